Background: an optimization exercise with open tools, aiming at small area. Do not read the settings as production practice. RTL that was checked went through simulation tests only; none was proved equivalent to the original. Order is by start time. A run may have started before the one above it ended, and the first run may already hold edits. Some runs may be left out. An edit can pass the tests and still lose a function that they never use. The RTL of run 1 was laid out without a check of its function. Power figures rest on the tool's default switching activity, not on a simulated workload.

`design/flow/config.mk`:
```
export PLATFORM = sky130hd
export DESIGN_NAME = obj_track
export DESIGN_NICKNAME = obj_track
export VERILOG_FILES = /design/flow/design.v
export SDC_FILE = /design/flow/constraint.sdc
export NUM_CORES = 4
export LEC_CHECK = 0
export CAP_MARGIN = 20
export CORE_MARGIN = 2
export CORE_UTILIZATION = 40
export PLACE_DENSITY = 0.6
export SLEW_MARGIN = 20
```
`design/flow/constraint.sdc`:
```
create_clock -name core_clock -period 8.0 [get_ports {sys_clk}]
set_input_delay 1.6000 -clock core_clock [delete_from_list [all_inputs] [get_ports {sys_clk}]]
set_output_delay 1.6000 -clock core_clock [all_outputs]
set_load 0.01 [all_outputs]
```
`design/flow/design.v`:
```
module mul_obj_check #(
    parameter H_PIXEL  = 11'd800,
    parameter V_PIXEL  = 10'd600,
    parameter MIN_DISC = 10'd50
) 
(
    input  wire                         sys_clk                    ,
    input  wire                         sys_rst_n                  ,
    input  wire                         pre_hs                     ,
    input  wire                         pre_vs                     ,
    input  wire                         pre_wr_en                  ,
    input  wire                         pre_1bit                   ,
    output wire                         mul_hs                     ,
    output wire                         mul_vs                     ,
    output wire                         mul_wr_en                  ,
    output wire  [687:0]                pos_data_flat    
);
  reg [42:0] pos_data [15:0];
  reg [42:0] pos_data_out [15:0];
  reg vs_r;
  reg vs_fall,vs_rise;
  reg [10:0] cnt_x,cnt_x_r;
  reg [ 9:0] cnt_y,cnt_y_r;
  wire field_valid;
always_ff @(posedge sys_clk or negedge sys_rst_n) begin 
    if(sys_rst_n == 1'b0) begin
        vs_r <= 1'b0;
    end
    else begin
        vs_r <= pre_vs;
    end
end
always_ff @(posedge sys_clk or negedge sys_rst_n) begin : fall
    if(sys_rst_n == 1'b0) begin
    	vs_fall <= 1'b0;
        vs_rise <= 1'b0;
    end
    else if (!pre_vs && vs_r) begin
        vs_fall <= 1'b1;
    end
    else if (!vs_r && pre_vs) begin
        vs_rise <= 1'b1;
    end
    else begin
        vs_fall <= 1'b0;
        vs_rise <= 1'b0;
    end
end
reg wr_en_r,pre_1bit_r;
always @(posedge sys_clk or negedge sys_rst_n) begin
    if(!sys_rst_n) begin
    	wr_en_r <= 1'b0;
        pre_1bit_r <= 1'b0;
    end
    else begin
        wr_en_r <= pre_wr_en;
        pre_1bit_r <= pre_1bit;
    end
end
assign field_valid = ((cnt_x > 20 && cnt_x < (H_PIXEL - 20))&& (cnt_y > 15 && cnt_y < (V_PIXEL - 15))) ? 1'b1 : 1'b0;
always @(posedge sys_clk or negedge sys_rst_n) begin
    if(sys_rst_n == 1'b0) begin
    	cnt_x <= 11'd0;
    end
    else if(pre_wr_en)begin
        if(cnt_x < (H_PIXEL - 1)) begin
            cnt_x <= cnt_x + 1'b1;
        end
        else begin
            cnt_x <= 11'd0;
        end
    end
end
always @(posedge sys_clk or negedge sys_rst_n) begin
    if(sys_rst_n == 1'b0) begin
    	cnt_y <= 10'd0;
    end
    else if ((cnt_x == H_PIXEL - 1) && pre_wr_en) begin
        if (cnt_y < V_PIXEL - 1) begin
            cnt_y <= cnt_y + 1'b1;
        end
        else begin
            cnt_y <= 10'd0;
        end
    end
end
always @(posedge sys_clk or negedge sys_rst_n) begin
    if(!sys_rst_n) begin
    	cnt_x_r <= 11'd0;
        cnt_y_r <= 10'd0;
    end
    else begin
        cnt_x_r <= cnt_x;
        cnt_y_r <= cnt_y;
    end
end
  wire        target_flag [15:0];
  wire [10:0] target_right[15:0];
  wire [10:0] target_left [15:0];
  wire [ 9:0] target_up   [15:0];
  wire [ 9:0] target_down [15:0];
  wire [10:0] pixel_right[15:0];
  wire [10:0] pixel_left [15:0];
  wire [ 9:0] pixel_up   [15:0];
  wire [ 9:0] pixel_down [15:0];
  genvar i;
generate for ( i=0; i<16; i = i + 1) begin :sd
    assign pos_data_flat[43*i +: 43] = pos_data_out[i];
    assign target_flag[i]  = pos_data[i][42];
    assign target_down[i]  = pixel_down[i]  < (V_PIXEL - MIN_DISC)  ? (pixel_down[i] + MIN_DISC)    : (V_PIXEL);
    assign target_right[i] = pixel_right[i] < (H_PIXEL - MIN_DISC)  ? (pixel_right[i] + MIN_DISC)   : H_PIXEL;
    assign target_up[i]    = pixel_up[i]    > (MIN_DISC)            ? (pixel_up[i] - MIN_DISC)      : 10'd0;
    assign target_left[i]  = pixel_left[i]  > (MIN_DISC)            ? (pixel_left[i] - MIN_DISC)    : 11'd0;
    assign pixel_down[i] = pos_data[i][41:32];
    assign pixel_right[i]= pos_data[i][31:21];
    assign pixel_up[i]   = pos_data[i][20:11];
    assign pixel_left[i] = pos_data[i][10:0];
end 
endgenerate
reg [ 3:0]  tar_cnt;
reg [15:0] tar_flag; 
integer j,k;
always @(posedge sys_clk or negedge sys_rst_n) begin
    if(!sys_rst_n) begin
    	for (j =0; j<16; ++j) begin
           pos_data[j] <= 43'd0;
        end
        tar_flag <= 16'd0;
        tar_cnt  <= 4'd0;
    end
    else if(vs_fall) begin
        for (j =0; j<16; ++j) begin  
            pos_data[j] <= 43'd0;
        end
        tar_flag <= 16'd0;
        tar_cnt  <= 4'd0;
    end
    else begin
        if(pre_wr_en && (!pre_1bit) && field_valid)begin
        for (j = 0;j < 16;++j) begin
            if((!target_flag[j]) && (tar_flag != 16'hffff)) begin
                tar_flag[j] <= 1'b1;
            end
            else begin
            if(((cnt_x < target_left[j]) || (cnt_x > target_right[j]) || (cnt_y < target_up[j]) || (cnt_y > target_down[j]))
            && (tar_flag != 16'hffff)) begin
                tar_flag[j] <= 1'b1; 
            end
            else begin
                tar_flag[j] <= 1'b0; 
            end 
            end
        end
    end
        else begin
            tar_flag <= 16'd0; 
        end
        if (wr_en_r && (!pre_1bit_r)&& field_valid) begin
            if (tar_flag == 16'hffff) begin  
            tar_cnt <= tar_cnt + 1'b1;
            pos_data[tar_cnt] <= {1'b1,cnt_y_r,cnt_x_r,cnt_y_r,cnt_x_r};
            tar_flag <= 16'd0;
        end
            else if(tar_flag > 16'd0) begin
            for (k = 0;k < 16;++k ) begin
                if(tar_flag[k] == 1'b0) begin  
                    pos_data[k][42] <= 1'b1;
                    if(cnt_x_r < pos_data[k][10:0]) begin
                        pos_data[k][10:0] <= cnt_x_r; 
                    end
                    else if(cnt_x_r > pos_data[k][31:21]) begin
                        pos_data[k][31:21] <= cnt_x_r; 
                    end
                    else if (cnt_y_r > pos_data[k][41:32]) begin
                        pos_data[k][41:32] <= cnt_y_r; 
                    end
                    else if (cnt_y_r < pos_data[k][20:11]) begin
                        pos_data[k][20:11] <= cnt_y_r; 
                    end
                end
            end
            tar_flag <= 16'd0;
        end
        end
    end
end
integer l;
always @(posedge sys_clk or negedge sys_rst_n) begin
    if(!sys_rst_n) begin
        for (l = 0;l<16 ;++l ) begin
            pos_data_out[l] <= 43'd0;
        end	
    end
    else if(vs_rise) begin
        for (l = 0;l<16 ;++l ) begin
            pos_data_out[l] <= pos_data[l];
        end
    end
    else begin
        for (l = 0;l<16 ;++l ) begin
            pos_data_out[l] <= pos_data_out[l];
        end
    end
end
reg [2:0] vs_reg;
reg [2:0] hs_reg;
reg [2:0] wr_en_reg;
always @(posedge sys_clk or negedge sys_rst_n) begin
    if(!sys_rst_n) begin
    	vs_reg <= 3'd0;
        hs_reg <= 3'd0;
        wr_en_reg <= 3'd0;
    end
    else begin
        vs_reg <= {vs_reg[1],vs_reg[0],pre_vs};
        hs_reg <= {hs_reg[1],hs_reg[0],pre_hs};
        wr_en_reg <= {wr_en_reg[1],wr_en_reg[0],pre_wr_en};
    end
end
assign mul_hs = hs_reg[2];
assign mul_vs = vs_reg[2];
assign mul_wr_en = wr_en_reg[2];
endmodule
module boundary_fusion #(
    parameter H_PIXEL = 'D1024,
    parameter V_PIXEL = 'D768
) 
(
    input wire sys_clk,
    input wire sys_rst_n,
    input wire pre_wr_en,
    input wire pre_hs,
    input wire pre_vs,
    input wire [687:0] pos_data_flat,
    input wire [15:0] cam_data,
    output wire [15:0] fusion_rgb565,
    output reg  fusion_hs,
    output reg  fusion_vs,
    output reg  fusion_wr_en,
    output reg [7:0] fusion_r,
    output reg [7:0] fusion_g,
    output reg [7:0] fusion_b,
    output wire [23:0] fusion_rgb888,
    output reg  [7:0] obj_num
);
  wire [7:0] cam_r = {cam_data[15:11], cam_data[15:13]};
  wire [7:0] cam_g = {cam_data[10:5] , cam_data[10:9] };
  wire [7:0] cam_b = {cam_data[4:0]  , cam_data[4:2]  };
(*keep = 1*)  reg [10:0] cnt_x;
(*keep = 1*)  reg [10:0] cnt_y;
(*keep = 1*)  wire [10:0] boundary_left [15:0];
(*keep = 1*)  wire [10:0] boundary_right [15:0];
(*keep = 1*)  wire [9:0] boundary_up [15:0];
(*keep = 1*)  wire [9:0] boundary_down [15:0];
(*keep = 1*)  wire boundary_flag[15:0];
genvar j;
generate 
    for (j = 0;j<16 ;++j ) begin : shift
        assign boundary_down[j]  = pos_data_flat[43*j+32 +: 10];
        assign boundary_right[j] = pos_data_flat[43*j+21 +: 11];
        assign boundary_up[j]    = pos_data_flat[43*j+11 +: 10];
        assign boundary_left[j]  = pos_data_flat[43*j +: 11];
        assign boundary_flag[j]  = pos_data_flat[43*j+42];
    end
endgenerate
always @(posedge sys_clk or negedge sys_rst_n) begin
    if(!sys_rst_n) begin
    	cnt_x <= 11'd0;
        cnt_y <= 11'd0;
    end
    else if(pre_wr_en) begin
        if (cnt_x < H_PIXEL - 1) begin
            cnt_x <= cnt_x + 1'b1;
            cnt_y <= cnt_y;
        end
        else if (cnt_x == H_PIXEL - 1)begin
            cnt_x <= 11'd0;
            if (cnt_y < V_PIXEL - 1) begin
                cnt_y <= cnt_y + 1'b1;
            end
            else begin
                cnt_y <= 11'd0;
            end
        end
    end
end
wire filed_valid;
assign filed_valid = (((H_PIXEL - 20)>cnt_x && cnt_x>20) && ((V_PIXEL-15)>cnt_y && cnt_y>20)) ? 1'b1 : 1'b0;
wire [15:0] add_flag1_r,add_flag2_r;
reg [15:0] add_flag1,add_flag2;
genvar i;
generate for ( i=0 ;i<16 ;++i ) begin 
    assign add_flag1_r[i] = (boundary_flag[i] && filed_valid && 
     (((cnt_x == boundary_right[i]) || (cnt_x == boundary_left[i]))
        && ((cnt_y <= boundary_down[i]) && (cnt_y >= boundary_up[i])))) ? 1'b1 : 1'b0;
    assign add_flag2_r[i] = (boundary_flag[i] && filed_valid && 
    (((cnt_x <= boundary_right[i]) && (cnt_x >= boundary_left[i]))
        && ((cnt_y == boundary_down[i]) || (cnt_y == boundary_up[i])))) ? 1'b1 : 1'b0;
end
endgenerate
always @(posedge sys_clk or negedge sys_rst_n) begin
    if(!sys_rst_n) begin
    	add_flag1 <= 16'd0;
        add_flag2 <= 16'd0;
    end
    else begin
        add_flag1 <= add_flag1_r;
        add_flag2 <= add_flag2_r;
    end
end
always @(posedge sys_clk or negedge sys_rst_n) begin
    if(!sys_rst_n) begin
    	fusion_r <= 8'd0;
        fusion_g <= 8'd0;
        fusion_b <= 8'd0;
    end
    else begin
            if ((add_flag1!=16'h0000) || (add_flag2!=16'h0000)) begin
                    fusion_r <= 8'd255;
                    fusion_g <= 8'd0;
                    fusion_b <= 8'd0;
            end
            else begin
                fusion_r <= cam_r;
                fusion_g <= cam_g;
                fusion_b <= cam_b;
            end
    end
end
always @(posedge sys_clk or negedge sys_rst_n) begin
    if(!sys_rst_n) begin
    	fusion_hs <= 1'b0;
        fusion_vs <= 1'b0;
        fusion_wr_en <= 1'b0;
    end
    else begin
        fusion_hs <= pre_hs;
        fusion_vs <= pre_vs;
        fusion_wr_en <= pre_wr_en;
    end
end
assign fusion_rgb565 = {fusion_r[7:3],fusion_g[7:2],fusion_b[7:3]};
assign fusion_rgb888 = {fusion_r,fusion_g,fusion_b};
reg [3:0] obj_num_reg1,obj_num_reg2,obj_num_reg3,obj_num_reg4;
reg [3:0] cnt_wait;
always @(posedge sys_clk or negedge sys_rst_n) begin
    if(!sys_rst_n) begin
    	obj_num_reg1 <= 4'd0;
        obj_num_reg2 <= 4'd0;
        obj_num_reg3 <= 4'd0;
        obj_num_reg4  <= 4'd0;
    end
    else begin
        obj_num_reg1 <= boundary_flag[0]+boundary_flag[1]+boundary_flag[2]+boundary_flag[3];
        obj_num_reg2 <= boundary_flag[4]+boundary_flag[5]+boundary_flag[6]+boundary_flag[7];
        obj_num_reg3 <= boundary_flag[8]+boundary_flag[9]+boundary_flag[10]+boundary_flag[11];
        obj_num_reg4 <= boundary_flag[12]+boundary_flag[13]+boundary_flag[14]+boundary_flag[15];
    end
end
always @(posedge sys_clk or negedge sys_rst_n) begin
    if(!sys_rst_n) begin
    	obj_num <= 8'd0;
    end
    else if (( obj_num_reg1 + obj_num_reg2 + obj_num_reg3 + obj_num_reg4) == 0 && cnt_wait!= 4'd2) begin
        obj_num <= obj_num;
    end
    else begin
        obj_num <= obj_num_reg1 + obj_num_reg2 + obj_num_reg3 + obj_num_reg4;
    end
end
always @(posedge sys_clk or negedge sys_rst_n) begin
    if(!sys_rst_n) begin
    	cnt_wait <= 4'd0;
    end
    else if (cnt_wait == 4'd2) begin
        cnt_wait <= 4'd0;
    end
    else begin
        cnt_wait <= cnt_wait + 1'b1;
    end
end
endmodule
module obj_track (
    input  wire        sys_clk,
    input  wire        sys_rst_n,
    input  wire        pre_hs,
    input  wire        pre_vs,
    input  wire        pre_wr_en,
    input  wire        pre_1bit,
    input  wire [15:0] cam_data,
    output wire [15:0] fusion_rgb565,
    output wire        fusion_hs,
    output wire        fusion_vs,
    output wire        fusion_wr_en,
    output wire [7:0]  obj_num
);
    localparam H_PIXEL  = 11'd800;
    localparam V_PIXEL  = 10'd600;
    localparam MIN_DISC = 'd100;
    wire         mul_hs, mul_vs, mul_wr_en;
    wire [687:0] pos_data;
    mul_obj_check #(
        .H_PIXEL  (H_PIXEL),
        .V_PIXEL  (V_PIXEL),
        .MIN_DISC (MIN_DISC)
    ) u_mul_obj_check (
        .sys_clk       (sys_clk),
        .sys_rst_n     (sys_rst_n),
        .pre_hs        (pre_hs),
        .pre_vs        (pre_vs),
        .pre_wr_en     (pre_wr_en),
        .pre_1bit      (pre_1bit),
        .mul_hs        (mul_hs),
        .mul_vs        (mul_vs),
        .mul_wr_en     (mul_wr_en),
        .pos_data_flat (pos_data)
    );
    boundary_fusion #(
        .H_PIXEL (H_PIXEL),
        .V_PIXEL (V_PIXEL)
    ) u_boundary_fusion (
        .sys_clk       (sys_clk),
        .sys_rst_n     (sys_rst_n),
        .pre_wr_en     (mul_wr_en),
        .pre_hs        (mul_hs),
        .pre_vs        (mul_vs),
        .pos_data_flat (pos_data),
        .cam_data      (cam_data),
        .fusion_rgb565 (fusion_rgb565),
        .fusion_hs     (fusion_hs),
        .fusion_vs     (fusion_vs),
        .fusion_wr_en  (fusion_wr_en),
        .fusion_r      (),
        .fusion_g      (),
        .fusion_b      (),
        .fusion_rgb888 (),
        .obj_num       (obj_num)
    );
endmodule
```
`design/flow/run.sh`:
```
#!/bin/bash
# synth_recipe.tcl (not shown) runs the flow's synth.tcl, then flattens the netlist and writes it again
# the make line also repeats each setting of config.mk as NAME=value (left out here)
make -C /OpenROAD-flow-scripts/flow DESIGN_CONFIG=/design/flow/config.mk WORK_HOME=/design/flow/orfs CLKGATE_MAP_FILE= SYNTH_SCRIPT=/design/flow/synth_recipe.tcl finish
```
==> flow_summary_export.csv, run 1 <==
group,metric,value,unit
clock_tree,clock-sinks,1544,
setup_path,crit_path_max_fanout,23,
final_layout,final_common_cell,"ha_1",
timing,rsz0062_at_grt,"false",
power,p_seq_share,33.0,%
power,power,28.2,mW
final_layout,drive_gt1_share,6.07,%
routing,final_antenna_net_count,0,
floorplan,die-area,293000,sq um
power,swShare,38.9,%
power,ir_worst_vdd,200,uV
timing,hold_viol,0,
synth,seq_area_frac_synth,33.5,%
grt,globalRouteTotalUtil,27.3,%
placement,place_ws,3.25,ns
synth,synth_cells,12700,
final_layout,layout.nets,14900,
setup_path,cp.arrival,5.45,ns
synth,async_flop_share,100,%
placement,hpwl,282000,um
grt,grt_pass1_wl,604000,um
floorplan,core,287000,sq um
synth,yosys_register_bits,1544,
timing,setup_slack,3.32,ns
clock_tree,cts_buffers,190,
synth,yosysTopAreaCell,"dfrtp_1",
routing,firstDrtPassIters,6,
synth,synth_top_area_share,33.5,%
routing,wl,407000,um
routing,wl_per_cell,24.4,um
timing,finalCritPeriodShare,58.6,%
synth,synth_edf_count,0,
power,pwr_density_cell,222,nW/um^2
clock_tree,cts_setup_buffers,0,
run_status,run_status,"timing/DRC/antenna clean",
placement,place_congestion,0.936,
timing,skew,0.0735,ns
floorplan,floorplan.rows,197,
routing,drtIter0Drc,9027,
final_layout,fillers,28000,
power,p_leak,59.7,nW
synth,synth_warnings,4,
clock_tree,clk_latency,0.90,ns
min_path,hp-class,"reg -> reg",
final_layout,multi_input_area,70500,sq um
final_layout,ff_latch_area,38800,sq um
grt,first_global_vias,92100,
clock_tree,cts_tree,"yes",
floorplan,initial_core_util,40.1,%
power,combinationalPowerShare,35.4,%
synth,synth_area_leaders,"dfrtp_1, ha_1, nand2_1",
routing,vias,97100,
timing,relSlewSlack,18.2,%
setup_path,cp-start-kind,"flop",
clock_tree,post_cts_resized,0,
synth,synth_cell_type_count,89,
routing,viasPerCell,5.81,
setup_path,r2r_setup_slack,3.32,ns
clock_tree,htreeDepth,4,
timing,max_freq,213,MHz
final_layout,synthToLayoutAreaGrowth,10.4,%
timing,fin_setup_tns,0,ns
routing,drc,0,
grt,antenna_found_initial,23,
timing,drv_slew,0,
grt,gr-total-overflow,0,
floorplan,io_pins,49,
floorplan,die_w,541,um
setup_path,worst-setup-path-type,"reg -> reg",
clock_tree,cts_root_buffer,"clkbuf_16",
grt,grt_max_degree,188,
setup_path,crit_path_end_kind,"flop",
timing,finalCriticalPeriod,4.68,ns
timing,worst_pin_slew,1.21,ns
synth,syn_area,115000,sq um
final_layout,reg_top3,"u_mul_obj_check.pos_data: 688 flops, u_mul_obj_check.pos_data_out: 688 flops",
synth,synth-main-ff-cell,"dfrtp_1",
clock_tree,cts_max_path_buffers,4,
power,p_int,17.3,mW
timing,hold_ws,0.345,ns
clock_tree,hold_buffers,0,
final_layout,layout_common_cells,"ha_1, dfrtp_1, nand2_1, inv_1, o21ai_0",
floorplan,fp.dieH,541,um
power,pwr-share-clk,31.6,%
synth,avgSynthCellArea,9.05,sq um
clock_tree,path_clk_slew,0.06,ns
timing,finalSetupViolations,0,
placement,io_buffers,45,
power,power.switching,11.0,mW
setup_path,required,8.77,ns
run,maxCapViolations,0,
-- cell usage after synthesis (85+ instances only) --
master,count
nor2b_1,184
nor2_1,459
a21oi_1,650
ha_1,2088
dfrtp_1,1544
nand4_1,281
xnor2_1,241
mux2i_1,406
o21ai_0,1118
clkbuf_1,329
nand3_1,270
mux2_2,105
a31oi_1,147
o21a_1,98
and2_1,85
nor3_1,216
o2bb2ai_1,121
a21o_1,262
nand2b_1,163
inv_1,1293
nand2_1,1497
a211oi_1,110
-- per-layer routing --
layer	GRT usage [%]	vias up	wire length [um]
met5	0	-	39
met4	10.8	6	17800
met3	4.44	782	30700
met2	43.2	3348	180000
met1	37.2	47400	178000
li1	-	45600	-
-- final timing paths --
path                                           startpoint                                   to  cells past startpoint
worst max-delay path             u_mul_obj_check.cnt_y[5]       u_mul_obj_check.pos_data[0][0]                      7
worst min-delay path            u_mul_obj_check.hs_reg[2]          u_boundary_fusion.fusion_hs                      0
worst max register to register   u_mul_obj_check.cnt_y[5]       u_mul_obj_check.pos_data[0][0]                      7
worst min register to register  u_mul_obj_check.hs_reg[2]          u_boundary_fusion.fusion_hs                      0
max in group asynchronous                       sys_rst_n  u_mul_obj_check.pos_data_out[0][35]                      3
min in group asynchronous                       sys_rst_n   u_mul_obj_check.pos_data_out[3][9]                      1
-- cells by family (layout without fill, tap and decap cells) --
kind of cell	count (synthesis)	in the layout	synth area share, %
other cells	2	28	0.00651
mux	513	513	4.57
xor+xnor	303	303	2.30
compound gates	3041	3041	16.4
flops	1544	1544	33.5
simple gates	3533	3533	14.7
buf+inv	1707	1869	5.64
fa+ha+maj	2097	2097	22.8
-- power by group through the flow --
stage	Clock [mW]	Combinational, mW	Sequential (mW)
CTS	9.06	9.75	9.30
finish	8.92	10.0	9.33
global route	9.35	11.0	9.37
floorplan	0	6.05	9.05
global placement	0	9.60	9.43
detailed placement	0	9.69	9.44
-- stage by stage --
step	instance area [sq um]	cells	util, %
5_1_grt	127000	16700	44.3
2_1_floorplan	115000	12800	-
3_5_place_dp	121000	16400	42.1
3_3_place_gp	121000	16400	42.1
4_1_cts	127000	16700	44.3
6_report	127000	16700	44.3
-- layout make-up --
type | instances | area share [%]
flip-flops and latches | 1544 | 30.5
multi-input cells | 9506 | 55.4
clock buffers | 257 | 4.27
clock inverters | 78 | 0.680
repair buffers | 239 | 1.64
well taps | 3781 | 3.72
diodes | 9 | 0.0177
inverters | 1295 | 3.82
-- critical path: stages (launching register included) --
cell and delay (ns):
dfrtp_2 0.73, or4_1 0.69, a21oi_1 0.28, o21ai_1 0.33, nor3_2 0.93, o21ai_0 0.57, a21o_1 0.61, mux2_2 0.41
==> inputs of run 2 (changes only) <==
==> design/flow/design.v (replaced) <==
module mul_obj_check (
    input  wire         sys_clk,
    input  wire         sys_rst_n,
    input  wire         pre_hs,
    input  wire         pre_vs,
    input  wire         pre_wr_en,
    input  wire         pre_1bit,
    output wire         mul_hs,
    output wire         mul_vs,
    output wire         mul_wr_en,
    output wire [639:0] box,        
    output reg  [3:0]   box_cnt,
    output reg          box_full
);
    reg [2:0] vs_reg, hs_reg, wr_en_reg;
    reg       vs_fall, vs_rise;
    reg       pre_1bit_r;
    reg [9:0] cnt_x, cnt_y;
    reg [15:0] tar_flag;
    reg [3:0]  tar_cnt;
    reg        full;
    wire vs_r    = vs_reg[0];
    wire wr_en_r = wr_en_reg[0];
    always @(posedge sys_clk or negedge sys_rst_n) begin
        if (!sys_rst_n) begin
            vs_reg <= 3'd0;
            hs_reg <= 3'd0;
            wr_en_reg <= 3'd0;
            pre_1bit_r <= 1'b0;
        end else begin
            vs_reg <= {vs_reg[1:0], pre_vs};
            hs_reg <= {hs_reg[1:0], pre_hs};
            wr_en_reg <= {wr_en_reg[1:0], pre_wr_en};
            pre_1bit_r <= pre_1bit;
        end
    end
    assign mul_hs = hs_reg[2];
    assign mul_vs = vs_reg[2];
    assign mul_wr_en = wr_en_reg[2];
    always @(posedge sys_clk or negedge sys_rst_n) begin
        if (!sys_rst_n) begin
            vs_fall <= 1'b0;
            vs_rise <= 1'b0;
        end else if (!pre_vs && vs_r) begin
            vs_fall <= 1'b1;
        end else if (!vs_r && pre_vs) begin
            vs_rise <= 1'b1;
        end else begin
            vs_fall <= 1'b0;
            vs_rise <= 1'b0;
        end
    end
    always @(posedge sys_clk or negedge sys_rst_n) begin
        if (!sys_rst_n) begin
            cnt_x <= 10'd0;
            cnt_y <= 10'd0;
        end else if (pre_wr_en) begin
            if (cnt_x != 10'd799) begin
                cnt_x <= cnt_x + 10'd1;
            end else begin
                cnt_x <= 10'd0;
                cnt_y <= (cnt_y != 10'd599) ? cnt_y + 10'd1 : 10'd0;
            end
        end
    end
    wire field_valid = (cnt_x > 10'd20) && (cnt_x < 10'd780) && (cnt_y > 10'd15) && (cnt_y < 10'd585);
    wire s1 = pre_wr_en && !pre_1bit && field_valid;
    wire s2 = wr_en_r && !pre_1bit_r && field_valid;
    wire tf_all = &tar_flag;
    wire tf_any = |tar_flag;
    wire proc = s2 && tf_any;               
    wire new_slot = !vs_fall && s2 && tf_all;
    wire widen = !vs_fall && s2 && tf_any && !tf_all;
    wire [9:0] x2 = cnt_x - 10'd1;
    wire [9:0] xp = cnt_x + 10'd100;
    wire [9:0] xm = (cnt_x >= 10'd100) ? cnt_x - 10'd100 : 10'd0;
    wire [9:0] yp = cnt_y + 10'd100;
    wire [9:0] ym = (cnt_y >= 10'd100) ? cnt_y - 10'd100 : 10'd0;
    wire [9:0] op_l = proc ? x2 : xp;
    wire [9:0] op_r = proc ? x2 : xm;
    wire [9:0] op_u = proc ? cnt_y : yp;
    wire [9:0] op_d = proc ? cnt_y : ym;
    reg [9:0] xmin [15:0];
    reg [9:0] xmax [15:0];
    reg [9:0] ymin [15:0];
    reg [9:0] ymax [15:0];
    wire [15:0] valid, outside, lt_l, gt_r, lt_u, gt_d;
    genvar i;
    generate for (i = 0; i < 16; i = i + 1) begin : sl
        assign valid[i] = full || (tar_cnt > i);
        assign lt_l[i] = op_l < xmin[i];
        assign gt_r[i] = op_r > xmax[i];
        assign lt_u[i] = op_u < ymin[i];
        assign gt_d[i] = op_d > ymax[i];
        assign outside[i] = lt_l[i] | gt_r[i] | lt_u[i] | gt_d[i];
        wire here = widen && !tar_flag[i];
        wire nw = new_slot && (tar_cnt == i);
        wire e_l = nw || (here && lt_l[i]);
        wire e_r = nw || (here && !lt_l[i] && gt_r[i]);
        wire e_d = nw || (here && !lt_l[i] && !gt_r[i] && gt_d[i]);
        wire e_u = nw || (here && !lt_l[i] && !gt_r[i] && !gt_d[i] && lt_u[i]);
        always @(posedge sys_clk) begin
            if (e_l) xmin[i] <= x2;
            if (e_r) xmax[i] <= x2;
            if (e_d) ymax[i] <= cnt_y;
            if (e_u) ymin[i] <= cnt_y;
        end
        reg [39:0] out;
        always @(posedge sys_clk) begin
            if (vs_rise) out <= {ymax[i], xmax[i], ymin[i], xmin[i]};
        end
        assign box[40*i +: 40] = out;
    end endgenerate
    always @(posedge sys_clk or negedge sys_rst_n) begin
        if (!sys_rst_n) begin
            tar_flag <= 16'd0;
            tar_cnt <= 4'd0;
            full <= 1'b0;
        end else if (vs_fall) begin
            tar_flag <= 16'd0;
            tar_cnt <= 4'd0;
            full <= 1'b0;
        end else begin
            if (s1 && !proc && !tf_all)
                tar_flag <= ~valid | outside;
            else
                tar_flag <= 16'd0;
            if (new_slot) begin
                tar_cnt <= tar_cnt + 4'd1;
                if (tar_cnt == 4'd15) full <= 1'b1;
            end
        end
    end
    always @(posedge sys_clk or negedge sys_rst_n) begin
        if (!sys_rst_n) begin
            box_cnt <= 4'd0;
            box_full <= 1'b0;
        end else if (vs_rise) begin
            box_cnt <= tar_cnt;
            box_full <= full;
        end
    end
endmodule
module boundary_fusion (
    input  wire         sys_clk,
    input  wire         sys_rst_n,
    input  wire         pre_wr_en,
    input  wire         pre_hs,
    input  wire         pre_vs,
    input  wire [639:0] box,
    input  wire [3:0]   box_cnt,
    input  wire         box_full,
    input  wire [15:0]  cam_data,
    output reg  [15:0]  fusion_rgb565,
    output reg          fusion_hs,
    output reg          fusion_vs,
    output reg          fusion_wr_en,
    output wire [7:0]   obj_num
);
    reg [9:0] cnt_x, cnt_y;
    always @(posedge sys_clk or negedge sys_rst_n) begin
        if (!sys_rst_n) begin
            cnt_x <= 10'd0;
            cnt_y <= 10'd0;
        end else if (pre_wr_en) begin
            if (cnt_x != 10'd799) begin
                cnt_x <= cnt_x + 10'd1;
            end else begin
                cnt_x <= 10'd0;
                cnt_y <= (cnt_y != 10'd599) ? cnt_y + 10'd1 : 10'd0;
            end
        end
    end
    wire field_valid = (cnt_x > 10'd20) && (cnt_x < 10'd780) && (cnt_y > 10'd20) && (cnt_y < 10'd585);
    wire [15:0] hit;
    genvar i;
    generate for (i = 0; i < 16; i = i + 1) begin : sl
        wire [9:0] xl = box[40*i +: 10];
        wire [9:0] yu = box[40*i+10 +: 10];
        wire [9:0] xr = box[40*i+20 +: 10];
        wire [9:0] yd = box[40*i+30 +: 10];
        wire valid = box_full || (box_cnt > i);
        assign hit[i] = valid && (cnt_x >= xl) && (cnt_x <= xr) && (cnt_y >= yu) && (cnt_y <= yd)
                        && ((cnt_x == xl) || (cnt_x == xr) || (cnt_y == yu) || (cnt_y == yd));
    end endgenerate
    reg red;
    always @(posedge sys_clk or negedge sys_rst_n) begin
        if (!sys_rst_n) begin
            red <= 1'b0;
            fusion_rgb565 <= 16'd0;
            fusion_hs <= 1'b0;
            fusion_vs <= 1'b0;
            fusion_wr_en <= 1'b0;
        end else begin
            red <= field_valid && (hit != 16'd0);
            fusion_rgb565 <= red ? 16'hF800 : cam_data;
            fusion_hs <= pre_hs;
            fusion_vs <= pre_vs;
            fusion_wr_en <= pre_wr_en;
        end
    end
    reg [4:0] num_r, num;
    reg [1:0] cnt_wait;
    always @(posedge sys_clk or negedge sys_rst_n) begin
        if (!sys_rst_n) begin
            num_r <= 5'd0;
            num <= 5'd0;
            cnt_wait <= 2'd0;
        end else begin
            num_r <= {box_full, box_full ? 4'd0 : box_cnt};
            if (num_r != 5'd0 || cnt_wait == 2'd2) num <= num_r;
            cnt_wait <= (cnt_wait == 2'd2) ? 2'd0 : cnt_wait + 2'd1;
        end
    end
    assign obj_num = {3'd0, num};
endmodule
module obj_track (
    input  wire        sys_clk,
    input  wire        sys_rst_n,
    input  wire        pre_hs,
    input  wire        pre_vs,
    input  wire        pre_wr_en,
    input  wire        pre_1bit,
    input  wire [15:0] cam_data,
    output wire [15:0] fusion_rgb565,
    output wire        fusion_hs,
    output wire        fusion_vs,
    output wire        fusion_wr_en,
    output wire [7:0]  obj_num
);
    wire         mul_hs, mul_vs, mul_wr_en;
    wire [639:0] box;
    wire [3:0]   box_cnt;
    wire         box_full;
    mul_obj_check u_mul_obj_check (
        .sys_clk   (sys_clk),
        .sys_rst_n (sys_rst_n),
        .pre_hs    (pre_hs),
        .pre_vs    (pre_vs),
        .pre_wr_en (pre_wr_en),
        .pre_1bit  (pre_1bit),
        .mul_hs    (mul_hs),
        .mul_vs    (mul_vs),
        .mul_wr_en (mul_wr_en),
        .box       (box),
        .box_cnt   (box_cnt),
        .box_full  (box_full)
    );
    boundary_fusion u_boundary_fusion (
        .sys_clk       (sys_clk),
        .sys_rst_n     (sys_rst_n),
        .pre_wr_en     (mul_wr_en),
        .pre_hs        (mul_hs),
        .pre_vs        (mul_vs),
        .box           (box),
        .box_cnt       (box_cnt),
        .box_full      (box_full),
        .cam_data      (cam_data),
        .fusion_rgb565 (fusion_rgb565),
        .fusion_hs     (fusion_hs),
        .fusion_vs     (fusion_vs),
        .fusion_wr_en  (fusion_wr_en),
        .obj_num       (obj_num)
    );
endmodule
==> run 2 against run 1 <==
Still clean. Non-clock buffer count increased by 5. Worst setup slack got worse by 2.3 ns. Synthesized area decreased by 34%. Worst hold slack improved by 0.010 ns. First-iteration DRC count decreased by 44%. Sequential share of layout area increased by 17 points. Flip-flop and latch count decreased by 154. Global-route usage decreased by 2.3 points. Via count decreased by 46%. Largest power group is now sequential cells.
==> flow_summary_export.csv, run 2 <==
group,metric,value,unit
synth,synth-main-ff-cell,"edfxtp_1",
power,power,20.0,mW
setup_path,cpMaxStageDelayCell,"o31ai_2",
timing,rsz0062_at_grt,"false",
floorplan,initial_core_util,40.2,%
setup_path,crit_path_max_fanout,16,
clock_tree,hold_buffers,0,
grt,grt_pass1_wl,349000,um
clock_tree,cts_tree,"yes",
synth,synth_area_leaders,"edfxtp_1, ha_1, inv_1",
timing,finalSetupViolations,0,
routing,viasPerCell,5.56,
grt,first_global_vias,51800,
clock_tree,clk_latency,0.84,ns
power,p_leak,42.0,nW
run,maxCapViolations,0,
clock_tree,cts_max_path_buffers,3,
synth,yosysTopAreaCell,"edfxtp_1",
floorplan,die_w,441,um
routing,vias,52100,
clock_tree,cts_setup_buffers,0,
setup_path,crit_path_end_kind,"flop",
floorplan,floorplan.rows,160,
final_layout,top_register,"u_mul_obj_check.sl.out",
timing,finalCriticalPeriod,6.99,ns
clock_tree,post_cts_resized,0,
floorplan,core,190000,sq um
final_layout,largest_reg_flops,640,
synth,synth_warnings,6,
routing,final_antenna_net_count,0,
grt,antenna_found_initial,21,
timing,drv_slew,0,
synth,synth_top_area_share,50.4,%
power,pwr_density_cell,230,nW/um^2
timing,finalCritPeriodShare,87.4,%
synth,yosys_register_bits,1390,
placement,hpwl,170000,um
synth,seq_area_frac_synth,54.0,%
final_layout,postLayoutCoreUtil,45.9,%
final_layout,final_common_cell,"edfxtp_1",
setup_path,slowest_delay,0.91,ns
floorplan,io_pins,49,
timing,worst_pin_slew,1.33,ns
setup_path,cp.arrival,7.43,ns
synth,synth_edf_count,1280,
timing,relSlewSlack,10.9,%
routing,drtIter0Drc,5019,
clock_tree,cts_root_buffer,"clkbuf_16",
final_layout,multi_input_area,30900,sq um
clock_tree,path_clk_slew,0.06,ns
setup_path,required,8.44,ns
final_layout,fillers,17000,
floorplan,fp.dieH,441,um
routing,wl,243000,um
grt,gr-total-overflow,0,
grt,grt_max_degree,152,
setup_path,path_buf_inv,3,
synth,avgSynthCellArea,12.0,sq um
final_layout,ff_latch_area,41200,sq um
timing,skew,0.0548,ns
grt,globalRouteTotalUtil,25.0,%
setup_path,worst-setup-path-type,"reg -> reg",
setup_path,crit_chain,"inv_1, ha_1, nor2b_1, o41a_1, o21ai_0, and3_1, buf_4, nand2_1, nand2_1, buf_4, ha_1, a21o_1, a21o_1, a21oi_1, o21ai_0, o21ai_0, nand2b_1, a221o_1, o31ai_2",
routing,wl_per_cell,25.9,um
setup_path,cp-start-kind,"flop",
synth,syn_area,76300,sq um
synth,async_flop_share,7.91,%
clock_tree,cts_buffers,155,
setup_path,crit_family,"compound AO/OA/AOI/OAI gates",
synth,synth_cell_type_count,74,
synth,synth_cells,6376,
timing,max_freq,143,MHz
final_layout,layout.nets,8019,
final_layout,layout_common_cells,"edfxtp_1, ha_1, inv_1, a21oi_1, o21ai_0",
placement,io_buffers,45,
routing,drc,0,
synth,synth.most_common_cell,"edfxtp_1",
run_status,run_status,"timing/DRC/antenna clean",
timing,fin_setup_tns,0,ns
final_layout,synthToLayoutAreaGrowth,14.2,%
floorplan,die-area,194000,sq um
placement,place_congestion,0.963,
clock_tree,htreeDepth,4,
timing,hold_viol,0,
final_layout,drive_gt1_share,8.53,%
synth,synth_commonest_cells,"edfxtp_1, ha_1, inv_1",
power,ir_worst_vdd,236,uV
setup_path,cp_common_cell,"o21ai_0",
routing,firstDrtPassIters,6,
clock_tree,clock-sinks,1390,
min_path,hp-class,"reg -> reg",
run 2: changes by cell type after synthesis, sizes merged, moves of 120 or more:
cell,change
clkbuf,-285
nand3,-160
a21oi,-339
dfrtp,-1434
ha,-819
xnor2,-203
o2bb2ai,-120
o21ai,-873
mux2i,-404
nand2,-1303
nor2,-238
edfxtp,+1280
run 2: power breakdown:
group | switching, mW | leakage [nW] | internal (mW)
Combinational | 2.84 | 27.2 | 1.38
Clock | 3.10 | 2.49 | 4.13
Sequential | 0.232 | 12.3 | 8.35
run 2: path summary, 6_finish.rpt:
check                           slack (ns)  depth (start not counted)                     endpoint                       from
worst max-delay path                  1.01                         19  u_mul_obj_check.xmin[10][8]   u_mul_obj_check.cnt_y[2]
worst min-delay path                  0.36                          0    u_mul_obj_check.hs_reg[1]  u_mul_obj_check.hs_reg[0]
worst max register to register        1.01                         19  u_mul_obj_check.xmin[10][8]   u_mul_obj_check.cnt_y[2]
worst min register to register        0.36                          0    u_mul_obj_check.hs_reg[1]  u_mul_obj_check.hs_reg[0]
max in group asynchronous             6.08                          2   u_boundary_fusion.cnt_y[5]                  sys_rst_n
min in group asynchronous             0.84                          1   u_boundary_fusion.num_r[4]                  sys_rst_n
run 2: per-stage QoR:
step           setup slack [ns]  std cells  area (sq um)  hold WS [ns]
2_1_floorplan             0.619       6378         76300         0.331
3_3_place_gp               1.16       9080         81900         0.332
3_5_place_dp               1.25       9080         81900         0.342
4_1_cts                    1.21       9366         87100         0.348
5_1_grt                   0.834       9369         87100         0.353
6_report                   1.01       9375         87200         0.355
run 2: logic make-up (layout without fill, tap and decap cells):
kind of cell    Yosys count  count (layout)  share of synthesized area, %
compound gates         1228            1228                          10.4
xor+xnor                 48              48                         0.585
fa+ha+maj              1269            1269                          20.8
buf+inv                1285            1764                          6.36
flops                  1390            1390                          54.0
mux                       8               8                         0.115
other cells               1              10                       0.00491
simple gates           1147            1147                          7.80
run 2: final cells by class:
type | instances | share of cell area [%]
Sequential cell | 1390 | 47.3
Multi-Input combinational cell | 3703 | 35.5
Inverter | 1234 | 5.31
Clock buffer | 186 | 4.68
Tap cell | 2511 | 3.60
Timing Repair Buffer | 244 | 2.36
Clock inverter | 100 | 1.22
Antenna cell | 7 | 0.0201
run 2: routing by layer:
metal	up-vias	track usage, %	routed length (um)
met3	482	4.72	19900
met1	25700	32.9	100000
met4	12	12.6	13100
met5	-	0	87
li1	23900	-	-
met2	2033	39.4	109000
==> inputs of run 3 (changes only) <==
--- a/design/flow/design.v
+++ b/design/flow/design.v
@@ -80,6 +80,16 @@
     wire [9:0] op_r = proc ? x2 : xm;
     wire [9:0] op_u = proc ? cnt_y : yp;
     wire [9:0] op_d = proc ? cnt_y : ym;
+    function automatic lt10(input [9:0] a, input [9:0] b);
+        integer n;
+        reg c;
+        begin
+            c = 1'b0;
+            for (n = 0; n < 10; n = n + 1)
+                c = (~a[n] & b[n]) | (~a[n] & c) | (b[n] & c);
+            lt10 = c;
+        end
+    endfunction
     reg [9:0] xmin [15:0];
     reg [9:0] xmax [15:0];
     reg [9:0] ymin [15:0];
@@ -88,10 +98,10 @@
     genvar i;
     generate for (i = 0; i < 16; i = i + 1) begin : sl
         assign valid[i] = full || (tar_cnt > i);
-        assign lt_l[i] = op_l < xmin[i];
-        assign gt_r[i] = op_r > xmax[i];
-        assign lt_u[i] = op_u < ymin[i];
-        assign gt_d[i] = op_d > ymax[i];
+        assign lt_l[i] = lt10(op_l, xmin[i]);
+        assign gt_r[i] = lt10(xmax[i], op_r);
+        assign lt_u[i] = lt10(op_u, ymin[i]);
+        assign gt_d[i] = lt10(ymax[i], op_d);
         assign outside[i] = lt_l[i] | gt_r[i] | lt_u[i] | gt_d[i];
         wire here = widen && !tar_flag[i];
         wire nw = new_slot && (tar_cnt == i);
@@ -172,6 +182,16 @@
         end
     end
     wire field_valid = (cnt_x > 10'd20) && (cnt_x < 10'd780) && (cnt_y > 10'd20) && (cnt_y < 10'd585);
+    function automatic lt10(input [9:0] a, input [9:0] b);
+        integer n;
+        reg c;
+        begin
+            c = 1'b0;
+            for (n = 0; n < 10; n = n + 1)
+                c = (~a[n] & b[n]) | (~a[n] & c) | (b[n] & c);
+            lt10 = c;
+        end
+    endfunction
     wire [15:0] hit;
     genvar i;
     generate for (i = 0; i < 16; i = i + 1) begin : sl
@@ -180,8 +200,8 @@
         wire [9:0] xr = box[40*i+20 +: 10];
         wire [9:0] yd = box[40*i+30 +: 10];
         wire valid = box_full || (box_cnt > i);
-        assign hit[i] = valid && (cnt_x >= xl) && (cnt_x <= xr) && (cnt_y >= yu) && (cnt_y <= yd)
-                        && ((cnt_x == xl) || (cnt_x == xr) || (cnt_y == yu) || (cnt_y == yd));
+        assign hit[i] = valid && !lt10(cnt_x, xl) && !lt10(xr, cnt_x) && !lt10(cnt_y, yu) && !lt10(yd, cnt_y)
+                        && (!lt10(xl, cnt_x) || !lt10(cnt_x, xr) || !lt10(yu, cnt_y) || !lt10(cnt_y, yd));
     end endgenerate
     reg red;
     always @(posedge sys_clk or negedge sys_rst_n) begin
==> design/flow/flow/run.sh (new file) <==
#!/bin/bash
# Layout flow: the standard flow (standard.sh), with one change in synthesis:
# the combinational logic is mapped by ABC with an area-oriented script
# (flow/area.abc) instead of ORFS's speed script. Everything else in
# synthesis (register mapping, flatten, renaming) is the standard flow's own script.
set -euo pipefail
W=$(pwd)
# ORFS synth.tcl with only the ABC script path replaced
sed 's#^\(\s*\)log_cmd abc {\*}$abc_args#\1set abc_args [lreplace $abc_args 1 1 '"$W"'/flow/area.abc]\n\1log_cmd abc {*}$abc_args#' \
    "$FLOW_HOME/scripts/synth.tcl" > "$W/synth_area.tcl"
grep -q "flow/area.abc" "$W/synth_area.tcl"
# The standard flow's synthesis script, sourcing the edited synth.tcl
sed "s#source \$::env(SCRIPTS_DIR)/synth.tcl#source $W/synth_area.tcl#" "$W/synth_recipe.tcl" > "$W/synth_flow.tcl"
grep -q "synth_area.tcl" "$W/synth_flow.tcl"
bash "$W/standard.sh" SYNTH_SCRIPT="$W/synth_flow.tcl" finish > "$W/make_finish.log" 2>&1
==> design/flow/flow/area.abc (new file) <==
strash
&get -n
&fraig -x
&put
dc2
strash
&get -n
&dch -f
&nf -R 1000
&put
strash
dc2
&get -n
&dch -f
&nf -R 1000
&put
==> design/flow/standard.sh (new file) <==
#!/bin/bash
# synth_recipe.tcl (not shown) runs the flow's synth.tcl, then flattens the netlist and writes it again
# the make line also repeats each setting of config.mk as NAME=value (left out here)
make -C /OpenROAD-flow-scripts/flow DESIGN_CONFIG=/design/flow/config.mk WORK_HOME=/design/flow/orfs CLKGATE_MAP_FILE= SYNTH_SCRIPT=/design/flow/synth_recipe.tcl "${@:-finish}"
removed: design/flow/run.sh
==> run 3 against run 2 <==
Sequential share of layout area increased by 11 points. Maximum frequency decreased by 2.0%. Power down 4.7%. Global-route usage increased by 3.4 points. Critical path depth rose by 5. Largest cell class unchanged. Sequential power decreased by 2%.
==> flow_summary_export.csv, run 3 <==
group,metric,value,unit
run_status,run_status,"timing/DRC/antenna clean",
min_path,hp-class,"reg -> reg",
timing,drv_slew,0,
timing,skew,0.0373,ns
timing,relSlewSlack,19.1,%
clock_tree,path_clk_slew,0.06,ns
timing,hold_viol,0,
placement,place_ws,1.28,ns
final_layout,synthToLayoutAreaGrowth,16.0,%
floorplan,initial_core_util,40.3,%
power,p_int,13.4,mW
final_layout,layout_common_cells,"edfxtp_1, nand2_1, a21oi_1, o21ai_0, nor2_1",
routing,drc,0,
grt,antenna_found_initial,5,
power,p_leak,22.5,nW
synth,synth_top_area_share,62.7,%
final_layout,fillers,13400,
floorplan,die-area,156000,sq um
clock_tree,cts_root_buffer,"clkbuf_16",
timing,finalSetupViolations,0,
power,swShare,30.0,%
placement,hpwl,158000,um
timing,finalCritPeriodShare,89.2,%
power,p_seq_share,44.0,%
timing,rsz0062_at_grt,"false",
clock_tree,hold_buffers,0,
power,power,19.1,mW
timing,setup_slack,0.865,ns
setup_path,worstRegToRegCells,24,
synth,synth_cells,4789,
power,ir_worst_vdd,207,uV
power,power.switching,5.73,mW
placement,io_buffers,45,
final_layout,multi_input_area,19900,sq um
synth,seq_area_frac_synth,67.2,%
setup_path,r2r_end,"u_mul_obj_check.ymin[8][1]",
setup_path,crit_path_end_kind,"flop",
synth,synth_edf_count,1280,
synth,synth_cell_type_count,69,
routing,vias,47800,
setup_path,cp-start-kind,"flop",
clock_tree,clock-sinks,1390,
min_path,min_to,"u_boundary_fusion.fusion_vs",
setup_path,required,8.40,ns
timing,fin_setup_tns,0,ns
setup_path,r2r_start,"u_mul_obj_check.cnt_y[2]",
clock_tree,clk_latency,0.82,ns
grt,gr-total-overflow,0,
routing,drtIter0Drc,6931,
timing,worst_pin_slew,1.20,ns
final_layout,drive_gt1_share,8.82,%
clock_tree,cts_buffers,154,
synth,synth_area_leaders,"edfxtp_1, dfrtp_1, o21ai_0",
timing,max_freq,140,MHz
floorplan,io_pins,49,
clock_tree,cts_max_path_buffers,3,
clock_tree,cts_setup_buffers,0,
run,maxCapViolations,0,
floorplan,die_w,396,um
routing,wl_per_cell,31.0,um
final_layout,largest_reg_flops,640,
synth,synth_warnings,6,
synth,synth_commonest_cells,"edfxtp_1, o21ai_0, nand2_1",
placement,place_congestion,1.03,
routing,final_antenna_net_count,0,
routing,firstDrtPassIters,9,
setup_path,r2r_setup_slack,0.86,ns
final_layout,layout.nets,5220,
synth,yosysTopAreaCell,"edfxtp_1",
power,pwr-share-clk,37.1,%
clock_tree,cts_tree,"yes",
final_layout,postLayoutCoreUtil,46.8,%
final_layout,top_register,"u_mul_obj_check.sl.out",
setup_path,crit_path_max_fanout,27,
synth,yosys_register_bits,1390,
floorplan,fp.dieH,396,um
min_path,hold_depth,0,
power,combinationalPowerShare,18.8,%
min_path,min_from,"u_mul_obj_check.vs_reg[2]",
grt,grt_max_degree,162,
synth,avgSynthCellArea,12.8,sq um
final_layout,final_common_cell,"edfxtp_1",
setup_path,worst-setup-path-type,"reg -> reg",
grt,first_global_vias,45500,
grt,grt_pass1_wl,319000,um
final_layout,ff_latch_area,41200,sq um
synth,async_flop_share,7.91,%
setup_path,cp.arrival,7.54,ns
timing,finalCriticalPeriod,7.14,ns
grt,globalRouteTotalUtil,28.4,%
routing,wl,227000,um
synth,synth-main-ff-cell,"edfxtp_1",
floorplan,floorplan.rows,143,
floorplan,core,152000,sq um
clock_tree,post_cts_resized,0,
power,pwr_density_cell,269,nW/um^2
clock_tree,htreeDepth,4,
synth,synth.most_common_cell,"edfxtp_1",
synth,syn_area,61300,sq um
routing,viasPerCell,6.51,
[run 3: changes by cell type in the layout (fill, tap and decap cells not counted), moves of 79 or more]
cell / delta
clkinv_1: +140
inv_1: -1230
nor2_1: +110
nand2_1: +172
a221oi_1: +79
o21ai_0: +92
o221ai_1: +82
a22oi_1: +226
nand4_1: -177
o22ai_1: +294
ha_1: -1248
a21o_1: -202
nand2b_1: +82
[run 3: worst max path at each step]
stage                                   from                     endpoint  slack [ns]  depth (start not counted)
detailed placement  u_mul_obj_check.cnt_y[2]   u_mul_obj_check.ymin[8][0]        1.28                         24
global placement    u_mul_obj_check.cnt_y[2]  u_mul_obj_check.ymin[14][0]        1.27                         23
floorplan           u_mul_obj_check.cnt_y[1]   u_mul_obj_check.ymin[0][0]        0.50                         19
finish              u_mul_obj_check.cnt_y[2]   u_mul_obj_check.ymin[8][1]        0.86                         24
global route        u_mul_obj_check.cnt_y[2]   u_mul_obj_check.ymin[8][1]        0.59                         24
CTS                 u_mul_obj_check.cnt_y[2]   u_mul_obj_check.ymin[8][1]        1.22                         24
[run 3: layout make-up]
cell class	instances	share of cell area, %
Sequential cell	1390	57.9
Clock inverter	86	1.25
Multi-Input combinational cell	3248	28.0
Antenna cell	2	0.00704
Tap cell	2030	3.57
Clock buffer	200	5.75
Timing Repair Buffer	233	2.68
Inverter	150	0.792
[run 3: logic make-up after synthesis]
| family | share of synthesized area, % |
|---|---|
| muxes | 0.141 |
| adders and majority gates | 1.05 |
| other | 0.00612 |
| buffers and inverters | 0.955 |
| and+or+nand+nor | 9.72 |
| xor gates and xnor gates | 0.614 |
| DFF | 67.2 |
| AOI/OAI and AO/OA | 20.3 |
[run 3: worst max-delay path, stage by stage, from the launching register on]
cell      delay [ns]
dfrtp_1         0.34
buf_4           0.39
clkinv_1        0.26
ha_1            0.26
clkinv_1        0.05
o21ai_0         0.10
o21ai_0         0.17
a21boi_0        0.17
nor3_1          0.30
nand3b_1        0.21
a31o_2          0.33
nand2_1         0.16
nor2_1          0.10
a21oi_4         0.60
buf_4           0.34
o22ai_1         0.11
a21oi_1         0.13
a221oi_1        0.07
o21ai_0         0.28
a222oi_1        0.15
o21ai_0         0.45
clkinv_1        0.12
nor3_1          0.56
nand2_1         0.11
o21ai_1         0.93
[run 3: per-layer routing]
metal	wire length [um]	vias up	global-route usage, %
li1	-	20300	-
met1	89500	24100	38.2
met2	100000	2849	43.1
met3	25300	548	6.84
met4	12300	6	13.7
met5	40	-	0
[run 3: per-stage QoR]
stage                     cell area [sq um]  instances  hold WS [ns]
final                                 71100       7339         0.349
after global routing                  71100       7337         0.357
after CTS                             71100       7337         0.346
after detailed placement              66100       7051         0.340
after global placement                66100       7050         0.338
after floorplan                       61300       4791         0.331
[run 3: power by group through the flow]
stage | clock (mW) | sequential (mW) | combinational (mW)
finish | 7.10 | 8.41 | 3.59
floorplan | 0 | 8.67 | 1.79
global placement | 0 | 8.56 | 3.49
CTS | 7.14 | 8.41 | 3.55
global route | 7.44 | 8.43 | 3.82
detailed placement | 0 | 8.56 | 3.53
==> inputs of run 4 (changes only) <==
--- a/design/flow/config.mk
+++ b/design/flow/config.mk
@@ -7,6 +7,7 @@
 export LEC_CHECK = 0
 export CAP_MARGIN = 20
 export CORE_MARGIN = 2
-export CORE_UTILIZATION = 40
-export PLACE_DENSITY = 0.6
+export CORE_UTILIZATION = 60
+export CTS_BUF_LIST = sky130_fd_sc_hd__clkbuf_4
+export PLACE_DENSITY = 0.7
 export SLEW_MARGIN = 20
==> run 4 against run 3 <==
Clock skew is 0.060 ns higher. Critical endpoint is now u_mul_obj_check.ymax[15][2]. Clock power is 14% lower. First-iteration DRC count is 2.8% higher. Critical path depth is 4 lower. Power shrank 5.1%. Combinational power hardly changed. Flip-flop and latch count stayed put. Synthesized area unchanged. Worst setup slack improved by 0.47 ns. Worst hold slack lost 0.024 ns.
==> flow_summary_export.csv, run 4 <==
group,metric,value,unit
run_status,run_status,"timing/DRC/antenna clean",
placement,hpwl,143000,um
final_layout,top_register,"u_mul_obj_check.sl.out",
floorplan,core,102000,sq um
synth,avgSynthCellArea,12.8,sq um
synth,yosysTopAreaCell,"edfxtp_1",
power,swShare,31.1,%
clock_tree,cts_root_buffer,"clkbuf_4",
clock_tree,clk_latency,1.25,ns
run,maxCapViolations,0,
setup_path,crit_path_max_fanout,18,
routing,drtIter0Drc,7126,
placement,io_buffers,45,
routing,wl_per_cell,30.1,um
routing,firstDrtPassIters,9,
grt,grt_pass1_wl,299000,um
synth,synth_top_area_share,62.7,%
routing,wl,211000,um
floorplan,initial_core_util,60.4,%
synth,yosys.area_share.simple,9.72,%
final_layout,final_common_cell,"edfxtp_1",
final_layout,postLayoutCoreUtil,68.7,%
clock_tree,cts_max_path_buffers,4,
power,power.switching,5.63,mW
final_layout,layout.nets,5428,
grt,gr-total-overflow,0,
setup_path,crit_path_end_kind,"flop",
placement,placed_area,65300,sq um
final_layout,fillers,7489,
synth,synth_warnings,6,
routing,vias,49200,
timing,drv_slew,0,
synth,synth_cell_type_count,69,
synth,syn_area,61300,sq um
clock_tree,cts_tree,"yes",
routing,final_antenna_net_count,0,
grt,grt_max_degree,185,
clock_tree,cts_setup_buffers,0,
synth,seq_area_frac_synth,67.2,%
clock_tree,cts_buffers,369,
power,p_leak,22.8,nW
setup_path,worst-setup-path-type,"reg -> reg",
timing,fin_setup_tns,0,ns
placement,place_congestion,1.03,
synth,synth_cells,4789,
synth,async_flop_share,7.91,%
setup_path,cp.arrival,7.47,ns
timing,finalCritPeriodShare,83.3,%
timing,finalCriticalPeriod,6.66,ns
power,pwr-share-clk,33.7,%
synth,synth.area.mux_share,0.141,%
power,p_int,12.5,mW
synth,synth-main-ff-cell,"edfxtp_1",
power,ir_worst_vdd,299,uV
synth,synthAdderAreaFrac,1.05,%
power,combinationalPowerShare,19.9,%
timing,hold_viol,0,
synth,synth_area_leaders,"edfxtp_1, dfrtp_1, o21ai_0",
timing,finalSetupViolations,0,
final_layout,largest_reg_flops,640,
floorplan,die_w,324,um
synth,synth_commonest_cells,"edfxtp_1, o21ai_0, nand2_1",
power,p_seq_share,46.4,%
final_layout,final_cell_area,69800,sq um
final_layout,drive_gt1_share,14.2,%
synth,synth-compound-area-share,20.3,%
clock_tree,path_clk_slew,0.07,ns
clock_tree,htreeDepth,5,
floorplan,floorplan.rows,117,
floorplan,fp.dieH,324,um
setup_path,cp-start-kind,"flop",
synth,synthXorXnorAreaFrac,0.614,%
timing,max_freq,150,MHz
synth,synth_top_family_by_area,"compound AO/OA/AOI/OAI gates",
clock_tree,post_cts_resized,0,
routing,viasPerCell,7.02,
setup_path,required,8.81,ns
floorplan,io_pins,49,
timing,relSlewSlack,18.5,%
final_layout,synthToLayoutAreaGrowth,13.8,%
synth,yosys_register_bits,1390,
clock_tree,hold_buffers,0,
grt,antenna_found_initial,5,
power,pwr_density_cell,260,nW/um^2
synth,synth.most_common_cell,"edfxtp_1",
grt,first_global_vias,47100,
routing,drc,0,
timing,skew,0.0972,ns
timing,rsz0062_at_grt,"false",
min_path,hp-class,"in -> async",
synth,synth_edf_count,1280,
timing,worst_pin_slew,1.21,ns
clock_tree,clock-sinks,1390,
final_layout,layout_common_cells,"edfxtp_1, clkbuf_4, nand2_1, o21ai_0, a21oi_1",
grt,globalRouteTotalUtil,40.1,%
floorplan,die-area,105000,sq um
## run 4: changes by cell type in the layout (fill, tap and decap cells not counted), moves of 9 or more
cell	previous run	this run
clkbuf_16	155	0
bufinv_16	13	4
clkbuf_4	0	541
clkbuf_1	41	0
clkinv_1	168	200
buf_4	184	167
clkinv_2	16	7
buf_12	3	14
## run 4: stage by stage
stage / setup WS [ns] / power, mW / hold WS (ns) / cells
after CTS: 1.53 / 18.1 / 0.280 / 7006
after detailed placement: 1.64 / 12.0 / 0.336 / 6382
after floorplan: 0.503 / 10.5 / 0.331 / 4791
final: 1.34 / 18.1 / 0.325 / 7014
after global placement: 1.69 / 12.0 / 0.344 / 6382
after global routing: 1.02 / 18.7 / 0.334 / 7009
## run 4: path summary, 6_finish.rpt
check | from | endpoint | slack, ns | cells after the start
min in group core_clock | u_mul_obj_check.hs_reg[2] | u_boundary_fusion.fusion_hs | 0.36 | 0
worst max register to register | u_mul_obj_check.cnt_y[2] | u_mul_obj_check.ymax[15][2] | 1.34 | 20
worst min-delay path | sys_rst_n | u_boundary_fusion.fusion_rgb565[12] | 0.32 | 1
worst min register to register | u_mul_obj_check.hs_reg[2] | u_boundary_fusion.fusion_hs | 0.36 | 0
max in group asynchronous | sys_rst_n | u_mul_obj_check.vs_rise | 6.14 | 2
worst max-delay path | u_mul_obj_check.cnt_y[2] | u_mul_obj_check.ymax[15][2] | 1.34 | 20
## run 4: layout make-up
| type | count | area [sq um] | area share [%] |
|---|---|---|---|
| Multi-Input combinational cell | 3248 | 19800 | 28.4 |
| Sequential cell | 1390 | 41200 | 59.0 |
| Inverter | 150 | 563 | 0.806 |
| Clock inverter | 83 | 442 | 0.633 |
| Timing Repair Buffer | 226 | 1990 | 2.84 |
| Antenna cell | 8 | 20.0 | 0.0287 |
| Clock buffer | 541 | 4060 | 5.82 |
| Tap cell | 1368 | 1710 | 2.45 |
## run 4: power by group through the flow
stage	sequential [mW]	clock, mW	combinational [mW]
after floorplan	8.67	0	1.79
after global placement	8.57	0	3.43
after detailed placement	8.57	0	3.47
after CTS	8.42	6.15	3.49
after global routing	8.43	6.52	3.76
final	8.42	6.11	3.60
## run 4: cells by family (layout without fill, tap and decap cells)
kind of cell / Yosys count / after routing
XOR/XNOR: 43 / 43
adder cells (fa/ha/maj): 59 / 59
AND/OR/NAND/NOR: 1249 / 1249
flip-flops: 1390 / 1390
AO/OA/AOI/OAI: 1886 / 1886
multiplexers: 8 / 8
other: 1 / 11
buffers and inverters: 153 / 1000
## run 4: critical path, cell delays in order, from the launching register on
cell and delay, ns:
dfrtp_1 0.68, clkinv_1 0.30, ha_1 0.27, clkinv_1 0.04
o21ai_0 0.07, o21ai_0 0.15, a21boi_0 0.15, nor3_1 0.32
nand3b_1 0.18, a31o_2 0.40, buf_4 0.28, nand2_1 0.17
nor3_1 0.12, a21oi_4 0.70, buf_4 0.37, a22oi_1 0.09
a21oi_1 0.23, a221oi_1 0.09, o21ai_0 0.60, nand2b_1 0.23
o21ai_1 0.80
## run 4: routing by layer
| metal | track usage, % | vias up | share of wire (%) |
|---|---|---|---|
| met1 | 53.0 | 23900 | 36 |
| li1 | - | 20900 | - |
| met2 | 62.0 | 3708 | 45 |
| met5 | 0 | - | 0.011 |
| met3 | 9.46 | 668 | 13 |
| met4 | 21.1 | 4 | 5.6 |
==> inputs of run 5 (changes only) <==
--- a/design/flow/design.v
+++ b/design/flow/design.v
@@ -8,6 +8,8 @@
     output wire         mul_hs,
     output wire         mul_vs,
     output wire         mul_wr_en,
+    output wire [9:0]   mul_x,      
+    output wire [9:0]   mul_y,
     output wire [639:0] box,        
     output reg  [3:0]   box_cnt,
     output reg          box_full
@@ -26,14 +28,13 @@
             vs_reg <= 3'd0;
             hs_reg <= 3'd0;
             wr_en_reg <= 3'd0;
-            pre_1bit_r <= 1'b0;
         end else begin
             vs_reg <= {vs_reg[1:0], pre_vs};
             hs_reg <= {hs_reg[1:0], pre_hs};
             wr_en_reg <= {wr_en_reg[1:0], pre_wr_en};
-            pre_1bit_r <= pre_1bit;
-        end
-    end
+        end
+    end
+    always @(posedge sys_clk) pre_1bit_r <= pre_1bit;
     assign mul_hs = hs_reg[2];
     assign mul_vs = vs_reg[2];
     assign mul_wr_en = wr_en_reg[2];
@@ -63,6 +64,10 @@
             end
         end
     end
+    wire [1:0]  lag = wr_en_reg[0] + wr_en_reg[1] + wr_en_reg[2];
+    wire [10:0] bx = {1'b0, cnt_x} - {9'd0, lag};
+    assign mul_x = bx[10] ? bx[9:0] + 10'd800 : bx[9:0];
+    assign mul_y = !bx[10] ? cnt_y : (cnt_y == 10'd0) ? 10'd599 : cnt_y - 10'd1;
     wire field_valid = (cnt_x > 10'd20) && (cnt_x < 10'd780) && (cnt_y > 10'd15) && (cnt_y < 10'd585);
     wire s1 = pre_wr_en && !pre_1bit && field_valid;
     wire s2 = wr_en_r && !pre_1bit_r && field_valid;
@@ -86,7 +91,7 @@
         begin
             c = 1'b0;
             for (n = 0; n < 10; n = n + 1)
-                c = (~a[n] & b[n]) | (~a[n] & c) | (b[n] & c);
+                c = (a[n] ^ b[n]) ? b[n] : c;
             lt10 = c;
         end
     endfunction
@@ -155,6 +160,8 @@
     input  wire         sys_clk,
     input  wire         sys_rst_n,
     input  wire         pre_wr_en,
+    input  wire [9:0]   cnt_x,      
+    input  wire [9:0]   cnt_y,
     input  wire         pre_hs,
     input  wire         pre_vs,
     input  wire [639:0] box,
@@ -167,29 +174,17 @@
     output reg          fusion_wr_en,
     output wire [7:0]   obj_num
 );
-    reg [9:0] cnt_x, cnt_y;
-    always @(posedge sys_clk or negedge sys_rst_n) begin
-        if (!sys_rst_n) begin
-            cnt_x <= 10'd0;
-            cnt_y <= 10'd0;
-        end else if (pre_wr_en) begin
-            if (cnt_x != 10'd799) begin
-                cnt_x <= cnt_x + 10'd1;
-            end else begin
-                cnt_x <= 10'd0;
-                cnt_y <= (cnt_y != 10'd599) ? cnt_y + 10'd1 : 10'd0;
-            end
-        end
-    end
     wire field_valid = (cnt_x > 10'd20) && (cnt_x < 10'd780) && (cnt_y > 10'd20) && (cnt_y < 10'd585);
-    function automatic lt10(input [9:0] a, input [9:0] b);
+    function automatic [1:0] cmp10(input [9:0] a, input [9:0] b);
         integer n;
-        reg c;
+        reg c, e;
+        reg [9:0] d;
         begin
+            d = a ^ b;
             c = 1'b0;
             for (n = 0; n < 10; n = n + 1)
-                c = (~a[n] & b[n]) | (~a[n] & c) | (b[n] & c);
-            lt10 = c;
+                c = d[n] ? b[n] : c;
+            cmp10 = {c, ~|d};
         end
     endfunction
     wire [15:0] hit;
@@ -200,8 +195,11 @@
         wire [9:0] xr = box[40*i+20 +: 10];
         wire [9:0] yd = box[40*i+30 +: 10];
         wire valid = box_full || (box_cnt > i);
-        assign hit[i] = valid && !lt10(cnt_x, xl) && !lt10(xr, cnt_x) && !lt10(cnt_y, yu) && !lt10(yd, cnt_y)
-                        && (!lt10(xl, cnt_x) || !lt10(cnt_x, xr) || !lt10(yu, cnt_y) || !lt10(cnt_y, yd));
+        wire [1:0] cl = cmp10(cnt_x, xl);
+        wire [1:0] cr = cmp10(xr, cnt_x);
+        wire [1:0] cu = cmp10(cnt_y, yu);
+        wire [1:0] cd = cmp10(yd, cnt_y);
+        assign hit[i] = valid && !cl[1] && !cr[1] && !cu[1] && !cd[1] && (cl[0] || cr[0] || cu[0] || cd[0]);
     end endgenerate
     reg red;
     always @(posedge sys_clk or negedge sys_rst_n) begin
@@ -249,6 +247,7 @@
     output wire [7:0]  obj_num
 );
     wire         mul_hs, mul_vs, mul_wr_en;
+    wire [9:0]   mul_x, mul_y;
     wire [639:0] box;
     wire [3:0]   box_cnt;
     wire         box_full;
@@ -262,6 +261,8 @@
         .mul_hs    (mul_hs),
         .mul_vs    (mul_vs),
         .mul_wr_en (mul_wr_en),
+        .mul_x     (mul_x),
+        .mul_y     (mul_y),
         .box       (box),
         .box_cnt   (box_cnt),
         .box_full  (box_full)
@@ -270,6 +271,8 @@
         .sys_clk       (sys_clk),
         .sys_rst_n     (sys_rst_n),
         .pre_wr_en     (mul_wr_en),
+        .cnt_x         (mul_x),
+        .cnt_y         (mul_y),
         .pre_hs        (mul_hs),
         .pre_vs        (mul_vs),
         .box           (box),
--- a/design/flow/config.mk
+++ b/design/flow/config.mk
@@ -8,6 +8,8 @@
 export CAP_MARGIN = 20
 export CORE_MARGIN = 2
 export CORE_UTILIZATION = 60
-export CTS_BUF_LIST = sky130_fd_sc_hd__clkbuf_4
+export CTS_BUF_LIST = sky130_fd_sc_hd__clkbuf_16
+export CTS_CLUSTER_DIAMETER = 50
+export CTS_CLUSTER_SIZE = 18
 export PLACE_DENSITY = 0.7
 export SLEW_MARGIN = 20
==> run 5 against run 4 <==
Critical path depth increased by 4. Core utilization increased by 0.95 points. Wire length decreased by 6.3%. Worst setup slack got worse by 0.49 ns. Die area decreased by 1.1%. Synthesized cell count decreased by 4.1%. Combinational power increased by 54%. Still clean. Highest routed layer unchanged. Sequential share of layout area decreased by 0.68 points.
==> flow_summary_export.csv, run 5 <==
group,metric,value,unit
synth,async_flop_share,6.50,%
placement,place_inst,6140,
setup_path,cp.arrival,7.80,ns
setup_path,worstRegToRegCells,24,
synth,avgSynthCellArea,13.2,sq um
clock_tree,clk_latency,0.75,ns
floorplan,die-area,104000,sq um
final_layout,postLayoutCoreUtil,69.7,%
placement,place_ws,0.942,ns
run,maxCapViolations,0,
timing,hold_viol,0,
setup_path,worst-setup-path-type,"reg -> reg",
floorplan,die_w,322,um
clock_tree,cts_max_path_buffers,3,
synth,synth-main-ff-cell,"edfxtp_1",
grt,globalRouteTotalUtil,38.1,%
power,power,20.6,mW
final_layout,final_common_cell,"edfxtp_1",
floorplan,fp.dieH,322,um
clock_tree,htreeDepth,4,
synth,synth_cell_type_count,70,
clock_tree,cts_tree,"yes",
routing,final_antenna_net_count,0,
final_layout,largest_reg_flops,640,
setup_path,crit_path_max_fanout,23,
grt,gr-total-overflow,0,
synth,synth_commonest_cells,"edfxtp_1, nand2_1, o21ai_0",
routing,wl,198000,um
timing,skew,0.0230,ns
setup_path,r2r_start,"u_mul_obj_check.wr_en_reg[2]",
synth,yosys_register_bits,1370,
timing,relSlewSlack,20.6,%
final_layout,layout_common_cells,"edfxtp_1, nand2_1, nor2_1, o22ai_1, o21ai_0",
setup_path,slowest_delay,0.79,ns
placement,hpwl,132000,um
synth,synth_top_area_share,63.4,%
synth,syn_area,60700,sq um
placement,place_congestion,0.996,
routing,firstDrtPassIters,6,
grt,grt_pass1_wl,285000,um
timing,hold_ws,0.354,ns
grt,grt_max_degree,161,
floorplan,initial_core_util,60.6,%
min_path,hp-class,"reg -> reg",
setup_path,crit_family,"simple AND/OR/NAND/NOR gates",
timing,setup_slack,0.848,ns
clock_tree,cts_buffers,136,
setup_path,cp-start-kind,"flop",
timing,finalSetupViolations,0,
routing,drtIter0Drc,7303,
clock_tree,path_clk_slew,0.06,ns
final_layout,drive_gt1_share,10.0,%
setup_path,crit_path_end_kind,"flop",
timing,fin_setup_tns,0,ns
timing,finalCriticalPeriod,7.15,ns
floorplan,core,100000,sq um
synth,synth_warnings,6,
power,ir_worst_vdd,362,uV
setup_path,path_buf_inv,1,
final_layout,layout.nets,5090,
clock_tree,cts_root_buffer,"clkbuf_16",
timing,max_freq,140,MHz
clock_tree,post_cts_resized,0,
power,pwr_density_cell,296,nW/um^2
synth,synth_area_leaders,"edfxtp_1, dfrtp_1, o22ai_1",
synth,synth.most_common_cell,"edfxtp_1",
run_status,run_status,"timing/DRC/antenna clean",
final_layout,fin_cells,6389,
final_layout,final_cell_area,69800,sq um
final_layout,synthToLayoutAreaGrowth,15.0,%
synth,yosysTopAreaCell,"edfxtp_1",
setup_path,cp_common_cell,"nor3_1",
timing,finalCritPeriodShare,89.4,%
synth,synth_edf_count,1280,
synth,synth_cells,4591,
setup_path,cpMaxStageDelayCell,"nor3_1",
clock_tree,hold_buffers,0,
routing,vias,46600,
floorplan,io_pins,49,
timing,rsz0062_at_grt,"false",
floorplan,floorplan.rows,116,
power,p_leak,22.6,nW
placement,placed_area,65000,sq um
min_path,min_from,"u_mul_obj_check.vs_reg[1]",
timing,worst_pin_slew,1.18,ns
setup_path,crit_chain,"ha_1, fa_1, fa_1, fa_4, nand2b_1, nand2_1, nor3_1, nand2_1, or2_0, nor3_1, a21oi_1, o21ai_4, buf_4, nor2_1, nor3_1, nand4_1, nor2_1, a31oi_1, nand3b_1, o2111ai_1, a311o_1, o2111ai_1, nor4_1, a211oi_1",
synth,seq_area_frac_synth,67.1,%
routing,wl_per_cell,31.0,um
setup_path,startpoint,"u_mul_obj_check.wr_en_reg[2]",
grt,antenna_found_initial,6,
clock_tree,cts_setup_buffers,0,
setup_path,cp_num_cells,24,
final_layout,top_register,"u_mul_obj_check.sl.out",
min_path,hold_depth,0,
setup_path,required,8.65,ns
clock_tree,clock-sinks,1370,
routing,drc,0,
timing,drv_slew,0,
grt,first_global_vias,43900,
placement,io_buffers,45,
routing,viasPerCell,7.29,
-- run 5: cell types whose count changed after synthesis, moves of 49 or more --
cell	before	now
a31oi_1	84	35
ha_1	21	84
a21oi_1	351	279
nor2b_1	136	43
clkinv_1	150	65
nand2b_1	157	26
-- run 5: worst reg2reg max path, stage by stage, from the launching register on --
cell and delay [ns]:
dfrtp_1 0.39, ha_1 0.32, fa_1 0.58, fa_1 0.23
fa_4 0.29, nand2b_1 0.15, nand2_1 0.16, nor3_1 0.79
nand2_1 0.20, or2_0 0.34, nor3_1 0.54, a21oi_1 0.22
o21ai_4 0.37, buf_4 0.45, nor2_1 0.10, nor3_1 0.14
nand4_1 0.12, nor2_1 0.11, a31oi_1 0.11, nand3b_1 0.16
o2111ai_1 0.30, a311o_1 0.48, o2111ai_1 0.22, nor4_1 0.12
a211oi_1 0.19
-- run 5: final timing paths --
check / endpoint / slack [ns]
setup reg to reg: u_boundary_fusion.red / 0.85
max in group asynchronous: u_mul_obj_check.box_cnt[1] / 6.05
setup / recovery: u_boundary_fusion.red / 0.85
hold reg to reg: u_mul_obj_check.vs_reg[2] / 0.35
min in group asynchronous: u_boundary_fusion.cnt_wait[0] / 0.88
hold / removal: u_mul_obj_check.vs_reg[2] / 0.35
-- run 5: kinds of logic (layout without fill, tap and decap cells) --
| family | Yosys count | after routing | share of synthesized area (%) |
|---|---|---|---|
| flip-flops | 1370 | 1370 | 67.1 |
| adder cells (fa/ha/maj) | 139 | 139 | 2.69 |
| other | 1 | 7 | 0.00618 |
| buffers and inverters | 68 | 562 | 0.439 |
| multiplexers | 9 | 9 | 0.159 |
| AO/OA/AOI/OAI | 1791 | 1791 | 19.7 |
| XOR/XNOR | 102 | 102 | 1.47 |
| AND/OR/NAND/NOR | 1111 | 1111 | 8.45 |
-- run 5: final cells by class --
cell class	instances	area [sq um]
diodes	4	10.0
multi-input cells	3155	20200
repair buffers	253	2280
clock inverters	101	1140
flip-flops and latches	1370	40700
inverters	65	244
well taps	1298	1620
fillers	6930	30400
clock buffers	143	3580
-- run 5: metal layers --
layer  track usage, %  share of wire [%]
met1             52.1                 37
met2             57.9                 45
met3             8.03                 12
met4             20.1                5.7
met5                0             0.0066
-- run 5: power by group --
part,internal [mW],leakage [nW],switching (mW)
sequential,8.18,12.5,0.157
combinational,1.67,7.77,3.88
clock,3.84,2.33,2.91
==> inputs of run 6 (changes only) <==
--- a/design/flow/config.mk
+++ b/design/flow/config.mk
@@ -9,7 +9,7 @@
 export CORE_MARGIN = 2
 export CORE_UTILIZATION = 60
 export CTS_BUF_LIST = sky130_fd_sc_hd__clkbuf_16
-export CTS_CLUSTER_DIAMETER = 50
-export CTS_CLUSTER_SIZE = 18
+export CTS_CLUSTER_DIAMETER = 70
+export CTS_CLUSTER_SIZE = 24
 export PLACE_DENSITY = 0.7
 export SLEW_MARGIN = 20
==> run 6 against run 5 <==
Largest power group unchanged. Register-to-register slack about the same. Still clean on timing, DRC and antenna. Synthesized cell count stayed put. Wire length is 0.95% lower.
==> flow_summary_export.csv, run 6 <==
group,metric,value,unit
timing,drv_slew,0,
grt,first_global_vias,43200,
timing,rsz0062_at_grt,"false",
routing,drc,0,
synth,synth_commonest_cells,"edfxtp_1, nand2_1, o21ai_0",
synth,seq_area_frac_synth,67.1,%
grt,globalRouteTotalUtil,37.6,%
timing,setup_slack,0.835,ns
final_layout,largest_reg_flops,640,
placement,place_congestion,0.996,
synth,async_flop_share,6.50,%
min_path,hp-class,"reg -> reg",
routing,firstDrtPassIters,7,
synth,synth.most_common_cell,"edfxtp_1",
final_layout,layout_common_cells,"edfxtp_1, nand2_1, nor2_1, o22ai_1, o21ai_0",
synth,avgSynthCellArea,13.2,sq um
routing,viasPerCell,7.35,
power,pwr_density_cell,271,nW/um^2
synth,synth_warnings,6,
routing,wl,196000,um
min_path,min_from,"u_mul_obj_check.hs_reg[1]",
setup_path,r2r_start,"u_mul_obj_check.wr_en_reg[2]",
min_path,hold_depth,0,
floorplan,core,100000,sq um
clock_tree,path_clk_slew,0.09,ns
routing,final_antenna_net_count,0,
setup_path,cp.arrival,7.76,ns
floorplan,io_pins,49,
final_layout,postLayoutCoreUtil,67.5,%
synth,synth_cell_type_count,70,
floorplan,die-area,104000,sq um
routing,vias,46200,
timing,finalCriticalPeriod,7.16,ns
min_path,min_to,"u_mul_obj_check.hs_reg[2]",
setup_path,r2r_setup_slack,0.84,ns
clock_tree,cts_setup_buffers,0,
power,power,18.3,mW
final_layout,drive_gt1_share,8.03,%
routing,drtIter0Drc,7360,
clock_tree,clock-sinks,1370,
floorplan,die_w,322,um
floorplan,initial_core_util,60.6,%
clock_tree,post_cts_resized,0,
timing,hold_viol,0,
power,ir_worst_vdd,326,uV
synth,syn_area,60700,sq um
synth,yosys_register_bits,1370,
setup_path,r2r_end,"u_boundary_fusion.red",
timing,max_freq,140,MHz
timing,worst_pin_slew,1.20,ns
timing,finalSetupViolations,0,
clock_tree,cts_max_path_buffers,3,
setup_path,required,8.59,ns
floorplan,fp.dieH,322,um
run_status,run_status,"timing/DRC/antenna clean",
clock_tree,cts_root_buffer,"clkbuf_16",
placement,hpwl,132000,um
setup_path,worstRegToRegCells,24,
timing,relSlewSlack,19.4,%
final_layout,synthToLayoutAreaGrowth,11.4,%
final_layout,final_common_cell,"edfxtp_1",
grt,antenna_found_initial,4,
clock_tree,cts_buffers,78,
synth,synth_area_leaders,"edfxtp_1, dfrtp_1, o22ai_1",
setup_path,worst-setup-path-type,"reg -> reg",
clock_tree,htreeDepth,3,
synth,synth_top_area_share,63.4,%
final_layout,layout.nets,5032,
setup_path,crit_path_max_fanout,23,
timing,finalCritPeriodShare,89.6,%
grt,grt_max_degree,161,
placement,place_ws,0.942,ns
synth,synth_edf_count,1280,
synth,synth-main-ff-cell,"edfxtp_1",
clock_tree,cts_tree,"yes",
grt,grt_pass1_wl,282000,um
synth,synth_cells,4591,
setup_path,crit_path_end_kind,"flop",
routing,wl_per_cell,31.2,um
timing,hold_ws,0.362,ns
setup_path,cp-start-kind,"flop",
run,maxCapViolations,0,
power,p_leak,21.6,nW
clock_tree,clk_latency,0.70,ns
floorplan,floorplan.rows,116,
grt,gr-total-overflow,0,
timing,skew,0.0358,ns
final_layout,top_register,"u_mul_obj_check.sl.out",
clock_tree,hold_buffers,0,
placement,io_buffers,45,
synth,yosysTopAreaCell,"edfxtp_1",
==> run 6: per-stage QoR <==
step	std cells	instance area, sq um	setup TNS (ns)
finish	6280	67600	0
global route	6278	67600	0
CTS	6277	67600	0
detailed placement	6140	65000	0
global placement	6139	65000	0
floorplan	4593	60700	-0.126
==> run 6: worst max-delay path, stage by stage, from the launching register on <==
cell and delay (ns):
dfrtp_1 0.41, ha_1 0.33, fa_1 0.59, fa_1 0.23
fa_4 0.29, nand2b_1 0.14, nand2_1 0.15, nor3_1 0.76
nand2_1 0.21, or2_0 0.35, nor3_1 0.54, a21oi_1 0.22
o21ai_4 0.37, buf_4 0.42, nor2_1 0.10, nor3_1 0.16
nand4_1 0.12, nor2_1 0.10, a31oi_1 0.11, nand3b_1 0.17
o2111ai_1 0.27, a311o_1 0.47, o2111ai_1 0.21, nor4_1 0.12
a211oi_1 0.19
==> run 6: power breakdown <==
group / switching [mW] / total [mW] / leakage, nW / internal (mW)
Clock: 2.46 / 4.45 / 1.30 / 1.99
Combinational: 3.87 / 5.54 / 7.77 / 1.66
Sequential: 0.155 / 8.32 / 12.5 / 8.17
==> run 6: cells by family (layout without fill, tap and decap cells) <==
family / after synthesis / after routing / synth area share [%]
buffers and inverters: 68 / 455 / 0.439
adder cells (fa/ha/maj): 139 / 139 / 2.69
XOR/XNOR: 102 / 102 / 1.47
AND/OR/NAND/NOR: 1111 / 1111 / 8.45
other: 1 / 5 / 0.00618
multiplexers: 9 / 9 / 0.159
flip-flops: 1370 / 1370 / 67.1
AO/OA/AOI/OAI: 1791 / 1791 / 19.7
==> run 6: how the worst max path moves through the flow <==
| stage | startpoint | depth (start not counted) | slack [ns] | end |
|---|---|---|---|---|
| floorplan | u_mul_obj_check.wr_en_reg[2] | 20 | -0.13 | u_boundary_fusion.red |
| global placement | u_mul_obj_check.wr_en_reg[2] | 19 | 0.87 | u_boundary_fusion.red |
| detailed placement | u_mul_obj_check.wr_en_reg[2] | 23 | 0.94 | u_boundary_fusion.red |
| CTS | u_mul_obj_check.wr_en_reg[2] | 23 | 0.88 | u_boundary_fusion.red |
| global route | u_mul_obj_check.cnt_x[1] | 24 | 0.47 | u_boundary_fusion.red |
| finish | u_mul_obj_check.wr_en_reg[2] | 24 | 0.84 | u_boundary_fusion.red |
==> run 6: layout make-up <==
class,instances,area [sq um]
well taps,1298,1620
inverters,65,244
flip-flops and latches,1370,40700
clock inverters,56,497
fillers,7155,32600
clock buffers,81,2030
diodes,2,5.00
multi-input cells,3155,20200
repair buffers,253,2280
==> run 6: metal layers <==
| metal | share of wire (%) | vias to the layer above | GRT usage, % |
|---|---|---|---|
| met5 | 0.032 | - | 0 |
| li1 | - | 19700 | - |
| met4 | 5.7 | 6 | 18.8 |
| met3 | 12 | 485 | 7.12 |
| met1 | 37 | 22700 | 52.1 |
| met2 | 45 | 3240 | 57.6 |
==> inputs of run 7 (changes only) <==
--- a/design/flow/config.mk
+++ b/design/flow/config.mk
@@ -9,7 +9,7 @@
 export CORE_MARGIN = 2
 export CORE_UTILIZATION = 60
 export CTS_BUF_LIST = sky130_fd_sc_hd__clkbuf_16
-export CTS_CLUSTER_DIAMETER = 70
-export CTS_CLUSTER_SIZE = 24
+export CTS_CLUSTER_DIAMETER = 75
+export CTS_CLUSTER_SIZE = 28
 export PLACE_DENSITY = 0.7
 export SLEW_MARGIN = 20
==> run 7 against run 6 <==
Critical path depth unchanged. Clock skew grew 0.0057 ns. Die area unchanged. Cell count is 0.49% lower. Maximum frequency rose by 0.60%. Combinational power is essentially flat. Count of clock-buffer cells in the layout decreased by 17. Wire length is 0.23% lower.
==> flow_summary_export.csv, run 7 <==
group,metric,value,unit
timing,finalCriticalPeriod,7.12,ns
grt,grt_pass1_wl,281000,um
synth,synth-main-ff-cell,"edfxtp_1",
final_layout,layout_common_cells,"edfxtp_1, nand2_1, nor2_1, o22ai_1, o21ai_0",
clock_tree,hold_buffers,0,
final_layout,drive_gt1_share,7.44,%
min_path,min_from,"u_mul_obj_check.hs_reg[1]",
clock_tree,cts_tree,"yes",
grt,first_global_vias,42900,
grt,met2_usage,57.7,%
power,ir_worst_vdd,341,uV
setup_path,worst-setup-path-type,"reg -> reg",
synth,synth_edf_count,1280,
clock_tree,path_clk_slew,0.11,ns
floorplan,io_pins,49,
grt,antenna_found_initial,5,
timing,drv_slew,0,
placement,hpwl,132000,um
timing,hold_viol,0,
routing,wl_per_cell,31.3,um
grt,use_met3,6.89,%
final_layout,fillers,7223,
routing,drc,0,
min_path,hp-class,"reg -> reg",
setup_path,required,8.66,ns
setup_path,crit_path_max_fanout,23,
clock_tree,post_cts_resized,0,
timing,setup_slack,0.878,ns
final_layout,largest_reg_flops,640,
timing,rsz0062_at_grt,"false",
routing,viasPerCell,7.33,
placement,place_congestion,0.996,
routing,firstDrtPassIters,8,
grt,grt_use_met1,52.1,%
setup_path,r2r_setup_slack,0.88,ns
clock_tree,clk_latency,0.75,ns
floorplan,die_w,322,um
grt,gr-total-overflow,0,
synth,synth_commonest_cells,"edfxtp_1, nand2_1, o21ai_0",
min_path,hold_depth,0,
floorplan,floorplan.rows,116,
synth,synth_cell_type_count,70,
final_layout,postLayoutCoreUtil,66.9,%
synth,async_flop_share,6.50,%
final_layout,synthToLayoutAreaGrowth,10.5,%
clock_tree,cts_max_path_buffers,3,
timing,max_freq,140,MHz
run,maxCapViolations,0,
setup_path,crit_path_end_kind,"flop",
synth,syn_area,60700,sq um
timing,finalSetupViolations,0,
floorplan,initial_core_util,60.6,%
synth,synth_area_leaders,"edfxtp_1, dfrtp_1, o22ai_1",
final_layout,layout.nets,5016,
synth,synth_cells,4591,
final_layout,top_register,"u_mul_obj_check.sl.out",
timing,worst_pin_slew,1.17,ns
placement,place_ws,0.942,ns
synth,yosysTopAreaCell,"edfxtp_1",
clock_tree,clock-sinks,1370,
setup_path,worstRegToRegCells,24,
setup_path,r2r_start,"u_mul_obj_check.wr_en_reg[2]",
power,p_leak,21.3,nW
synth,avgSynthCellArea,13.2,sq um
timing,skew,0.0415,ns
floorplan,core,100000,sq um
routing,final_antenna_net_count,0,
grt,globalRouteTotalUtil,37.5,%
timing,relSlewSlack,21.7,%
synth,synth_warnings,6,
synth,synth.most_common_cell,"edfxtp_1",
grt,grt_max_degree,161,
grt,gr-max-usage-layer,"met2",
routing,wl,195000,um
power,pwr_density_cell,264,nW/um^2
setup_path,cp.arrival,7.78,ns
clock_tree,htreeDepth,2,
timing,finalCritPeriodShare,89.0,%
setup_path,cp-start-kind,"flop",
routing,vias,45800,
floorplan,fp.dieH,322,um
synth,yosys_register_bits,1370,
floorplan,die-area,104000,sq um
clock_tree,cts_buffers,61,
run_status,run_status,"timing/DRC/antenna clean",
synth,synth_top_area_share,63.4,%
min_path,min_to,"u_mul_obj_check.hs_reg[2]",
routing,drtIter0Drc,7555,
clock_tree,cts_root_buffer,"clkbuf_16",
clock_tree,cts_setup_buffers,0,
placement,io_buffers,45,
final_layout,final_common_cell,"edfxtp_1",
synth,seq_area_frac_synth,67.1,%
setup_path,r2r_end,"u_boundary_fusion.red",
run 7: cell counts after synthesis:
Identical to the previous run, type by type.
run 7: layer usage:
| metal | part of all wire [%] | wire length, um | vias to the layer above |
|---|---|---|---|
| met5 | 0.014 | 27 | - |
| met4 | 5.5 | 10800 | 4 |
| li1 | - | - | 19600 |
| met2 | 45 | 87800 | 3157 |
| met3 | 12 | 23700 | 464 |
| met1 | 37 | 73100 | 22600 |
run 7: worst max-delay path, stage by stage, from the launching register on:
cell and delay (ns):
dfrtp_1 0.40, ha_1 0.33, fa_1 0.58, fa_1 0.23, fa_4 0.29, nand2b_1 0.14
nand2_1 0.15, nor3_1 0.77, nand2_1 0.20, or2_0 0.34, nor3_1 0.54, a21oi_1 0.22
o21ai_4 0.38, buf_4 0.42, nor2_1 0.10, nor3_1 0.14, nand4_1 0.12, nor2_1 0.11
a31oi_1 0.12, nand3b_1 0.17, o2111ai_1 0.29, a311o_1 0.47, o2111ai_1 0.21, nor4_1 0.12
a211oi_1 0.18
run 7: through the flow:
step	cell area, sq um	hold WS (ns)	setup TNS [ns]	cells	power [mW]
after detailed placement	65000	0.338	0	6140	13.8
after floorplan	60700	0.331	-0.126	4593	11.5
after global routing	67000	0.371	0	6247	18.3
after CTS	67000	0.365	0	6245	17.5
final	67000	0.363	0	6249	17.7
after global placement	65000	0.338	0	6139	13.7
run 7: final cells by class:
class | count | area [sq um] | area share (%)
timing repair buffer | 254 | 2300 | 3.44
tap | 1298 | 1620 | 2.42
antenna | 2 | 5.00 | 0.00747
clock inverter | 41 | 325 | 0.486
clock buffer | 64 | 1600 | 2.39
multi-input combinational | 3155 | 20200 | 30.1
sequential | 1370 | 40700 | 60.7
inverter | 65 | 244 | 0.364
run 7: worst max path at each step:
stage                                 startpoint                     to  slack, ns  cells past startpoint
floorplan           u_mul_obj_check.wr_en_reg[2]  u_boundary_fusion.red      -0.13                     20
global placement    u_mul_obj_check.wr_en_reg[2]  u_boundary_fusion.red       0.87                     19
detailed placement  u_mul_obj_check.wr_en_reg[2]  u_boundary_fusion.red       0.94                     23
CTS                 u_mul_obj_check.wr_en_reg[2]  u_boundary_fusion.red       0.92                     23
global route            u_mul_obj_check.cnt_x[1]  u_boundary_fusion.red       0.51                     24
finish              u_mul_obj_check.wr_en_reg[2]  u_boundary_fusion.red       0.88                     24
run 7: logic make-up after synthesis:
logic type,share of synthesized area [%]
xor+xnor,1.47
fa+ha+maj,2.69
other cells,0.00618
flops,67.1
mux,0.159
buf+inv,0.439
compound gates,19.7
simple gates,8.45
run 7: power by group:
group	internal (mW)	leakage (nW)	switching (mW)
clock	1.54	0.992	2.30
combinational	1.67	7.78	3.86
sequential	8.17	12.5	0.156
total	11.4	21.3	6.32
==> inputs of run 8 (changes only) <==
--- a/design/flow/config.mk
+++ b/design/flow/config.mk
@@ -7,9 +7,9 @@
 export LEC_CHECK = 0
 export CAP_MARGIN = 20
 export CORE_MARGIN = 2
-export CORE_UTILIZATION = 60
+export CORE_UTILIZATION = 75
 export CTS_BUF_LIST = sky130_fd_sc_hd__clkbuf_16
-export CTS_CLUSTER_DIAMETER = 75
+export CTS_CLUSTER_DIAMETER = 60
 export CTS_CLUSTER_SIZE = 28
-export PLACE_DENSITY = 0.7
+export PLACE_DENSITY = 0.85
 export SLEW_MARGIN = 20
==> run 8 against run 7 <==
Still clean. Sequential power is essentially flat. Via count grew 10%. Die area shrank 20%. Combinational power grew 6.0%. Global-route usage grew 14 points. Worst setup slack lost 0.28 ns.
==> flow_summary_export.csv, run 8 <==
group,metric,value,unit
setup_path,required,8.59,ns
synth,async_flop_share,6.50,%
power,p_leak,21.8,nW
routing,final_antenna_net_count,0,
min_path,hp-class,"reg -> reg",
synth,synth_cell_type_count,70,
synth,synth_edf_count,1280,
routing,viasPerCell,8.30,
grt,gr-total-overflow,0,
floorplan,io_pins,49,
clock_tree,cts_buffers,85,
run_status,run_status,"timing/DRC/antenna clean",
routing,wl_per_cell,35.4,um
synth,synth_warnings,6,
synth,syn_area,60700,sq um
clock_tree,cts_tree,"yes",
final_layout,ff_latch_area,40700,sq um
timing,finalSetupViolations,0,
synth,yosys_register_bits,1370,
final_layout,layout.nets,5053,
clock_tree,cts_max_path_buffers,3,
clock_tree,clk_latency,0.71,ns
setup_path,r2r_setup_slack,0.60,ns
run,maxCapViolations,0,
timing,finalCriticalPeriod,7.40,ns
placement,io_buffers,45,
grt,globalRouteTotalUtil,51.5,%
clock_tree,hold_buffers,0,
floorplan,fp.dieH,288,um
grt,grt_pass1_wl,308000,um
final_layout,largest_reg_flops,640,
synth,synth-main-ff-cell,"edfxtp_1",
setup_path,crit_path_max_fanout,35,
synth,avgSynthCellArea,13.2,sq um
timing,skew,0.0472,ns
routing,firstDrtPassIters,10,
final_layout,fin_cells,6082,
final_layout,multi_input_area,20200,sq um
clock_tree,htreeDepth,3,
setup_path,r2r_end,"u_boundary_fusion.red",
setup_path,r2r_start,"u_mul_obj_check.wr_en_reg[2]",
timing,hold_viol,0,
floorplan,core,80300,sq um
routing,drtIter0Drc,11400,
routing,drc,0,
routing,wl,216000,um
setup_path,startpoint,"u_mul_obj_check.wr_en_reg[2]",
final_layout,drive_gt1_share,8.85,%
placement,place_inst,5915,
clock_tree,post_cts_resized,0,
clock_tree,path_clk_slew,0.10,ns
synth,synth_cells,4591,
synth,synth.most_common_cell,"edfxtp_1",
synth,synth_commonest_cells,"edfxtp_1, nand2_1, o21ai_0",
timing,rsz0062_at_grt,"false",
synth,yosysTopAreaCell,"edfxtp_1",
timing,hold_ws,0.369,ns
final_layout,layout_common_cells,"edfxtp_1, nand2_1, nor2_1, o21ai_0, o22ai_1",
synth,synth_top_area_share,63.4,%
timing,finalCritPeriodShare,92.5,%
clock_tree,cts_setup_buffers,0,
setup_path,worst-setup-path-type,"reg -> reg",
grt,first_global_vias,48100,
setup_path,worstRegToRegCells,23,
floorplan,die-area,83200,sq um
timing,relSlewSlack,16.0,%
final_layout,final_common_cell,"edfxtp_1",
clock_tree,clock-sinks,1370,
setup_path,cp.arrival,7.99,ns
timing,max_freq,135,MHz
placement,hpwl,139000,um
floorplan,initial_core_util,75.5,%
placement,place_congestion,1.04,
clock_tree,cts_root_buffer,"clkbuf_16",
synth,seq_area_frac_synth,67.1,%
timing,worst_pin_slew,1.26,ns
timing,drv_slew,0,
floorplan,floorplan.rows,104,
synth,synth_area_leaders,"edfxtp_1, dfrtp_1, o22ai_1",
grt,antenna_found_initial,19,
setup_path,critPathCapture,"u_boundary_fusion.red",
floorplan,die_w,288,um
final_layout,fillers,3850,
final_layout,synthToLayoutAreaGrowth,11.8,%
final_layout,top_register,"u_mul_obj_check.sl.out",
routing,vias,50500,
timing,fin_setup_tns,0,ns
setup_path,crit_path_end_kind,"flop",
power,pwr_density_cell,284,nW/um^2
power,ir_worst_vdd,776,uV
grt,grt_max_degree,162,
setup_path,cp-start-kind,"flop",
run 8: changes by cell type in the layout (fill, tap and decap cells not counted), moves of 7 or more:
cell / before / now
buf_4: 186 / 208
clkbuf_16: 64 / 86
inv_1: 14 / 2
inv_8: 1 / 13
buf_12: 23 / 13
clkinv_8: 2 / 10
inv_12: 4 / 12
inv_16: 1 / 8
run 8: final cells by class:
class                   count  area share, %
flip-flops and latches   1370           60.0
clock buffers              86           3.17
diodes                      6         0.0221
well taps                1060           1.96
inverters                  65          0.360
multi-input cells        3155           29.7
clock inverters            73           1.40
repair buffers            267           3.39
run 8: worst min-delay path by stage:
stage / startpoint / endpoint / slack [ns] / depth (start not counted)
2_1_floorplan: u_mul_obj_check.hs_reg[2] / u_boundary_fusion.fusion_hs / 0.33 / 0
3_3_place_gp: u_mul_obj_check.vs_reg[2] / u_boundary_fusion.fusion_vs / 0.33 / 0
3_5_place_dp: u_mul_obj_check.hs_reg[1] / u_mul_obj_check.hs_reg[2] / 0.33 / 0
4_1_cts: u_mul_obj_check.vs_reg[1] / u_mul_obj_check.vs_reg[2] / 0.37 / 0
5_1_grt: u_mul_obj_check.vs_reg[1] / u_mul_obj_check.vs_reg[2] / 0.38 / 0
6_report: u_mul_obj_check.vs_reg[1] / u_mul_obj_check.vs_reg[2] / 0.37 / 0
run 8: power breakdown:
part           internal [mW]  switching (mW)  total (mW)  leakage (nW)
Clock                   2.26            2.84        5.10          1.52
Sequential              8.17           0.165        8.33          12.5
Combinational           1.63            4.23        5.86          7.79
Total                   12.1            7.23        19.3          21.8
run 8: cell families after synthesis:
logic type,count (synthesis),share of synthesized area (%)
simple gates,1111,8.45
buf+inv,68,0.439
xor+xnor,102,1.47
other cells,1,0.00618
compound gates,1791,19.7
mux,9,0.159
fa+ha+maj,139,2.69
flops,1370,67.1
run 8: critical path, stage by stage, from the launching register on:
cell	delay [ns]
dfrtp_1	0.42
ha_1	0.33
fa_1	0.51
fa_1	0.48
fa_4	0.48
nand2b_1	0.20
nand3_1	0.13
xnor2_1	0.24
ha_1	0.33
o21ai_4	0.82
buf_4	0.59
o221ai_1	0.20
nor4b_1	0.36
o21ai_0	0.16
nor4_1	0.28
nand4b_1	0.38
o31ai_1	0.23
buf_4	0.27
a21oi_1	0.08
a211oi_1	0.26
nand3_1	0.11
nand3_1	0.15
nor4_1	0.06
a211oi_1	0.19
run 8: metal layers:
| layer | share of wire (%) | global-route usage (%) | vias to the layer above |
|---|---|---|---|
| met4 | 9.0 | 35.2 | 18 |
| met3 | 19 | 19.8 | 1417 |
| met5 | 0.057 | 0 | - |
| met2 | 42 | 74.7 | 5802 |
| li1 | - | - | 19800 |
| met1 | 30 | 64.6 | 23500 |
run 8: through the flow:
step / power (mW) / utilization [%] / cell area (sq um) / setup slack, ns
3_3_place_gp: 13.5 / 80.5 / 64700 / 1.20
3_5_place_dp: 13.8 / 80.5 / 64700 / 1.00
2_1_floorplan: 11.5 / - / 60700 / -0.126
6_report: 19.3 / 84.5 / 67800 / 0.602
4_1_cts: 18.8 / 84.4 / 67800 / 0.943
5_1_grt: 19.6 / 84.5 / 67800 / 0.319
==> inputs of run 9 (changes only) <==
--- a/design/flow/flow/area.abc
+++ b/design/flow/flow/area.abc
@@ -14,3 +14,8 @@
 &dch -f
 &nf -R 1000
 &put
+strash
+&get -n
+&dch -f
+&nf -R 2000 -E 500
+&put
--- a/design/flow/config.mk
+++ b/design/flow/config.mk
@@ -7,9 +7,9 @@
 export LEC_CHECK = 0
 export CAP_MARGIN = 20
 export CORE_MARGIN = 2
-export CORE_UTILIZATION = 75
+export CORE_UTILIZATION = 60
 export CTS_BUF_LIST = sky130_fd_sc_hd__clkbuf_16
-export CTS_CLUSTER_DIAMETER = 60
+export CTS_CLUSTER_DIAMETER = 75
 export CTS_CLUSTER_SIZE = 28
-export PLACE_DENSITY = 0.85
+export PLACE_DENSITY = 0.7
 export SLEW_MARGIN = 20
==> run 9 against run 8 <==
Sequential power is essentially flat. Sequential share of layout area grew 0.40 points. Count of clock-buffer cells in the layout shrank 14. Flip-flop and latch count is the same. Worst hold slack lost 0.012 ns. Critical path type unchanged. Critical endpoint unchanged. Register-to-register slack lost 0.24 ns. Still clean.
==> flow_summary_export.csv, run 9 <==
group,metric,value,unit
synth,synth_area_leaders,"edfxtp_1, dfrtp_1, o22ai_1",
power,p_leak,21.3,nW
placement,placed_area,65100,sq um
floorplan,core,99900,sq um
synth,synth_warnings,6,
synth,synth-main-ff-cell,"edfxtp_1",
setup_path,crit_chain,"ha_1, fa_1, fa_1, fa_4, o21ai_0, buf_4, or3_1, nor4_1, nand2_1, xnor2_2, buf_4, buf_4, a221oi_1, a31oi_1, o21ai_0, a31oi_1, o311ai_0, nor4_1, a21oi_1",
setup_path,required,8.57,ns
clock_tree,clock-sinks,1370,
power,pwr-share-clk,22.9,%
grt,grt_max_degree,159,
grt,globalRouteTotalUtil,39.8,%
synth,synth_commonest_cells,"edfxtp_1, o21ai_0, o22ai_1",
power,p_seq_share,45.4,%
grt,first_global_vias,42500,
routing,drc,0,
final_layout,final_common_cell,"edfxtp_1",
synth,synth_edf_count,1280,
timing,drv_slew,0,
synth,synth_top_area_share,63.7,%
timing,skew,0.0442,ns
synth,synth.most_common_cell,"edfxtp_1",
setup_path,cp-start-kind,"flop",
grt,gr-total-overflow,0,
final_layout,largest_reg_flops,640,
setup_path,crit_path_max_fanout,17,
floorplan,floorplan.rows,116,
timing,finalCriticalPeriod,7.63,ns
floorplan,initial_core_util,60.4,%
timing,relSlewSlack,13.7,%
final_layout,synthToLayoutAreaGrowth,11.8,%
routing,wl,207000,um
floorplan,die_w,321,um
timing,max_freq,131,MHz
run,maxCapViolations,0,
synth,yosys_register_bits,1370,
placement,hpwl,142000,um
final_layout,postLayoutCoreUtil,67.5,%
setup_path,r2r_start,"u_mul_obj_check.wr_en_reg[2]",
timing,finalCritPeriodShare,95.4,%
synth,seq_area_frac_synth,67.5,%
clock_tree,clk_latency,0.70,ns
timing,finalSetupViolations,0,
power,p_int,11.7,mW
min_path,hp-class,"reg -> reg",
synth,async_flop_share,6.50,%
floorplan,die-area,103000,sq um
synth,synth_cells,4490,
power,pwr_density_cell,273,nW/um^2
clock_tree,cts_tree,"yes",
routing,vias,46200,
placement,place_congestion,1.04,
grt,grt_pass1_wl,293000,um
min_path,min_from,"u_mul_obj_check.hs_reg[1]",
setup_path,worst-setup-path-type,"reg -> reg",
synth,avgSynthCellArea,13.4,sq um
clock_tree,hold_buffers,0,
timing,rsz0062_at_grt,"false",
routing,drtIter0Drc,8538,
final_layout,drive_gt1_share,9.21,%
routing,wl_per_cell,33.3,um
final_layout,layout_common_cells,"edfxtp_1, o22ai_1, o21ai_0, nand2_1, nor2_1",
power,power.switching,6.68,mW
power,combinationalPowerShare,31.8,%
clock_tree,cts_buffers,67,
final_layout,final_cell_area,67400,sq um
final_layout,layout.nets,4971,
setup_path,startpoint,"u_mul_obj_check.wr_en_reg[2]",
setup_path,crit_path_end_kind,"flop",
timing,hold_viol,0,
power,ir_worst_vdd,516,uV
final_layout,top_register,"u_mul_obj_check.sl.out",
floorplan,fp.dieH,321,um
synth,synth_cell_type_count,66,
grt,antenna_found_initial,11,
power,swShare,36.3,%
clock_tree,cts_root_buffer,"clkbuf_16",
run_status,run_status,"timing/DRC/antenna clean",
floorplan,io_pins,49,
synth,yosysTopAreaCell,"edfxtp_1",
clock_tree,cts_max_path_buffers,3,
setup_path,cp_common_cell,"buf_4",
timing,worst_pin_slew,1.28,ns
synth,syn_area,60300,sq um
placement,io_buffers,45,
setup_path,cp.arrival,8.20,ns
routing,viasPerCell,7.44,
setup_path,slowest_delay,0.89,ns
setup_path,cpMaxStageDelayCell,"xnor2_2",
clock_tree,htreeDepth,3,
clock_tree,path_clk_slew,0.10,ns
routing,firstDrtPassIters,9,
routing,final_antenna_net_count,0,
==> run 9: routing by layer <==
| metal | global-route usage (%) | wire length, um | up-vias | part of all wire, % |
|---|---|---|---|---|
| li1 | - | - | 19600 | - |
| met1 | 57.5 | 78300 | 22600 | 38 |
| met2 | 56.9 | 86500 | 3536 | 42 |
| met3 | 9.32 | 29900 | 489 | 14 |
| met4 | 20.1 | 12100 | 14 | 5.8 |
| met5 | 0 | 123 | - | 0.059 |
==> run 9: per-stage QoR <==
stage          hold slack (ns)  setup TNS, ns  total power [mW]  cells  worst slack, ns
2_1_floorplan            0.331         -0.116              11.7   4492           -0.116
3_3_place_gp             0.336              0              14.0   6091            0.436
3_5_place_dp             0.338              0              14.1   6091            0.395
4_1_cts                  0.360              0              18.2   6204            0.347
5_1_grt                  0.361              0              19.0   6205            0.129
6_report                 0.357              0              18.4   6208            0.366
==> run 9: cell type report <==
cell class	instances	area (sq um)
inverter	87	327
clock inverter	41	432
clock buffer	72	1800
multi-input combinational	3032	19900
antenna	4	10.0
fill	7080	32500
timing repair buffer	304	2620
tap	1298	1620
sequential	1370	40700
==> run 9: cell families after synthesis <==
family	after synthesis	synth area share (%)
adders and majority gates	127	2.51
DFF	1370	67.5
buffers and inverters	90	0.579
xor gates and xnor gates	89	1.29
other	1	0.00622
and+or+nand+nor	935	7.02
muxes	4	0.0706
AOI/OAI and AO/OA	1874	21.1
==> run 9: power by group through the flow <==
| stage | clock (mW) | sequential [mW] | combinational (mW) |
|---|---|---|---|
| after global routing | 4.43 | 8.37 | 6.17 |
| after global placement | 0 | 8.50 | 5.53 |
| after floorplan | 0 | 8.54 | 3.12 |
| after CTS | 4.20 | 8.34 | 5.68 |
| after detailed placement | 0 | 8.50 | 5.64 |
| final | 4.20 | 8.35 | 5.85 |
==> run 9: final timing paths <==
kind	endpoint	slack, ns	cells after the start
max	u_boundary_fusion.red	0.37	19
min in group asynchronous	u_boundary_fusion.fusion_rgb565[15]	0.86	1
min reg2reg	u_mul_obj_check.hs_reg[2]	0.36	0
min	u_mul_obj_check.hs_reg[2]	0.36	0
max in group asynchronous	u_boundary_fusion.num[0]	5.94	2
max reg2reg	u_boundary_fusion.red	0.37	19
==> run 9: worst max-delay path, delay by kind of cell, from the launching register on <==
family	cells	cell delay [ns]
xor+xnor	1	0.89
simple gates	4	1.50
buf+inv	3	0.81
flops	1	0.40
compound gates	7	2.49
fa+ha+maj	4	1.41
==> run 9: timing repair <==
action                                  CTS  global route
buffers inserted                          0             0
endpoints found under the hold margin     0             0
resized for setup                         0             1
endpoints found under the setup margin    0             1
==> inputs of run 10 (changes only) <==
--- a/design/flow/config.mk
+++ b/design/flow/config.mk
@@ -8,8 +8,8 @@
 export CAP_MARGIN = 20
 export CORE_MARGIN = 2
 export CORE_UTILIZATION = 60
-export CTS_BUF_LIST = sky130_fd_sc_hd__clkbuf_16
-export CTS_CLUSTER_DIAMETER = 75
-export CTS_CLUSTER_SIZE = 28
+export CTS_BUF_LIST = sky130_fd_sc_hd__clkbuf_8
+export CTS_CLUSTER_DIAMETER = 60
+export CTS_CLUSTER_SIZE = 16
 export PLACE_DENSITY = 0.7
 export SLEW_MARGIN = 20
==> run 10 against run 9 <==
Synthesized cell count did not move. Sequential power barely moved. Worst hold slack got worse by 0.016 ns. Via count rose by 0.62%. Largest power group unchanged. Critical path type unchanged. Count of clock-buffer cells in the layout rose by 51. Flip-flop and latch count did not move. First-iteration DRC count barely moved. Synthesized area did not move.
==> flow_summary_export.csv, run 10 <==
group,metric,value,unit
synth,synth.most_common_cell,"edfxtp_1",
setup_path,required,8.74,ns
placement,io_buffers,45,
min_path,hold_depth,0,
floorplan,core,99900,sq um
floorplan,initial_core_util,60.4,%
floorplan,fp.dieH,321,um
clock_tree,cts_buffers,112,
final_layout,drive_gt1_share,10.4,%
timing,skew,0.0488,ns
grt,grt_max_degree,159,
final_layout,final_common_cell,"edfxtp_1",
setup_path,r2r_setup_slack,0.31,ns
final_layout,ff_latch_area,40700,sq um
grt,gr-total-overflow,0,
timing,finalCriticalPeriod,7.69,ns
grt,antenna_found_initial,11,
run_status,run_status,"timing/DRC/antenna clean",
timing,max_freq,130,MHz
placement,place_congestion,1.04,
synth,async_flop_share,6.50,%
clock_tree,post_cts_resized,0,
routing,firstDrtPassIters,10,
synth,synth_commonest_cells,"edfxtp_1, o21ai_0, o22ai_1",
power,p_leak,21.4,nW
clock_tree,path_clk_slew,0.11,ns
floorplan,floorplan.rows,116,
setup_path,worstRegToRegCells,22,
synth,synth_cells,4490,
timing,worst_pin_slew,1.33,ns
min_path,hp-class,"reg -> reg",
grt,globalRouteTotalUtil,39.8,%
timing,fin_setup_tns,0,ns
run,maxCapViolations,0,
clock_tree,hold_buffers,0,
min_path,min_to,"u_boundary_fusion.fusion_hs",
grt,first_global_vias,42600,
clock_tree,clock-sinks,1370,
setup_path,crit_path_max_fanout,63,
power,ir_worst_vdd,526,uV
setup_path,worst-setup-path-type,"reg -> reg",
routing,final_antenna_net_count,0,
setup_path,cp-start-kind,"flop",
routing,vias,46500,
final_layout,layout_common_cells,"edfxtp_1, o22ai_1, o21ai_0, nand2_1, nor2_1",
grt,grt_pass1_wl,294000,um
routing,viasPerCell,7.39,
clock_tree,cts_max_path_buffers,3,
final_layout,multi_input_area,19900,sq um
final_layout,largest_reg_flops,640,
clock_tree,cts_tree,"yes",
timing,relSlewSlack,10.7,%
min_path,min_from,"u_mul_obj_check.hs_reg[2]",
routing,drc,0,
timing,rsz0062_at_grt,"false",
setup_path,cp.arrival,8.43,ns
placement,hpwl,142000,um
synth,seq_area_frac_synth,67.5,%
setup_path,r2r_end,"u_boundary_fusion.red",
final_layout,layout.nets,5016,
timing,finalCritPeriodShare,96.1,%
timing,drv_slew,0,
synth,syn_area,60300,sq um
setup_path,r2r_start,"u_mul_obj_check.wr_en_reg[2]",
setup_path,crit_path_end_kind,"flop",
synth,avgSynthCellArea,13.4,sq um
timing,hold_ws,0.341,ns
synth,synth-main-ff-cell,"edfxtp_1",
synth,synth_area_leaders,"edfxtp_1, dfrtp_1, o22ai_1",
synth,yosysTopAreaCell,"edfxtp_1",
timing,hold_viol,0,
final_layout,synthToLayoutAreaGrowth,11.8,%
clock_tree,htreeDepth,3,
clock_tree,cts_root_buffer,"clkbuf_8",
synth,synth_cell_type_count,66,
routing,drtIter0Drc,8535,
timing,finalSetupViolations,0,
floorplan,io_pins,49,
final_layout,fillers,7130,
synth,synth_top_area_share,63.7,%
routing,wl,207000,um
synth,yosys_register_bits,1370,
routing,wl_per_cell,32.9,um
floorplan,die-area,103000,sq um
clock_tree,cts_setup_buffers,0,
synth,synth_edf_count,1280,
clock_tree,clk_latency,0.84,ns
final_layout,top_register,"u_mul_obj_check.sl.out",
synth,synth_warnings,6,
floorplan,die_w,321,um
power,pwr_density_cell,271,nW/um^2
run 10: cell counts after synthesis:
No cell type changed its count.
run 10: metal layers:
layer  GRT usage, %  wire, um
met5              0        36
met3           9.29     29700
met4           20.2     11900
met1           57.9     79000
met2           56.5     86600
run 10: power breakdown:
| group | internal [mW] | total [mW] | switching (mW) |
|---|---|---|---|
| Combinational | 1.73 | 5.84 | 4.12 |
| Clock | 1.63 | 4.09 | 2.46 |
| Sequential | 8.19 | 8.35 | 0.160 |
| Total | 11.5 | 18.3 | 6.73 |
run 10: how the worst max path moves through the flow:
stage                                       startpoint                    end  slack (ns)  depth (start not counted)
after floorplan           u_mul_obj_check.wr_en_reg[2]  u_boundary_fusion.red       -0.12                         19
after global placement    u_mul_obj_check.wr_en_reg[2]  u_boundary_fusion.red        0.44                         22
after detailed placement  u_mul_obj_check.wr_en_reg[2]  u_boundary_fusion.red        0.40                         22
after CTS                 u_mul_obj_check.wr_en_reg[2]  u_boundary_fusion.red        0.31                         22
after global routing      u_mul_obj_check.wr_en_reg[1]  u_boundary_fusion.red        0.11                         23
final                     u_mul_obj_check.wr_en_reg[2]  u_boundary_fusion.red        0.31                         22
run 10: stage by stage:
| stage | setup WS [ns] | power [mW] | instances | utilization [%] | cell area (sq um) |
|---|---|---|---|---|---|
| 3_5_place_dp | 0.395 | 14.1 | 6091 | 65.2 | 65100 |
| 2_1_floorplan | -0.116 | 11.7 | 4492 | - | 60300 |
| 5_1_grt | 0.110 | 18.9 | 6291 | 67.5 | 67400 |
| 3_3_place_gp | 0.436 | 14.0 | 6091 | 65.2 | 65100 |
| 6_report | 0.311 | 18.3 | 6294 | 67.5 | 67400 |
| 4_1_cts | 0.306 | 18.1 | 6289 | 67.5 | 67400 |
run 10: worst max-delay path, stage by stage (launching register included):
cell	delay, ns
dfrtp_1	0.40
ha_1	0.33
fa_1	0.57
fa_1	0.23
fa_4	0.28
o21ai_0	0.08
buf_4	0.16
or3_1	0.37
or4_1	0.41
buf_4	0.21
nor4_1	0.31
nor3b_1	0.36
nand2_1	0.20
a2111oi_4	0.75
buf_12	0.39
o21ai_0	0.29
a31oi_2	0.66
o221ai_1	0.48
nor4_1	0.37
a21oi_1	0.16
o311ai_0	0.21
nor4_1	0.18
a21oi_1	0.18
run 10: logic make-up (layout without fill, tap and decap cells):
kind of cell    Yosys count  in the layout  share of synthesized area (%)
compound gates         1874           1874                           21.1
simple gates            935            935                           7.02
fa+ha+maj               127            127                           2.51
other cells               1              8                        0.00622
buf+inv                  90            589                          0.579
flops                  1370           1370                           67.5
xor+xnor                 89             89                           1.29
mux                       4              4                         0.0706
run 10: cell type report:
| type | count | area share [%] |
|---|---|---|
| Sequential cell | 1370 | 60.4 |
| Inverter | 87 | 0.484 |
| Timing Repair Buffer | 304 | 3.88 |
| Antenna cell | 5 | 0.0186 |
| Multi-Input combinational cell | 3032 | 29.5 |
| Tap cell | 1298 | 2.41 |
| Clock buffer | 123 | 2.51 |
| Clock inverter | 75 | 0.880 |

separate check: timing with driven ports:
How much do the figures lean on ideal ports? The routed layouts below were timed once more, with nothing changed but the port constraints.
Step 1 sets driving cells, clkbuf_16 on the clock port and buf_2 on the other inputs (assumed; they add their load-dependent delay and slew).
Step 2, shift: input delay + t, output delay - t, t = (earliest + latest rising clock arrival at the registers) / 2. This alone moves slack from input paths to output paths.
Three values: ideal ports, drivers, drivers and shift; two values: the first two.
run	t (ns)	setup slack, ns	worst register clock-pin slew, ns	worst slew at a driven data input, ns
run 1	0.960	3.315 / 3.315 / 3.315	0.07 / 0.07	0.13
run 2	0.896	1.008 / 1.008 / 1.008	0.07 / 0.07	0.06
run 3	0.876	0.865 / 0.865 / 0.865	0.07 / 0.07	0.04
run 4	1.280	1.338 / 1.338 / 1.338	0.09 / 0.09	0.04
run 5	0.818	0.848 / 0.848 / 0.848	0.07 / 0.07	0.04
run 6	0.757	0.835 / 0.835 / 0.835	0.10 / 0.10	0.04
run 7	0.805	0.878 / 0.878 / 0.878	0.12 / 0.12	0.04
run 8	0.766	0.602 / 0.602 / 0.602	0.11 / 0.11	0.04
run 9	0.750	0.366 / 0.366 / 0.366	0.11 / 0.11	0.05
run 10	0.883	0.311 / 0.311 / 0.311	0.11 / 0.11	0.05
After both steps setup and hold are still met in every run listed.
